Source: an optimization exercise on an open RTL-to-GDS flow (aim: small area). Production flows keep margins and buffers that such runs may drop. Function was checked by simulation only, so behaviour that the tests miss may differ from the original. The runs stand in the order in which they began. Some may have run side by side, so a run need not build on the results above it, and the first need not be the original design. The series may have gaps, and a smaller design here may also do less where the tests do not look. No activity file was given, so power comes from the tool's default toggle rates.

File: run.sh
#!/bin/bash
# synth_recipe.tcl (not shown) runs the flow's synth.tcl, then flattens the netlist and writes it again
# the make line also repeats each setting of config.mk as NAME=value (left out here)
make -C /OpenROAD-flow-scripts/flow DESIGN_CONFIG=/design/flow/config.mk WORK_HOME=/design/flow/orfs CLKGATE_MAP_FILE= SYNTH_SCRIPT=/design/flow/synth_recipe.tcl finish
File: config.mk
export PLATFORM = sky130hd
export DESIGN_NAME = simpcpu
export DESIGN_NICKNAME = simpcpu
export VERILOG_FILES = /design/flow/design.v
export SDC_FILE = /design/flow/constraint.sdc
export NUM_CORES = 4
export LEC_CHECK = 0
export CAP_MARGIN = 20
export CORE_MARGIN = 2
export CORE_UTILIZATION = 40
export PLACE_DENSITY = 0.6
export SLEW_MARGIN = 20
File: constraint.sdc
create_clock -name core_clock -period 12.0 [get_ports {clk}]
set_input_delay 2.4000 -clock core_clock [delete_from_list [all_inputs] [get_ports {clk}]]
set_output_delay 2.4000 -clock core_clock [all_outputs]
set_load 0.01 [all_outputs]
File: design.v
`timescale 1ns / 1ps
module alu(
		input [4:0] op,
		input [W-1:0] in0,
		input [W-1:0] in1,
		output [W-1:0] out0,
		output [W-1:0] out1
    );
parameter W=16;
localparam	ZERO = 5'd0,
				ONE  = 5'd1,
				ADD  = 5'd2,
				SUB  = 5'd3,
				SHL  = 5'd4,
				SHR  = 5'd5,
				AND  = 5'd6,
				OR   = 5'd7,
				NOT  = 5'd8,
				XOR  = 5'd9,
				SWP  = 5'd10,
				DUP  = 5'd11,
				GZ   = 5'd12,
				GTH  = 5'd13,
				LTH  = 5'd14,
				ET   = 5'd15,
				DIR = 5'd16,
				INC = 5'd17,
				DEC = 5'd18;
reg [W-1:0] dout0,dout1;
assign out0=dout0;
assign out1=dout1;
always @ (*) begin
	case (op)
	ZERO:begin
		dout0 = 16'd0;
		dout1 = 16'd0;
	end
	ONE:begin
		dout0 = 16'd1;
		dout1 = 16'd1;
	end
	ADD:begin
		{dout1,dout0} = in0 + in1;
	end
	SUB:begin
		{dout1,dout0} = in0 - in1;
	end
	SHL:begin
		dout0 = in0 << in1;
		dout1 = 16'd0;
	end
	SHR:begin
		dout0 = in0 >> in1;
		dout1 = 16'd0;
	end
	AND:begin
		dout0 = in0 & in1;
		dout1 = 16'd0;
	end
	OR:begin
		dout0 = in0 | in1;
		dout1 = 16'd0;
	end
	XOR:begin
		dout0 = in0 ^ in1;
		dout1 = 16'd0;
	end
	NOT:begin
		dout0 = ~in0;
		dout1 = 16'd0;
	end
	SWP:begin
		dout0 = in1;
		dout1 = in0;
	end
	DUP:begin
		dout0 = in0;
		dout1 = in0;
	end
	GZ:begin
		dout0 = in0>0;
		dout1 = 16'd0;
	end
	GTH:begin
		dout0 = in0>in1;
		dout1 = 16'd0;
	end
	LTH:begin
		dout0 = in0==in1;
		dout1 = 16'd0;
	end
	ET:begin
		dout0 = in0==in1;
		dout1 = 16'd0;
	end
	DIR:begin
		dout0 = in0;
		dout1 = in1;
	end
	INC:begin
		dout0 = in0+1;
		dout1 = in0;
	end
	DEC:begin
		dout0 = in0-1;
		dout1 = in0;
	end
	ET:begin
		dout0 = in0-1;
		dout1 = in0;
	end
	default:begin
		dout0 = in0;
		dout1 = in1;
	end
	endcase
end
endmodule
`timescale 1ns / 1ps
module astack( 
		input clk,
		input cs,
		input rst,
		input [W-1:0] r0in,
		input [W-1:0] r1in,
		input [2:0] dsel,
		output [W-1:0] r0out,
		output [W-1:0] r1out,
		input [2:0] mode
    );
localparam NONE = 0,
	 PUSH = 1,
	POP = 2,
        REP1 = 3,
	REP2 = 4,
	POPREP = 5,
	BUB = 6;
parameter W = 16;
parameter D = 16;
reg [W-1:0] vals [D-1:0];
reg [W-1:0] vals_new [D-1:0];
assign r0out = vals[0];
assign r1out = vals[dsel];
integer cur;
integer k;
always @ (*) begin
	for(cur=0;cur<D;cur=cur+1) begin
		vals_new[cur] = vals[cur];
	end
	case(mode)
		NONE:begin
			for(cur=0;cur<D;cur=cur+1) begin
				vals_new[cur] = vals[cur];
			end
		end
		REP1:begin
			for(cur=1;cur<D;cur=cur+1) begin
				vals_new[cur] = vals[cur];
			end
			vals_new[0]=r0in;
		end
		REP2:begin
			for(cur=2;cur<D;cur=cur+1) begin
				vals_new[cur] = vals[cur];
			end
			vals_new[0]=r0in;
			vals_new[1]=r1in;
		end
		POPREP:begin
			vals_new[0] = r0in;
			for(cur=1;cur<D-1;cur=cur+1) begin
				vals_new[cur] = vals[cur+1];
			end
		end
		POP:begin
			for(cur=0;cur<D-1;cur=cur+1) begin
				vals_new[cur] = vals[cur+1];
			end
		end
		PUSH:begin
			vals_new[0] = r0in;
			for(cur=1;cur<D;cur=cur+1) begin
				vals_new[cur] = vals[cur-1];
			end
		end
		BUB:begin
			vals_new[0] = r0in;
			for(cur=1;cur<D;cur=cur+1) begin
				vals_new[cur] = vals[cur>dsel?cur:cur-1];
			end
		end
		default:begin
			for(cur=0;cur<D;cur=cur+1) begin
				vals_new[cur] = vals[cur];
			end
		end
	endcase
end
always @ (posedge clk) begin
	if (rst) begin
		for(k=0;k<D;k=k+1) begin
			vals[k] <=0;
		end
	end else if (cs) begin
		for(k=0;k<D;k=k+1) begin
			vals[k] <= vals_new[k];
		end
	end
end
endmodule
`timescale 1ns / 1ps
module simpcpu(
		input clk,
		input rst,
		input [15:0] datain,
		output [15:0] dataout,
		output [15:0] addrout,
		output datacs,
		output datawrite,
		input hold,
		output halted
    );
localparam	F_1    = 5'd0,
		F_2    = 5'd1,
		LIT_1  = 5'd2,
		LIT_2  = 5'd3,
		ALU_1  = 5'd4,
		DIN_1  = 5'd5,
		DIN_2  = 5'd6,
		DOUT_1 = 5'd7,
		DOUT_2 = 5'd8,
		CRET_1  = 5'd9,
		CALL_1 = 5'd10,
		RET_1  = 5'd11,
		HLT_1  = 5'd12,
		NOP_1  = 5'd13,
		JMPN_1 = 5'd14,
		PLS_1  = 5'd15,
		CST_1  = 5'd16;
localparam	OP_NOP = 4'd0,		 
				OP_LIT = 4'd1,		 
				OP_RD  = 4'd2,		 
				OP_WR  = 4'd3,		 
				OP_ALU = 4'd4,		 
				OP_CRT = 4'd5,		 
				OP_JMN = 4'd6,		 
				OP_CAL = 4'd7,		 
				OP_RET = 4'd8,		 
				OP_HLT = 4'd9,		 
				OP_PLS = 4'd10,		 
				OP_CST = 4'd11;		 
reg [4:0] state_d,state_q;							 
reg [15:0] ip_d,ip_q;								 
reg [15:0] op_d,op_q,op_src;							 
reg [15:0] d0in,d1in,c0in;							 
reg [2:0] csmode;										 
reg [2:0] dsmode;										 
reg [15:0] dout;										 
reg [15:0] aout;										 
reg wr;													 
reg hlt;													 
wire [15:0] d0out,d1out,c0out,a0out,a1out;	 
wire [4:0] aluop;										 
wire [3:0] mainop;									 
wire [2:0] stackop;
wire [2:0] stackd1;									 
assign dataout = dout;
assign addrout = aout;
assign datawrite = wr;
assign halted = hlt;
assign datacs = 1'b1;
assign mainop = op_src[3:0];
assign aluop  = op_src[8:4];
assign stackop = op_src[11:9];
assign stackd1 = op_src[14:12];
astack datstack (
	.r0in(d0in),
	.r1in(d1in),
	.r0out(d0out),
	.r1out(d1out),
	.clk(clk),
	.mode(dsmode),
	.cs(~hold),
	.dsel(stackd1),
	.rst(rst)
);
astack #(.D(16)) callstack (
	.r0in(c0in),
	.r1in(16'd0),
	.r0out(c0out),
	.clk(clk),
	.mode(csmode),
	.cs(~hold),
	.dsel(3'd1),
	.rst(rst)
);
alu thealu (
	.in0(d0out),
	.in1(d1out),
	.out0(a0out),
	.out1(a1out),
	.op(aluop)
);
always @ (*) begin
	state_d = state_q;
	op_d = op_q;
	op_src = op_q;
	ip_d = ip_q;
	aout = ip_q;
	dout = 16'd0;
	wr = 1'b0;
	hlt = 1'b0;
	dsmode = 3'd0;
	csmode = 3'd0;
	d0in = 16'd0;
	d1in = 16'd0;
	c0in = 16'd0;
	case (state_q)
	F_1:begin  
		state_d = F_2;
		op_d = op_q;
		aout = ip_q;
		dout = 16'd0;
		wr = 1'b0;
		hlt = 1'b0;
		dsmode = 3'd0;
		csmode = 3'd0;
		d0in = 16'd0;
		d1in = 16'd0;
		c0in = 16'd0;
		op_src = op_q;
		ip_d = ip_q;
	end
	F_2:begin  
		op_src = datain;
		case(mainop)
		OP_NOP:begin
			state_d = F_2;
			op_d = 16'd0;
			aout = ip_q+1;
			dout = 16'd0;
			wr = 1'd0;
			hlt = 1'd0;
			dsmode = 3'd0;
			csmode = 3'd0;
			d0in = 16'd0;
			d1in = 16'd0;
			c0in = 16'd0;
			ip_d = ip_q+1;
		end
		OP_LIT:begin
			state_d = LIT_2;
			op_d = datain;
			aout = ip_q + 1;
			dout = 16'd0;
			wr = 1'b0;
			hlt = 1'b0;
			dsmode = 3'd0;
			csmode = 3'd0;
			d0in = 16'd0;
			d1in = 16'd0;
			c0in = 16'd0;
			ip_d = ip_q + 1;
		end
		OP_RD:begin
			state_d = DIN_2;
			op_d = datain;
			aout = d0out;
			dout = 16'd0;
			wr = 1'b0;
			hlt = 1'b0;
			dsmode = 3'd0;
			csmode = 3'd0;
			d0in = datain;
			d1in = 16'd0;
			c0in = 16'd0;
			ip_d = ip_q + 1;
		end
		OP_WR:begin
			state_d = DOUT_2;
			op_d = datain;
			aout = d0out;
			dout = d1out;
			wr = 1'b1;
			hlt = 1'b0;
			dsmode = 3'd0;
			csmode = 3'd0;
			d0in = 16'd0;
			d1in = 16'd0;
			c0in = 16'd0;
			ip_d = ip_q;
		end
		OP_ALU:begin
			state_d = F_2;
			op_d = op_q;
			aout = ip_q + 1;
			dout = 16'd0;
			wr = 1'b0;
			hlt = 1'b0;
			dsmode = stackop;
			csmode = 3'd0;
			d0in = a0out;
			d1in = a1out;
			c0in = 16'd0;
			ip_d = ip_q + 1;
		end
		OP_CRT:begin
			state_d = F_2;
			op_d = op_q;
			aout=(a0out!=16'd0)?c0out:ip_q+1;
			dout = 16'd0;
			wr = 1'b0;
			hlt = 1'b0;
			dsmode = stackop;
			csmode = 3'd2;
			d0in = a0out;
			d1in = a1out;
			c0in = 16'd0;
			ip_d = (a0out!=16'd0)?c0out:ip_q+1;
		end
		OP_CAL:begin
			state_d = F_2;
			op_d = op_q;
			aout=d0out;
			dout = 16'd0;
			wr = 1'b0;
			hlt = 1'b0;
			dsmode = stackop;
			csmode = 3'd1;
			d0in = a0out;
			d1in = a1out;
			c0in = ip_q+1;
			ip_d = d0out;
		end
		OP_RET:begin
			state_d = F_2;
			op_d = op_q;
			aout=c0out;
			dout = 16'd0;
			wr = 1'b0;
			hlt = 1'b0;
			dsmode = stackop;
			csmode = 3'd2;
			d0in = a0out;
			d1in = a1out;
			c0in = 16'd0;
			ip_d =c0out;
		end
		OP_HLT:begin
			state_d = HLT_1;
			dout = 16'd0;
			ip_d = ip_q;
			aout = ip_q;
		end
		OP_JMN:begin
			state_d = F_2;
			op_d = op_q;
			aout=d0out;
			dout = 16'd0;
			wr = 1'b0;
			hlt = 1'b0;
			dsmode = stackop;
			csmode = 3'd0;
			d0in = a0out;
			d1in = a1out;
			c0in = 16'd0;
			ip_d = d0out;
		end
		OP_CST:begin
			state_d = F_2;
			op_d = op_q;
			aout=ip_q+1;
			dout = 16'd0;
			wr = 1'b0;
			hlt = 1'b0;
			dsmode = stackop;
			csmode = aluop[1:0];
			d0in = c0out;
			d1in = 16'd0;
			c0in = 16'd0;
			ip_d = ip_q+1;
		end
		OP_PLS:begin
			state_d = F_2;
			op_d = op_q;
			aout= ip_q+1;
			dout = 16'd0;
			wr = 1'b0;
			hlt = 1'b0;
			dsmode = stackop;
			csmode = 3'd1;
			d0in = a0out;
			d1in = a1out;
			c0in = ip_q;
			ip_d = ip_q+1;
		end		
		default:begin
			state_d = F_2;
			op_d = 16'd0;
			aout = ip_q+1;
			dout = 16'd0;
			wr = 1'd0;
			hlt = 1'd0;
			dsmode = 3'd0;
			csmode = 3'd0;
			d0in = 16'd0;
			d1in = 16'd0;
			c0in = 16'd0;
			ip_d = ip_q+1;
		end
		endcase
	end
	LIT_2:begin  
		state_d = F_2;
		op_d = op_q;
		aout=ip_q+1;
		dout = 16'd0;
		wr = 1'b0;
		hlt = 1'b0;
		dsmode = stackop;
		csmode = 3'd0;
		d0in = datain;
		d1in = 16'd0;
		c0in = 16'd0;
		op_src = op_q;
		ip_d = ip_q + 1;
	end
	DIN_2:begin  
		state_d = F_2;
		op_d = op_q;
		aout=ip_q;
		dout = 16'd0;
		wr = 1'b0;
		hlt = 1'b0;
		dsmode = stackop;
		csmode = 3'd0;
		d0in = datain;
		d1in = 16'd0;
		c0in = 16'd0;
		op_src = op_q;
		ip_d = ip_q;
	end
	DOUT_2:begin  
		state_d = F_1;
		op_d = op_q;
		aout = d0out;
		dout = d1out;
		wr = 1'b1;
		hlt = 1'b0;
		dsmode = stackop;
		csmode = 3'd0;
		d0in = 16'd0;
		d1in = 16'd0;
		c0in = 16'd0;
		op_src = op_q;
		ip_d = ip_q + 1;
	end
	HLT_1:begin	 
		state_d = HLT_1;
		op_d = op_q;
		aout=ip_q;
		dout = 16'd0;
		wr = 1'b0;
		hlt = 1'b1;
		dsmode = stackop;
		csmode = 3'd0;
		d0in = 16'd0;
		d1in = 16'd0;
		c0in = 16'd0;
		op_src = op_q;
		ip_d = ip_q;
	end
	default:begin	
		op_src = datain;
		state_d = F_2;
		op_d = 16'd0;
		aout = ip_q+1;
		dout = 16'd0;
		wr = 1'd0;
		hlt = 1'd0;
		dsmode = 3'd0;
		csmode = 3'd0;
		d0in = 16'd0;
		d1in = 16'd0;
		c0in = 16'd0;
		ip_d = ip_q+1;
	end
	endcase
end
always @ (posedge clk) begin
	if(!hold) begin
		state_q <= state_d;
		op_q <= op_d;
		ip_q <= ip_d;
	end
	if(rst) begin
		state_q <= F_1;
		op_q <= 0;
		ip_q <= 0;
	end
end
endmodule
==> results of run 1 <==
==> what timing repair did <==
item	in CTS	in global routing
pin swaps	1	1
buffers inserted	2	2
resized for setup	6	20
setup endpoints to repair	13	16
==> through the flow <==
step                power (mW)  hold WS [ns]  cells  cell area, um2
detailed placement        2.72         0.446   5167           35900
global placement          2.73         0.441   5167           35900
CTS                       4.82         0.455   5283           38300
floorplan                 2.40         0.436   4193           33700
global route              4.98         0.475   5286           38400
finish                    4.81         0.453   5289           38400
==> cells in the final DEF, fill, tap and decap left out, types with 56 or more instances in the layout <==
master,netlist,layout
inv_1,70,70
nor2_1,632,626
nand2_1,231,231
a211oi_1,480,480
buf_4,10,258
clkbuf_16,0,66
a21oi_1,194,187
o21ai_0,125,125
dfxtp_1,547,546
nand3_1,98,98
mux2i_1,277,277
a22oi_1,245,244
a221oi_1,56,56
ha_1,62,61
==> state kept, by name (all words and copies together), names as in the netlist <==
register / count
callstack.vals: 256
datstack.vals: 256
ip_q: 16
op_q: 15
state_q: 4
==> area by class of cell <==
cell class | count | area, um2
clock buffer | 88 | 1870
fill | 8196 | 45100
sequential | 547 | 11000
tap | 1080 | 1350
clock inverter | 26 | 439
antenna | 3 | 7.51
timing repair buffer | 319 | 2660
inverter | 74 | 278
multi-input combinational | 3152 | 20900
==> logic make-up after synthesis <==
family	Yosys count	synth area share (%)
AO/OA/AOI/OAI	1560	33.7
buffers and inverters	494	6.01
multiplexers	287	8.58
other	1	0.0111
AND/OR/NAND/NOR	1194	15.5
flip-flops	547	32.5
XOR/XNOR	46	1.25
adder cells (fa/ha/maj)	64	2.42
==> worst min-delay path, stage by stage, from the launching register on <==
cell and delay [ns]:
dfxtp_1 0.30, nand2_1 0.05, a21oi_1 0.05
==> power by group <==
| group | switching (mW) | total, mW | internal [mW] | leakage [nW] |
|---|---|---|---|---|
| registers | 0.0341 | 1.88 | 1.85 | 4.41 |
| clock network | 0.853 | 2.08 | 1.23 | 1.12 |
| logic | 0.554 | 0.848 | 0.294 | 6.37 |
==> final timing paths <==
path,endpoint,slack (ns)
setup / recovery,addrout[1],0.23
hold / removal,datstack.vals[15][1],0.45
setup reg to reg,ip_q[6],4.25
hold reg to reg,datstack.vals[15][1],0.45
==> metal layers <==
layer  global-route usage (%)  vias up  share of wire, %
li1                         -    15900                 -
met5                        0        -            0.0093
met2                     41.1     1579                41
met4                     16.7        2               6.3
met3                     5.07      369               8.1
met1                     40.3    15900                45
==> results.txt, run 1 <==
status no timing/DRC/antenna violations; family with the most delay on the worst path compound AO/OA/AOI/OAI gates; sequential area share after synthesis between 30% and 40%; R2R Path Start state_q[3]; Final #Nets 4,243; hold path cells 2; H-tree Lvls 3; Cell Area, Synth ~0.034 mm2; Post-synth EDFFs 0; max-slew violations 0; Die W ~300 um; largest net degree at the start of global routing 261; Finished Core Util between 40% and 50%; CTS sink cnt 547; CP Class in2out; Final min period 11.77 ns; r2r worst-path depth 27; Synth Area per Inst ~8.0 um2; most common cell in the netlist nor2_1; Die ar. 0.0865 mm2; WP buf/inv 6; total global routing overflow 0; DR iter-0 viols 3,995; DR pass1 iterations 9; library cells used by synthesis around 110; Setup Skew about 0.058 ns; Max Freq roughly 0.085 GHz; Worst-path clk slew 0.06 ns; Synth Flop Type dfxtp_1; Slew Limit Headroom between 20% and 30%; Levels on crit path 28; chip height 294 um; CTS buffer count 66; Hold Crit Start datstack.vals[15][1]; WL final 129,000 um; CP Launch Type input port; Setup TNS 0 ns; final setup violation count 0; ranking of synthesized cells by area dfxtp_1 (33%), a211oi_1 (11%), mux2i_1 (8.2%), nor2_1 (7.0%), a22oi_1 (5.5%); DP HPWL approximately 90,000 um; share of layout cells above drive strength 1 a little under an eighth; commonest cells in the netlist nor2_1 (632), dfxtp_1 (547), a211oi_1 (480); post-DR vias/cell 6.38; first-pass GRT wire length between 150,000 and 200,000 um; crit path DAT about 9.4 ns; antenna violations before repair 2; Pleak around 12 nW; Critical-path top delay cell or4b_4; final worst slack about 0.23 ns; GPL Wtd Cong roughly 1.1; Yosys reg bits roughly 550; Worst EP required around 9.6 ns; Pwr Density 125 mW/mm2; number of I/O pins between 50 and 60; via count roughly 34,000; Yosys warnings 8; Max Cap Violations 0; worst stage delay on the critical path 0.58 ns; Clock Path Buffers 3; IO Port Bufs 52; CTS Hold Bufs 0; area grow syn2layout 14.1%; Core Area around 0.084 mm2; DRC 0; Post-Synthesis Cells 4,193; Final Hold Fails 0; worst slack, placed -0.188 ns; Final ANT Viol Nets 0; period utilization 98.1%; RSZ-0062 raised after global routing false; Max IR drop VDD slightly below 100 uV; area fraction of the dominant cell type after synthesis between 30% and 40%; Clk Latency, worst-skew pair between 0.6 and 0.7 ns; DR WL/cell approximately 24 um; Worst setup startpoint datain[14]; vias in the first global route around 30,000; Crit. End Element primary output; Rows about 110; worst min-delay path class reg2reg; largest fanout on the critical path 13; Worst-Margin Slew 1.15 ns; CTS tree built; GRT Resource Usage Total between 20 and 30%; CTS root buf clkbuf_16; Initial Utilization 40.3%; post-synth top area cell dfxtp_1; Async SR Flop Fraction 0%
==> run 2: changes to the inputs <==
==> design.v (replaced) <==
module alu(
		input en,                
		input [4:0] op,
		input [W-1:0] in0,
		input [W-1:0] in1,
		output [W-1:0] out0,
		output [W-1:0] out1,
		output nz                
	);
parameter W = 16;
wire [31:0] opd = {31'd0, en} << op;
wire o_add = opd[2], o_sub = opd[3], o_shl = opd[4], o_shr = opd[5];
wire o_gth = opd[13], o_inc = opd[17], o_dec = opd[18];
wire o_gz = opd[12], o_eq = opd[14] | opd[15];
wire useb = o_add | o_sub | o_gth | o_eq;
wire inv  = o_sub | o_gth | o_eq | o_dec;
wire cin  = o_sub | o_gth | o_eq | o_inc;
wire [W-1:0] bop = (in1 & {W{useb}}) ^ {W{inv}};
wire [W-1:0] sum;
wire [4:0] cb;                           
wire [3:0] zb;                           
assign cb[0] = cin;
addc #(.N(4)) add_0 (.a(in0[3:0]), .b(bop[3:0]), .ci(cin), .s(sum[3:0]), .co(cb[1]));
assign zb[0] = ~|sum[3:0];
genvar i;
generate
	for (i = 1; i < 4; i = i + 1) begin : blk
		wire [3:0] s0, s1;
		wire c0, c1;
		addc #(.N(4)) add_a (.a(in0[4*i+3:4*i]), .b(bop[4*i+3:4*i]), .ci(1'b0), .s(s0), .co(c0));
		addc #(.N(4)) add_b (.a(in0[4*i+3:4*i]), .b(bop[4*i+3:4*i]), .ci(1'b1), .s(s1), .co(c1));
		assign sum[4*i+3:4*i] = cb[i] ? s1 : s0;
		assign cb[i+1] = cb[i] ? c1 : c0;
		assign zb[i] = cb[i] ? ~|s1 : ~|s0;
	end
endgenerate
wire cout = cb[4];
wire z = &zb;
wire big = |in1[W-1:4];
wire [W-1:0] x, t, rt;
generate
	for (i = 0; i < W; i = i + 1) begin : r
		assign x[i] = o_shr ? in0[W-1-i] : in0[i];
		assign rt[i] = t[W-1-i];
	end
endgenerate
assign t = x << in1[3:0];
wire shl_en = o_shl & ~big;
wire shr_en = o_shr & ~big;
reg [3:0] lut;
always @(*) begin
	case (op)
	5'd6:  lut = 4'b1000;           
	5'd7:  lut = 4'b1110;           
	5'd8:  lut = 4'b0011;           
	5'd9:  lut = 4'b0110;           
	5'd10: lut = 4'b1010;           
	5'd11, 5'd16, 5'd19, 5'd20, 5'd21, 5'd22, 5'd23, 5'd24, 5'd25, 5'd26,
	5'd27, 5'd28, 5'd29, 5'd30, 5'd31:
	       lut = 4'b1100;           
	default: lut = 4'b0000;
	endcase
	if (!en) lut = 4'b0000;
end
wire [W-1:0] lo;
generate
	for (i = 0; i < W; i = i + 1) begin : l
		assign lo[i] = lut[{in0[i], in1[i]}];
	end
endgenerate
wire sumop = o_add | o_sub | o_inc | o_dec;
wire flag = opd[1] | (o_gz & ~z) | (o_gth & cout & ~z) | (o_eq & z);
assign nz = (sumop & ~z) | ((shl_en | shr_en) & (|t)) | (|lo) | flag;
assign out0 = lo | (sum & {W{sumop}}) |
              (t & {W{shl_en}}) | (rt & {W{shr_en}}) | {{(W-1){1'b0}}, flag};
wire pa1 = opd[10] | opd[11] | o_inc | o_dec;
wire pb1 = opd[16] | (en & (op > 5'd18));
assign out1 = (in0 & {W{pa1}}) | (in1 & {W{pb1}}) | {W{o_sub & ~cout}} |
              {{(W-1){1'b0}}, opd[1] | (o_add & cout)};
endmodule
module addc #(
		parameter N = 8
	) (
		input [N-1:0] a,
		input [N-1:0] b,
		input ci,
		output [N-1:0] s,
		output co
	);
wire [N:0] c;
assign c[0] = ci;
genvar i;
generate
	for (i = 0; i < N; i = i + 1) begin : b_
		assign s[i] = a[i] ^ b[i] ^ c[i];
		assign c[i+1] = (a[i] & b[i]) | (c[i] & (a[i] ^ b[i]));
	end
endgenerate
assign co = c[N];
endmodule
module astack #(
		parameter W = 16,
		parameter D = 16,
		parameter SEL = 1        
	) (
		input clk,
		input p,
		input [D-1:0] k,
		input [D-1:0] u,
		input [D-1:0] d,
		input r1,
		input [W-1:0] in0,
		input [W-1:0] in1,
		input [7:0] dsel_oh,     
		output [W-1:0] r0out,
		output [W-1:0] r1out
	);
reg [W-1:0] vals [D-1:0];
wire [W-1:0] pw = {W{p}};
wire [W-1:0] in0p = in0 ^ pw;
wire [W-1:0] in1p = in1 ^ pw;
assign r0out = vals[0] ^ pw;
generate
	if (SEL) begin : rd1
		wire [W-1:0] r1s;
		ohsel #(.W(W), .N(8)) sel (
			.oh(dsel_oh),
			.v({vals[7], vals[6], vals[5], vals[4], vals[3], vals[2], vals[1], vals[0]}),
			.y(r1s)
		);
		assign r1out = r1s ^ pw;
	end else begin : nord1
		assign r1out = {W{1'b0}};
	end
endgenerate
genvar i;
generate
	for (i = 0; i < D; i = i + 1) begin : e
		wire [W-1:0] above = (i == 0) ? in0p : vals[(i == 0) ? 0 : i - 1];
		wire [W-1:0] below = (i == D - 1) ? {W{1'b0}} : vals[(i == D - 1) ? i : i + 1];
		wire [W-1:0] extra = (i == 1 && SEL) ? (in1p & {W{r1}}) : {W{1'b0}};
		always @(posedge clk)
			vals[i] <= ~((vals[i] & {W{k[i]}}) | (above & {W{u[i]}}) |
			             (below & {W{d[i]}}) | extra);
	end
endgenerate
endmodule
module ohsel #(
		parameter W = 16,
		parameter N = 8
	) (
		input [N-1:0] oh,
		input [W*N-1:0] v,
		output [W-1:0] y
	);
integer j;
reg [W-1:0] t;
always @(*) begin
	t = {W{1'b0}};
	for (j = 0; j < N; j = j + 1)
		t = t | (v[j*W +: W] & {W{oh[j]}});
end
assign y = t;
endmodule
module simpcpu(
		input clk,
		input rst,
		input [15:0] datain,
		output [15:0] dataout,
		output [15:0] addrout,
		output datacs,
		output datawrite,
		input hold,
		output halted
	);
localparam S_F1 = 3'd0, S_F2 = 3'd1, S_LIT = 3'd2, S_DIN = 3'd3,
           S_DOUT = 3'd4, S_HLT = 3'd5, S_FW = 3'd6;
reg [2:0] st;
reg [15:0] ip;
reg [5:0] opq;
reg pol;                     
wire f1   = (st == S_F1);
wire fw   = (st == S_FW);
wire f2   = (st == S_F2);
wire lit2 = (st == S_LIT);
wire din2 = (st == S_DIN);
wire dout2 = (st == S_DOUT);
wire hlt  = (st == S_HLT);
wire sec  = lit2 | din2 | dout2;
wire [3:0] mop = datain[3:0];
wire [15:0] mdec = 16'd1 << mop;
wire i_rd  = f2 & mdec[2];
wire i_wr  = f2 & mdec[3];
wire i_crt = f2 & mdec[5];
wire i_jmn = f2 & mdec[6];
wire i_cal = f2 & mdec[7];
wire i_ret = f2 & mdec[8];
wire i_hlt = f2 & mdec[9];
wire i_pls = f2 & mdec[10];
wire i_cst = f2 & mdec[11];
wire i_lit = f2 & mdec[1];
wire i_alu = f2 & (mdec[4] | mdec[5] | mdec[6] | mdec[7] | mdec[8] | mdec[10]);
wire [2:0] dsel  = f2 ? datain[14:12] : opq[5:3];
wire [2:0] dmode = (i_alu | i_cst) ? datain[11:9] : sec ? opq[2:0] : 3'd0;
wire [15:0] d0out, d1out, c0out, a0out, a1out;
wire a0nz;
wire [15:0] ipinc = ip + 16'd1;
alu thealu (
	.en(i_alu),
	.op(datain[8:4]),
	.in0(d0out),
	.in1(d1out),
	.out0(a0out),
	.out1(a1out),
	.nz(a0nz)
);
wire taken = i_crt & a0nz;
wire memop = i_rd | i_wr | dout2;
wire s_d  = memop | i_jmn | i_cal;
wire s_c  = i_ret | taken;
wire s_ip = f1 | hlt | i_hlt;
wire s_inc = ~(s_d | s_c | s_ip);
assign addrout = (ip & {16{s_ip}}) | (ipinc & {16{s_inc}}) |
                 (d0out & {16{s_d}}) | (c0out & {16{s_c}});
wire go = ~hold & ~rst;
wire ipk = ~rst & (hold | memop);
wire ipa = go & ~memop;
assign dataout = d1out;
assign datawrite = i_wr | dout2;
assign halted = hlt;
assign datacs = 1'b1;
wire m_push = dmode == 3'd1;
wire m_pop  = dmode == 3'd2;
wire m_rep1 = dmode == 3'd3;
wire m_rep2 = dmode == 3'd4;
wire m_poprep = dmode == 3'd5;
wire m_bub  = dmode == 3'd6;
wire m_w0 = m_push | m_rep1 | m_rep2 | m_poprep | m_bub;
wire [15:0] dk, du, dd;
genvar i;
generate
	for (i = 0; i < 16; i = i + 1) begin : ds
		wire up, dn;
		if (i == 0) begin
			assign up = m_w0;
			assign dn = m_pop;
		end else if (i == 1) begin
			assign up = m_push | (m_bub & (dsel != 3'd0));
			assign dn = m_pop | m_poprep;
		end else if (i < 8) begin
			assign up = m_push | (m_bub & (dsel >= i));
			assign dn = m_pop | m_poprep;
		end else if (i < 15) begin
			assign up = m_push;
			assign dn = m_pop | m_poprep;
		end else begin
			assign up = m_push;
			assign dn = 1'b0;
		end
		assign du[i] = go & up;
		assign dd[i] = go & dn;
		assign dk[i] = ~rst & ~(go & (up | dn | (i == 1 && m_rep2)));
	end
endgenerate
wire [15:0] d0in = a0out | (c0out & {16{i_cst}}) |
                   (datain & {16{lit2 | din2}});
wire [15:0] d1in = a1out;
astack #(.W(16), .D(16)) datstack (
	.clk(clk),
	.p(pol),
	.k(dk), .u(du), .d(dd), .r1(go & m_rep2),
	.in0(d0in), .in1(d1in),
	.dsel_oh(8'd1 << dsel),
	.r0out(d0out), .r1out(d1out)
);
wire [1:0] cmode = i_cst ? datain[5:4] : (i_cal | i_pls) ? 2'd1 :
                   (i_crt | i_ret) ? 2'd2 : 2'd0;
wire c_push = cmode == 2'd1;
wire c_pop  = cmode == 2'd2;
wire c_rep  = cmode == 2'd3;
wire [15:0] ck, cu, cd;
generate
	for (i = 0; i < 16; i = i + 1) begin : cs
		wire dn = (i == 15) ? 1'b0 : c_pop;
		assign cu[i] = go & (c_push | (i == 0 && c_rep));
		assign cd[i] = go & dn;
		assign ck[i] = ~rst & ~(cu[i] | cd[i]);
	end
endgenerate
wire [15:0] c0in = (ipinc & {16{i_cal}}) | (ip & {16{i_pls}});
astack #(.W(16), .D(16), .SEL(0)) callstack (
	.clk(clk),
	.p(pol),
	.k(ck), .u(cu), .d(cd), .r1(1'b0),
	.in0(c0in), .in1(16'd0),
	.dsel_oh(8'd0),
	.r0out(c0out), .r1out()
);
always @(posedge clk) begin
	if (rst) begin
		st <= S_F1;
	end else if (!hold) begin
		case (st)
		S_F2: st <= mdec[1] ? S_LIT : mdec[2] ? S_DIN : mdec[3] ? S_DOUT :
		            mdec[9] ? S_HLT : S_F2;
		S_DOUT: st <= S_FW;
		S_HLT: st <= S_HLT;
		default: st <= S_F2;
		endcase
	end
	pol <= rst | ~pol;
	ip <= (ip & {16{ipk}}) | (addrout & {16{ipa}});
	if (!hold && f2)
		opq <= {datain[14:12], datain[11:9]};
end
endmodule
==> flow/run.sh (new file) <==
#!/bin/bash
# Own layout flow: the standard flow (standard.sh, unchanged synthesis) with
# two settings changed through the environment the ORFS scripts read:
#  - every input and output port is still buffered, with sky130_fd_sc_hd__buf_2
#    (the default picks clkdlybuf4s50_1, a slow delay buffer)
#  - clock tree synthesis clusters up to 30 sinks within 100 um per leaf buffer
#    and adds no dummy loads
# The make output goes to standard.log; each ORFS step logs under orfs/logs.
set -euo pipefail
export BUFFER_PORTS_ARGS="-buffer_cell sky130_fd_sc_hd__buf_2"
export CTS_ARGS="-sink_clustering_enable -repair_clock_nets -sink_clustering_size 30 -sink_clustering_max_diameter 100 -dont_use_dummy_load"
bash standard.sh > standard.log 2>&1
==> standard.sh (new file) <==
#!/bin/bash
# synth_recipe.tcl (not shown) runs the flow's synth.tcl, then flattens the netlist and writes it again
# the make line also repeats each setting of config.mk as NAME=value (left out here)
make -C /OpenROAD-flow-scripts/flow DESIGN_CONFIG=/design/flow/config.mk WORK_HOME=/design/flow/orfs CLKGATE_MAP_FILE= SYNTH_SCRIPT=/design/flow/synth_recipe.tcl "${@:-finish}"
--- a/config.mk
+++ b/config.mk
@@ -9,4 +9,6 @@
 export CORE_MARGIN = 2
 export CORE_UTILIZATION = 40
 export PLACE_DENSITY = 0.6
+export SETUP_SLACK_MARGIN = 0.15
 export SLEW_MARGIN = 20
+export SYNTH_HIERARCHICAL = 1
removed: run.sh
==> results.txt, run 2 <==
status no timing/DRC/antenna violations; Final #Nets around 2,200; CTS root buf clkbuf_16; Pwr Density 156 mW/mm2; DP HPWL 48,500 um; Clock Path Buffers 3; period utilization approximately 97%; Worst EP required 9.60 ns; WL final 71,000 um; CTS Hold Bufs 0; Final Hold Fails 0; CTS tree built; worst min-delay path class reg2reg; Crit. End Element primary output; # fillers roughly 5,600; Critical-path top delay cell or4b_2; most frequent cells in the layout dfxtp_1 (531), a222oi_1 (490), a22oi_1 (111); GPL Wtd Cong 0.991; antenna violations before repair 3; Max IR drop VDD 81.7 uV; first-pass GRT wire length about 110,000 um; final setup violation count 0; Post-Synthesis Cells 2,211; post-DR vias/cell between 6 and 7; Die W around 250 um; Clk Latency, worst-skew pair 0.58 ns; CTS buffer count 24; Overall Power about 4 mW; number of I/O pins 54; Final min period ~12 ns; Slew Limit Headroom 24.4%; area of the multi-input gates ~0.012 mm2; H-tree Lvls 1; Pleak ~9.3 nW; DR pass1 iterations 17; largest net degree at the start of global routing about 110; Synth Area per Inst between 10 and 15 um2; final worst slack ~0.39 ns; largest registers callstack.vals: 256 flops, datstack.vals: 256 flops, ip: 16 flops; total global routing overflow 0; Max Cap Violations 0; RSZ-0062 raised after global routing false; chip height ~250 um; Core Area 0.0592 mm2; area grow syn2layout 7.01%; CP Launch Type input port; Die ar. 0.0622 mm2; worst slack, placed roughly 0.022 ns; worst stage delay on the critical path around 0.63 ns; GRT Resource Usage Total ~21%; Cell Area, Synth 0.0241 mm2; share of layout cells above drive strength 1 about 11%; max-slew violations 0; vias in the first global route ~18,000; Register Area around 0.011 mm2; DR iter-0 viols approximately 4,400; Final ANT Viol Nets 0; crit path DAT 9.21 ns; Max Freq ~0.086 GHz; Setup TNS 0 ns; Initial Utilization roughly two fifths; DRC 0; CTS sink cnt 538; DR WL/cell about 24 um; Worst-Margin Slew 1.13 ns; Worst-path clk slew ~0.08 ns; Rows slightly below 90; CP Class in2out; Yosys warnings 13; largest fanout on the critical path 20; Setup Skew 0.0734 ns; IO Port Bufs 52; commonest non-fill, non-tap cell in the layout dfxtp_1; via count just over 20,000
## run 2: layout make-up
type | count | area share, %
antenna | 1 | 0.00971
clock buffer | 24 | 2.33
inverter | 88 | 1.29
multi-input combinational | 1397 | 46.9
sequential | 538 | 42.0
tap | 773 | 3.75
timing repair buffer | 136 | 3.66
## run 2: worst max-delay path, delay by kind of cell
kind,cells,cell delay [ns]
multiplexers,3,0.93
AO/OA/AOI/OAI,6,1.59
buffers and inverters,8,1.09
AND/OR/NAND/NOR,9,1.87
adder cells (fa/ha/maj),4,1.09
XOR/XNOR,1,0.22
## run 2: worst paths after layout
path | startpoint | end | slack, ns | cells past startpoint
max | datain[13] | addrout[8] | 0.39 | 31
max reg2reg | st[1] | ip[7] | 3.88 | 29
min reg2reg | callstack.vals[15][3] | callstack.vals[14][3] | 0.42 | 1
min | callstack.vals[15][3] | callstack.vals[14][3] | 0.42 | 1
## run 2: metrics by stage
step | std cells | hold WS [ns] | utilization (%) | instance area [um2]
after global routing | 2957 | 0.424 | 43.5 | 25800
after floorplan | 2215 | 0.408 | - | 24100
after CTS | 2949 | 0.416 | 43.2 | 25600
after detailed placement | 2925 | 0.432 | 42.2 | 25000
after global placement | 2925 | 0.423 | 42.2 | 25000
final | 2957 | 0.415 | 43.5 | 25800
## run 2: routing by layer
metal | share of wire [%] | wire length (um) | vias up | global-route usage, %
li1 | - | - | 9321 | -
met4 | 2.6 | 1820 | 4 | 6.14
met1 | 46 | 32600 | 10400 | 31.7
met5 | 0.025 | 18 | - | 0
met3 | 6.8 | 4850 | 95 | 2.76
met2 | 45 | 31700 | 841 | 32.7
## run 2: repair_timing
| action | CTS | global route |
|---|---|---|
| setup endpoints to repair | 11 | 16 |
| pin swaps | 0 | 3 |
| setup buffers | 0 | 5 |
| gates resized for setup | 1 | 14 |
## run 2: power breakdown
group          internal, mW  switching (mW)
Sequential             1.99           0.193
Clock                 0.359           0.530
Combinational         0.400           0.546
Total                  2.75            1.27
==> run 3: changes to the inputs <==
--- a/design.v
+++ b/design.v
@@ -1,11 +1,11 @@
 module alu(
-		input en,                
+		input en,
 		input [4:0] op,
 		input [W-1:0] in0,
 		input [W-1:0] in1,
 		output [W-1:0] out0,
 		output [W-1:0] out1,
-		output nz                
+		output nz
 	);
 parameter W = 16;
 wire [31:0] opd = {31'd0, en} << op;
@@ -15,38 +15,17 @@
 wire useb = o_add | o_sub | o_gth | o_eq;
 wire inv  = o_sub | o_gth | o_eq | o_dec;
 wire cin  = o_sub | o_gth | o_eq | o_inc;
-wire [W-1:0] bop = (in1 & {W{useb}}) ^ {W{inv}};
 wire [W-1:0] sum;
-wire [4:0] cb;                           
-wire [3:0] zb;                           
-assign cb[0] = cin;
-addc #(.N(4)) add_0 (.a(in0[3:0]), .b(bop[3:0]), .ci(cin), .s(sum[3:0]), .co(cb[1]));
-assign zb[0] = ~|sum[3:0];
-genvar i;
-generate
-	for (i = 1; i < 4; i = i + 1) begin : blk
-		wire [3:0] s0, s1;
-		wire c0, c1;
-		addc #(.N(4)) add_a (.a(in0[4*i+3:4*i]), .b(bop[4*i+3:4*i]), .ci(1'b0), .s(s0), .co(c0));
-		addc #(.N(4)) add_b (.a(in0[4*i+3:4*i]), .b(bop[4*i+3:4*i]), .ci(1'b1), .s(s1), .co(c1));
-		assign sum[4*i+3:4*i] = cb[i] ? s1 : s0;
-		assign cb[i+1] = cb[i] ? c1 : c0;
-		assign zb[i] = cb[i] ? ~|s1 : ~|s0;
-	end
-endgenerate
-wire cout = cb[4];
-wire z = &zb;
-wire big = |in1[W-1:4];
-wire [W-1:0] x, t, rt;
-generate
-	for (i = 0; i < W; i = i + 1) begin : r
-		assign x[i] = o_shr ? in0[W-1-i] : in0[i];
-		assign rt[i] = t[W-1-i];
-	end
-endgenerate
-assign t = x << in1[3:0];
-wire shl_en = o_shl & ~big;
-wire shr_en = o_shr & ~big;
+wire cout, z;
+addsub #(.W(W)) add (
+	.a(in0), .b(in1), .useb(useb), .inv(inv), .cin(cin),
+	.s(sum), .co(cout), .z(z)
+);
+wire [W-1:0] sh;
+wire shnz;
+shifter #(.W(W)) shf (
+	.a(in0), .b(in1), .l(o_shl), .r(o_shr), .y(sh), .nz(shnz)
+);
 reg [3:0] lut;
 always @(*) begin
 	case (op)
@@ -63,21 +42,39 @@
 	if (!en) lut = 4'b0000;
 end
 wire [W-1:0] lo;
-generate
-	for (i = 0; i < W; i = i + 1) begin : l
-		assign lo[i] = lut[{in0[i], in1[i]}];
-	end
-endgenerate
+bitop #(.W(W)) bop (.a(in0), .b(in1), .lut(lut), .y(lo));
 wire sumop = o_add | o_sub | o_inc | o_dec;
 wire flag = opd[1] | (o_gz & ~z) | (o_gth & cout & ~z) | (o_eq & z);
-assign nz = (sumop & ~z) | ((shl_en | shr_en) & (|t)) | (|lo) | flag;
-assign out0 = lo | (sum & {W{sumop}}) |
-              (t & {W{shl_en}}) | (rt & {W{shr_en}}) | {{(W-1){1'b0}}, flag};
+assign nz = (sumop & ~z) | shnz | (|lo) | flag;
+assign out0 = lo | (sum & {W{sumop}}) | sh | {{(W-1){1'b0}}, flag};
 wire pa1 = opd[10] | opd[11] | o_inc | o_dec;
 wire pb1 = opd[16] | (en & (op > 5'd18));
 assign out1 = (in0 & {W{pa1}}) | (in1 & {W{pb1}}) | {W{o_sub & ~cout}} |
               {{(W-1){1'b0}}, opd[1] | (o_add & cout)};
 endmodule
+module addsub #(
+		parameter W = 16
+	) (
+		input [W-1:0] a,
+		input [W-1:0] b,
+		input useb,
+		input inv,
+		input cin,
+		output [W-1:0] s,
+		output co,
+		output z
+	);
+localparam H = W / 2;
+wire [W-1:0] bb = (b & {W{useb}}) ^ {W{inv}};
+wire cl, c0, c1;
+wire [W-1:H] s0, s1;
+addc #(.N(H)) add_l (.a(a[H-1:0]), .b(bb[H-1:0]), .ci(cin), .s(s[H-1:0]), .co(cl));
+addc #(.N(W-H)) add_0 (.a(a[W-1:H]), .b(bb[W-1:H]), .ci(1'b0), .s(s0), .co(c0));
+addc #(.N(W-H)) add_1 (.a(a[W-1:H]), .b(bb[W-1:H]), .ci(1'b1), .s(s1), .co(c1));
+assign s[W-1:H] = cl ? s1 : s0;
+assign co = cl ? c1 : c0;
+assign z = ~|s[H-1:0] & (cl ? ~|s1 : ~|s0);
+endmodule
 module addc #(
 		parameter N = 8
 	) (
@@ -98,6 +95,61 @@
 endgenerate
 assign co = c[N];
 endmodule
+module shifter #(
+		parameter W = 16
+	) (
+		input [W-1:0] a,
+		input [W-1:0] b,
+		input l,
+		input r,
+		output [W-1:0] y,
+		output nz
+	);
+wire big = |b[W-1:4];
+wire [W-1:0] s1, s2, s3, t;
+shstage #(.W(W), .K(1), .INV(0)) st0 (.x(a),  .sl(b[0] & ~r), .sr(b[0] & r), .sn(~b[0]), .y(s1));
+shstage #(.W(W), .K(2), .INV(1)) st1 (.x(s1), .sl(b[1] & ~r), .sr(b[1] & r), .sn(~b[1]), .y(s2));
+shstage #(.W(W), .K(4), .INV(0)) st2 (.x(s2), .sl(b[2] & ~r), .sr(b[2] & r), .sn(~b[2]), .y(s3));
+shstage #(.W(W), .K(8), .INV(1)) st3 (.x(s3), .sl(b[3] & ~r), .sr(b[3] & r), .sn(~b[3]), .y(t));
+wire en = (l | r) & ~big;
+assign y = t & {W{en}};
+assign nz = en & (|t);
+endmodule
+module shstage #(
+		parameter W = 16,
+		parameter K = 1,
+		parameter INV = 0
+	) (
+		input [W-1:0] x,
+		input sl,
+		input sr,
+		input sn,
+		output [W-1:0] y
+	);
+genvar i;
+generate
+	for (i = 0; i < W; i = i + 1) begin : b_
+		wire xl = (i >= K) ? x[(i >= K) ? i - K : 0] : INV[0];
+		wire xr = (i + K < W) ? x[(i + K < W) ? i + K : 0] : INV[0];
+		assign y[i] = ~((sl & xl) | (sr & xr) | (sn & x[i]));
+	end
+endgenerate
+endmodule
+module bitop #(
+		parameter W = 16
+	) (
+		input [W-1:0] a,
+		input [W-1:0] b,
+		input [3:0] lut,
+		output [W-1:0] y
+	);
+genvar i;
+generate
+	for (i = 0; i < W; i = i + 1) begin : l
+		assign y[i] = lut[{a[i], b[i]}];
+	end
+endgenerate
+endmodule
 module astack #(
 		parameter W = 16,
 		parameter D = 16,
@@ -176,7 +228,7 @@
 localparam S_F1 = 3'd0, S_F2 = 3'd1, S_LIT = 3'd2, S_DIN = 3'd3,
            S_DOUT = 3'd4, S_HLT = 3'd5, S_FW = 3'd6;
 reg [2:0] st;
-reg [15:0] ip;
+wire [15:0] ip, ipinc;
 reg [5:0] opq;
 reg pol;                     
 wire f1   = (st == S_F1);
@@ -204,7 +256,6 @@
 wire [2:0] dmode = (i_alu | i_cst) ? datain[11:9] : sec ? opq[2:0] : 3'd0;
 wire [15:0] d0out, d1out, c0out, a0out, a1out;
 wire a0nz;
-wire [15:0] ipinc = ip + 16'd1;
 alu thealu (
 	.en(i_alu),
 	.op(datain[8:4]),
@@ -220,11 +271,17 @@
 wire s_c  = i_ret | taken;
 wire s_ip = f1 | hlt | i_hlt;
 wire s_inc = ~(s_d | s_c | s_ip);
-assign addrout = (ip & {16{s_ip}}) | (ipinc & {16{s_inc}}) |
-                 (d0out & {16{s_d}}) | (c0out & {16{s_c}});
 wire go = ~hold & ~rst;
 wire ipk = ~rst & (hold | memop);
 wire ipa = go & ~memop;
+ipdp dp (
+	.clk(clk),
+	.s_ip(s_ip), .s_inc(s_inc), .s_d(s_d), .s_c(s_c),
+	.ipk(ipk), .ipa(ipa),
+	.cal(i_cal), .pls(i_pls), .cst(i_cst), .ld(lit2 | din2),
+	.d0out(d0out), .c0out(c0out), .a0out(a0out), .datain(datain),
+	.ip(ip), .ipinc(ipinc), .addrout(addrout), .c0in(c0in), .d0in(d0in)
+);
 assign dataout = d1out;
 assign datawrite = i_wr | dout2;
 assign halted = hlt;
@@ -262,8 +319,7 @@
 		assign dk[i] = ~rst & ~(go & (up | dn | (i == 1 && m_rep2)));
 	end
 endgenerate
-wire [15:0] d0in = a0out | (c0out & {16{i_cst}}) |
-                   (datain & {16{lit2 | din2}});
+wire [15:0] d0in, c0in;
 wire [15:0] d1in = a1out;
 astack #(.W(16), .D(16)) datstack (
 	.clk(clk),
@@ -287,7 +343,6 @@
 		assign ck[i] = ~rst & ~(cu[i] | cd[i]);
 	end
 endgenerate
-wire [15:0] c0in = (ipinc & {16{i_cal}}) | (ip & {16{i_pls}});
 astack #(.W(16), .D(16), .SEL(0)) callstack (
 	.clk(clk),
 	.p(pol),
@@ -309,8 +364,36 @@
 		endcase
 	end
 	pol <= rst | ~pol;
-	ip <= (ip & {16{ipk}}) | (addrout & {16{ipa}});
 	if (!hold && f2)
 		opq <= {datain[14:12], datain[11:9]};
 end
 endmodule
+module ipdp(
+		input clk,
+		input s_ip, s_inc, s_d, s_c,    
+		input ipk, ipa,                 
+		input cal, pls,                 
+		input cst, ld,                  
+		input [15:0] d0out, c0out, a0out, datain,
+		output reg [15:0] ip,
+		output [15:0] ipinc,
+		output [15:0] addrout,
+		output [15:0] c0in,
+		output [15:0] d0in
+	);
+wire [16:0] ipc;
+assign ipc[0] = 1'b1;
+genvar j;
+generate
+	for (j = 0; j < 16; j = j + 1) begin : inc
+		assign ipinc[j] = ip[j] ^ ipc[j];
+		assign ipc[j+1] = ip[j] & ipc[j];
+	end
+endgenerate
+assign addrout = (ip & {16{s_ip}}) | (ipinc & {16{s_inc}}) |
+                 (d0out & {16{s_d}}) | (c0out & {16{s_c}});
+assign c0in = (ipinc & {16{cal}}) | (ip & {16{pls}});
+assign d0in = a0out | (c0out & {16{cst}}) | (datain & {16{ld}});
+always @(posedge clk)
+	ip <= (ip & {16{ipk}}) | (addrout & {16{ipa}});
+endmodule
==> flow/run.sh (replaced) <==
#!/bin/bash
# Own layout flow: the standard flow (standard.sh, unchanged synthesis) with
# a few settings changed through the environment the ORFS scripts read:
#  - every input and output port is still buffered, with sky130_fd_sc_hd__buf_2
#    (the default picks clkdlybuf4s50_1, a slow delay buffer)
#  - clock tree synthesis clusters up to 30 sinks within 100 um per leaf buffer
#    and adds no dummy loads
#  - placement, resizing, CTS and global routing see a max fanout of 50
#    (flow/fanout.tcl), so buffer trees split the stacks' wide select nets
# The make output goes to standard.log; each ORFS step logs under orfs/logs.
set -euo pipefail
here=$(pwd)
export BUFFER_PORTS_ARGS="-buffer_cell sky130_fd_sc_hd__buf_2"
export CTS_ARGS="-sink_clustering_enable -repair_clock_nets -sink_clustering_size 30 -sink_clustering_max_diameter 100 -dont_use_dummy_load"
for step in GLOBAL_PLACE RESIZE CTS GLOBAL_ROUTE; do
	export PRE_${step}_TCL="$here/flow/fanout.tcl"
done
bash standard.sh > standard.log 2>&1
==> flow/fanout.tcl (new file) <==
set_max_fanout 50 [current_design]
==> results.txt, run 3 <==
commonest non-fill, non-tap cell in the layout dfxtp_1; sw power between 1 and 1.5 mW; Comb pwr share ~22%; Max Cap Violations 0; Worst-path clk slew roughly 0.10 ns; worst slack, placed 0.139 ns; top sig layer met4; area grow syn2layout 6.55%; Slew Limit Headroom between 20% and 30%; Antenna Cells 0; DRC 0; chip height 246 um; Max Freq ~0.086 GHz; Seq pwr share between 50% and 60%; met2 WL 29,400 um; Worst EP required around 9.6 ns; RSZ-0062 raised after global routing false; Setup TNS 0 ns; Yosys warnings 14; Pleak 9.05 nW; Sw Ratio 30.8%; Max IR drop VDD 101 uV; first-pass GRT wire length 99,800 um; Post-Synthesis Cells between 2,000 and 2,500; Initial Utilization 40.5%; Clk Latency, worst-skew pair around 0.58 ns; WP buf/inv 8; CTS tree built; most frequent cells in the layout dfxtp_1 (532), a222oi_1 (514), a22oi_1 (134); Critical-path top delay cell fa_1; period utilization 96.6%; number of I/O pins 54; final setup violation count 0; DP HPWL between 40,000 and 50,000 um; CP Class in2out; Pwr Density ~160 mW/mm2; DR WL/cell 23.2 um; Top cell by count, worst path fa_1; vias in the first global route 17,100; DR pass1 iterations 14; antenna violations before repair 0; via count between 15,000 and 20,000; Final Hold Fails 0; share of layout cells above drive strength 1 between 10% and 20%; Final ANT Viol Nets 0; Die W about 250 um; GPL Wtd Cong just under 1; Finished Core Util 43.2%; Core Area between 0.05 and 0.06 mm2; worst stage delay on the critical path ~0.41 ns; clock share of power around 22%; status no timing/DRC/antenna violations; Rows 88; Die ar. ~0.06 mm2; DRT met1 WL slightly below 30,000 um; Final min period between 10 and 15 ns; Clock Path Buffers 3; Crit. End Element primary output; DR iter-0 viols between 4,000 and 5,000; max-slew violations 0; WL final between 60,000 and 70,000 um; crit path DAT between 9 and 10 ns; CP Launch Type input port; final worst slack about 0.4 ns; total global routing overflow 0; Setup Fix Bufs, Post-CTS 0; # fillers approximately 5,500; post-DR vias/cell between 6 and 7; worst min-delay path class reg2reg; largest fanout on the critical path 8; H-tree Lvls 1; CTS root buf clkbuf_16; GRT Resource Usage Total between 20% and 30%; Cell Area, Synth approximately 0.023 mm2; hold_ws between 0.4 and 0.5 ns; Setup Skew 0.0663 ns; CTS sink cnt around 540; Worst-Margin Slew 1.15 ns; CTS buffer count 22; Synth Area per Inst roughly 12 um2; largest net degree at the start of global routing between 50 and 60; Pint approximately 2.7 mW; metal3 WL 4040 um; IO Port Bufs 52; largest registers callstack.vals: 256 flops, datstack.vals: 256 flops, dp.ip: 16 flops; family with the most delay on the worst path adder cells; Final #Nets just over 2,000
[run 3: cell count changes in the layout (fill, tap and decap cells not counted), moves of 16 or more]
cell | previous run | this run
a22o_1 | 12 | 32
a222oi_1 | 490 | 514
nor2_1 | 68 | 37
buf_4 | 81 | 101
o22ai_1 | 17 | 1
nand2_1 | 72 | 54
inv_1 | 85 | 39
o21ai_0 | 55 | 11
a22oi_1 | 111 | 134
[run 3: repair_timing]
item | 4_1_cts | 5_1_grt
resized for setup | 1 | 30
hold buffers | 0 | 0
pin swaps | 0 | 9
setup endpoints to repair | 3 | 16
cloned | 0 | 1
[run 3: routing by layer]
| layer | GRT usage (%) | vias to the layer above |
|---|---|---|
| met3 | 1.96 | 65 |
| met1 | 29.3 | 9689 |
| li1 | - | 8769 |
| met2 | 32.1 | 803 |
| met4 | 3.81 | 0 |
| met5 | 0 | - |
[run 3: final timing paths]
path / start / end / slack [ns] / depth (start not counted)
setup / recovery: datain[13] / addrout[0] / 0.41 / 35
hold / removal: datstack.vals[15][6] / datstack.vals[14][6] / 0.45 / 1
setup reg to reg: st[1] / dp.ip[15] / 3.77 / 34
hold reg to reg: datstack.vals[15][6] / datstack.vals[14][6] / 0.45 / 1
[run 3: through the flow]
stage | instances | total power, mW | instance area [um2]
2_1_floorplan | 2018 | 2.77 | 23400
3_3_place_gp | 2744 | 3.03 | 24200
3_5_place_dp | 2744 | 3.05 | 24200
4_1_cts | 2766 | 3.90 | 24800
5_1_grt | 2767 | 4.07 | 24900
6_report | 2767 | 3.89 | 24900
[run 3: layout make-up]
class	instances	area [um2]	share of cell area, %
Inverter	41	154	0.618
Timing Repair Buffer	154	1020	4.11
Multi-Input combinational cell	1247	11400	45.7
Tap cell	765	957	3.84
Clock buffer	22	551	2.21
Sequential cell	538	10800	43.5
[run 3: power groups by stage]
stage | clock (mW) | combinational [mW] | sequential, mW
2_1_floorplan | 0 | 0.619 | 2.15
3_3_place_gp | 0 | 0.838 | 2.19
3_5_place_dp | 0 | 0.845 | 2.20
4_1_cts | 0.888 | 0.849 | 2.16
5_1_grt | 0.946 | 0.932 | 2.19
6_report | 0.851 | 0.868 | 2.17
==> run 4: changes to the inputs <==
--- a/design.v
+++ b/design.v
@@ -3,6 +3,10 @@
 		input [4:0] op,
 		input [W-1:0] in0,
 		input [W-1:0] in1,
+		input [W-1:0] x0,        
+		input xs0,
+		input [W-1:0] x1,        
+		input xs1,
 		output [W-1:0] out0,
 		output [W-1:0] out1,
 		output nz
@@ -22,9 +26,9 @@
 	.s(sum), .co(cout), .z(z)
 );
 wire [W-1:0] sh;
-wire shnz;
+wire shen, shnz;
 shifter #(.W(W)) shf (
-	.a(in0), .b(in1), .l(o_shl), .r(o_shr), .y(sh), .nz(shnz)
+	.a(in0), .b(in1), .l(o_shl), .r(o_shr), .y(sh), .en(shen), .nz(shnz)
 );
 reg [3:0] lut;
 always @(*) begin
@@ -46,7 +50,8 @@
 wire sumop = o_add | o_sub | o_inc | o_dec;
 wire flag = opd[1] | (o_gz & ~z) | (o_gth & cout & ~z) | (o_eq & z);
 assign nz = (sumop & ~z) | shnz | (|lo) | flag;
-assign out0 = lo | (sum & {W{sumop}}) | sh | {{(W-1){1'b0}}, flag};
+assign out0 = lo | (sum & {W{sumop}}) | (sh & {W{shen}}) | {{(W-1){1'b0}}, flag} |
+              (x0 & {W{xs0}}) | (x1 & {W{xs1}});
 wire pa1 = opd[10] | opd[11] | o_inc | o_dec;
 wire pb1 = opd[16] | (en & (op > 5'd18));
 assign out1 = (in0 & {W{pa1}}) | (in1 & {W{pb1}}) | {W{o_sub & ~cout}} |
@@ -103,6 +108,7 @@
 		input l,
 		input r,
 		output [W-1:0] y,
+		output en,
 		output nz
 	);
 wire big = |b[W-1:4];
@@ -111,8 +117,8 @@
 shstage #(.W(W), .K(2), .INV(1)) st1 (.x(s1), .sl(b[1] & ~r), .sr(b[1] & r), .sn(~b[1]), .y(s2));
 shstage #(.W(W), .K(4), .INV(0)) st2 (.x(s2), .sl(b[2] & ~r), .sr(b[2] & r), .sn(~b[2]), .y(s3));
 shstage #(.W(W), .K(8), .INV(1)) st3 (.x(s3), .sl(b[3] & ~r), .sr(b[3] & r), .sn(~b[3]), .y(t));
-wire en = (l | r) & ~big;
-assign y = t & {W{en}};
+assign en = (l | r) & ~big;
+assign y = t;
 assign nz = en & (|t);
 endmodule
 module shstage #(
@@ -261,6 +267,8 @@
 	.op(datain[8:4]),
 	.in0(d0out),
 	.in1(d1out),
+	.x0(c0out), .xs0(i_cst),
+	.x1(datain), .xs1(lit2 | din2),
 	.out0(a0out),
 	.out1(a1out),
 	.nz(a0nz)
@@ -278,9 +286,9 @@
 	.clk(clk),
 	.s_ip(s_ip), .s_inc(s_inc), .s_d(s_d), .s_c(s_c),
 	.ipk(ipk), .ipa(ipa),
-	.cal(i_cal), .pls(i_pls), .cst(i_cst), .ld(lit2 | din2),
-	.d0out(d0out), .c0out(c0out), .a0out(a0out), .datain(datain),
-	.ip(ip), .ipinc(ipinc), .addrout(addrout), .c0in(c0in), .d0in(d0in)
+	.cal(i_cal), .pls(i_pls),
+	.d0out(d0out), .c0out(c0out),
+	.ip(ip), .ipinc(ipinc), .addrout(addrout), .c0in(c0in)
 );
 assign dataout = d1out;
 assign datawrite = i_wr | dout2;
@@ -319,7 +327,8 @@
 		assign dk[i] = ~rst & ~(go & (up | dn | (i == 1 && m_rep2)));
 	end
 endgenerate
-wire [15:0] d0in, c0in;
+wire [15:0] c0in;
+wire [15:0] d0in = a0out;      
 wire [15:0] d1in = a1out;
 astack #(.W(16), .D(16)) datstack (
 	.clk(clk),
@@ -373,13 +382,11 @@
 		input s_ip, s_inc, s_d, s_c,    
 		input ipk, ipa,                 
 		input cal, pls,                 
-		input cst, ld,                  
-		input [15:0] d0out, c0out, a0out, datain,
+		input [15:0] d0out, c0out,
 		output reg [15:0] ip,
 		output [15:0] ipinc,
 		output [15:0] addrout,
-		output [15:0] c0in,
-		output [15:0] d0in
+		output [15:0] c0in
 	);
 wire [16:0] ipc;
 assign ipc[0] = 1'b1;
@@ -393,7 +400,6 @@
 assign addrout = (ip & {16{s_ip}}) | (ipinc & {16{s_inc}}) |
                  (d0out & {16{s_d}}) | (c0out & {16{s_c}});
 assign c0in = (ipinc & {16{cal}}) | (ip & {16{pls}});
-assign d0in = a0out | (c0out & {16{cst}}) | (datain & {16{ld}});
 always @(posedge clk)
 	ip <= (ip & {16{ipk}}) | (addrout & {16{ipa}});
 endmodule
==> results.txt, run 4 <==
Slew Limit Headroom between 20% and 30%; RSZ-0062 raised after global routing false; Max Freq about 0.086 GHz; GRT Resource Usage Total 19.7%; worst min-delay path class reg2reg; total global routing overflow 0; DRC 0; IO Port Bufs between 50 and 60; DR pass1 iterations 17; Top cell by count, worst path fa_2; DP HPWL approximately 44,000 um; Crit. End Element primary output; antenna violations before repair 2; Setup Skew 0.0770 ns; WL final approximately 63,000 um; Finished Core Util 43.2%; DRT met1 WL between 20,000 and 30,000 um; Clk Latency, worst-skew pair between 0.5 and 0.6 ns; Rows slightly below 90; period utilization a little over nine tenths; area of the multi-input gates ~0.011 mm2; Final #Nets approximately 2,100; worst stage delay on the critical path between 0.4 and 0.5 ns; Pleak 8.85 nW; final worst slack a little over 0.4 ns; CTS buffer count 23; crit path DAT 9.19 ns; H-tree Lvls 1; Synth Area per Inst 11.5 um2; # fillers 5,474; largest fanout on the critical path 8; Setup TNS 0 ns; top sig layer met5; DR WL/cell approximately 23 um; share of layout cells above drive strength 1 between 10% and 20%; final setup violation count 0; Worst EP required approximately 9.6 ns; largest registers callstack.vals: 256 flops, datstack.vals: 256 flops, dp.ip: 16 flops; post-DR vias/cell around 7; via count around 19,000; Pwr Density 157 mW/mm2; CP Launch Type input port; Die W between 200 and 250 um; DR iter-0 viols 4,235; CTS sink cnt 538; met2 WL 27,800 um; CTS root buf clkbuf_16; Final ANT Viol Nets 0; Max IR drop VDD between 80 and 90 uV; family with the most delay on the worst path adder cells; placed insts ~2,700; most frequent cells in the layout dfxtp_1 (532), a222oi_1 (515), a22oi_1 (149); worst slack, placed roughly 0.078 ns; Final Hold Fails 0; commonest non-fill, non-tap cell in the layout dfxtp_1; WP buf/inv 7; metal3 WL about 3800 um; largest net degree at the start of global routing 51; first-pass GRT wire length 99,000 um; Die ar. roughly 0.06 mm2; Final min period 11.59 ns; Yosys warnings 14; Worst-Margin Slew between 1 and 1.5 ns; Initial Utilization 40.4%; Max Cap Violations 0; vias in the first global route around 17,000; Critical-path top delay cell fa_1; Register Area about 0.011 mm2; CP Class in2out; max-slew violations 0; Post-Synthesis Cells ~2,000; Worst-path clk slew 0.11 ns; CTS tree built; post-route insts no fill 2,776; Core Area 0.0577 mm2; area grow syn2layout 6.85%; Cell Area, Synth 0.0233 mm2; status no timing/DRC/antenna violations; number of I/O pins 54; Clock Path Buffers 3; chip height 245 um; GPL Wtd Cong 0.951
[run 4: worst paths after layout]
check                        from              endpoint  slack (ns)  cells after the start
max                    datain[13]            addrout[3]        0.41                     35
min          datstack.vals[15][8]  datstack.vals[14][8]        0.41                      1
max reg2reg                 st[0]             dp.ip[15]        3.82                     34
min reg2reg  datstack.vals[15][8]  datstack.vals[14][8]        0.41                      1
[run 4: per-layer routing]
metal  vias to the layer above  track usage, %
met5                         -               0
met4                         2            5.78
met3                        94            2.29
met2                       748            30.6
met1                      9668            28.8
li1                       8787               -
[run 4: repair_timing]
action                                  4_1_cts  5_1_grt
pin swaps                                     1       16
cloned                                        0        1
setup buffers                                 0        7
endpoints found under the setup margin       13       16
resized for setup                             3       47
hold buffers                                  0        0
[run 4: worst reg2reg max path, delay by kind of cell (launching register included)]
kind | cells | cell delay (ns)
compound gates | 9 | 1.63
xor+xnor | 2 | 0.41
fa+ha+maj | 8 | 2.66
buf+inv | 5 | 0.47
flops | 1 | 0.47
mux | 1 | 0.42
simple gates | 9 | 2.04
[run 4: power breakdown]
part	internal, mW	leakage [nW]	switching, mW
registers	1.99	4.52	0.181
logic	0.370	4.05	0.488
clock network	0.345	0.283	0.530
[run 4: cell type report]
class | count | share of cell area, %
multi-input combinational | 1246 | 45.5
sequential | 538 | 43.5
timing repair buffer | 147 | 4.00
tap | 765 | 3.84
clock buffer | 23 | 2.31
inverter | 56 | 0.859
antenna | 1 | 0.0100
[run 4: through the flow]
step | area, um2 | total power [mW] | hold WS (ns)
after global placement | 24100 | 3.01 | 0.423
final | 24900 | 3.90 | 0.407
after floorplan | 23300 | 2.77 | 0.407
after CTS | 24700 | 3.90 | 0.406
after global routing | 24900 | 4.09 | 0.436
after detailed placement | 24100 | 3.03 | 0.430
==> run 5: changes to the inputs <==
--- a/design.v
+++ b/design.v
@@ -45,13 +45,17 @@
 	endcase
 	if (!en) lut = 4'b0000;
 end
-wire [W-1:0] lo;
-bitop #(.W(W)) bop (.a(in0), .b(in1), .lut(lut), .y(lo));
+wire [W-1:0] lon;                        
+bitop #(.W(W)) bop (.a(in0), .b(in1), .lut(~lut), .y(lon));
 wire sumop = o_add | o_sub | o_inc | o_dec;
 wire flag = opd[1] | (o_gz & ~z) | (o_gth & cout & ~z) | (o_eq & z);
-assign nz = (sumop & ~z) | shnz | (|lo) | flag;
-assign out0 = lo | (sum & {W{sumop}}) | (sh & {W{shen}}) | {{(W-1){1'b0}}, flag} |
-              (x0 & {W{xs0}}) | (x1 & {W{xs1}});
+assign nz = (sumop & ~z) | shnz | ~(&lon) | flag;
+wire [W-1:0] o0;
+aomux #(.W(W)) om (
+	.lon(lon), .a(sum), .sa(sumop), .b(sh), .sb(shen),
+	.c(x0), .sc(xs0), .d(x1), .sd(xs1), .y(o0)
+);
+assign out0 = o0 | {{(W-1){1'b0}}, flag};
 wire pa1 = opd[10] | opd[11] | o_inc | o_dec;
 wire pb1 = opd[16] | (en & (op > 5'd18));
 assign out1 = (in0 & {W{pa1}}) | (in1 & {W{pb1}}) | {W{o_sub & ~cout}} |
@@ -141,6 +145,22 @@
 	end
 endgenerate
 endmodule
+module aomux #(
+		parameter W = 16
+	) (
+		input [W-1:0] lon,
+		input [W-1:0] a,
+		input sa,
+		input [W-1:0] b,
+		input sb,
+		input [W-1:0] c,
+		input sc,
+		input [W-1:0] d,
+		input sd,
+		output [W-1:0] y
+	);
+assign y = ~(lon & ~((a & {W{sa}}) | (b & {W{sb}})) & ~((c & {W{sc}}) | (d & {W{sd}})));
+endmodule
 module bitop #(
 		parameter W = 16
 	) (
@@ -211,14 +231,21 @@
 		input [W*N-1:0] v,
 		output [W-1:0] y
 	);
-integer j;
-reg [W-1:0] t;
-always @(*) begin
-	t = {W{1'b0}};
-	for (j = 0; j < N; j = j + 1)
-		t = t | (v[j*W +: W] & {W{oh[j]}});
-end
-assign y = t;
+wire [W-1:0] g0, g1, g2;
+aoi3 #(.W(W)) a0 (.s(oh[2:0]), .v(v[3*W-1:0]), .y(g0));
+aoi3 #(.W(W)) a1 (.s(oh[5:3]), .v(v[6*W-1:3*W]), .y(g1));
+aoi3 #(.W(W)) a2 (.s({1'b0, oh[7:6]}), .v({{W{1'b0}}, v[8*W-1:6*W]}), .y(g2));
+assign y = ~(g0 & g1 & g2);
+endmodule
+module aoi3 #(
+		parameter W = 16
+	) (
+		input [2:0] s,
+		input [3*W-1:0] v,
+		output [W-1:0] y
+	);
+assign y = ~((v[W-1:0] & {W{s[0]}}) | (v[2*W-1:W] & {W{s[1]}}) |
+             (v[3*W-1:2*W] & {W{s[2]}}));
 endmodule
 module simpcpu(
 		input clk,
--- a/config.mk
+++ b/config.mk
@@ -9,6 +9,6 @@
 export CORE_MARGIN = 2
 export CORE_UTILIZATION = 40
 export PLACE_DENSITY = 0.6
-export SETUP_SLACK_MARGIN = 0.15
+export SETUP_SLACK_MARGIN = 0.05
 export SLEW_MARGIN = 20
 export SYNTH_HIERARCHICAL = 1
==> results.txt, run 5 <==
H-tree Lvls 1; Final #Nets 2,090; CP Launch Type input port; final setup violation count 0; DR WL/cell ~24 um; R2R Path Start st[0]; number of I/O pins 54; worst stage delay on the critical path roughly 0.4 ns; Hold Path Sink callstack.vals[13][14]; post-DR vias/cell around 6.9; Clk Latency, worst-skew pair roughly 0.58 ns; Critical-path top delay cell a222oi_1; CTS sink cnt 538; area of the multi-input gates ~0.011 mm2; CP Class in2out; placed insts roughly 2,800; Top cell by count, worst path fa_2; GR Util met2 roughly 30%; post-route insts no fill ~2,800; Max IR drop VDD 94.7 uV; Max Cap Violations 0; Hold Crit Start callstack.vals[14][14]; post-route design area approximately 0.025 mm2; period utilization a little over nine tenths; Final ANT Viol Nets 0; GRT Resource Usage Total 20.8%; Die ar. 0.0599 mm2; Cell Area, Synth around 0.023 mm2; # fillers 5,422; Yosys warnings 13; largest fanout on the critical path 8; r2r worst-path depth 35; hold path cells 1; CTS buffer count 23; met3 Track Usage GR roughly 1.7%; Worst EP required approximately 9.6 ns; IO Port Bufs between 50 and 60; Finished Core Util roughly 44%; Final Hold Fails 0; Initial Utilization about two fifths; reg2reg setup slack 3.72 ns; Post-Synthesis Cells 1,996; via count ~19,000; CTS Hold Bufs 0; DRC 0; largest registers callstack.vals: 256 flops, datstack.vals: 256 flops, dp.ip: 16 flops; share of layout cells above drive strength 1 14.6%; Worst-Margin Slew between 1 and 1.5 ns; Worst-path clk slew 0.10 ns; Max Freq between 0.08 and 0.09 GHz; chip height 245 um; largest net degree at the start of global routing 51; Setup Skew about 0.05 ns; CTS root buf clkbuf_16; Clock Path Buffers 3; max-slew violations 0; total global routing overflow 0; most frequent cells in the layout a222oi_1 (578), dfxtp_1 (532), buf_4 (117); status no timing/DRC/antenna violations; Final min period 11.63 ns; met1 Use GR a little under a third; WL final about 66,000 um; first-pass GRT wire length 102,000 um; Slew Limit Headroom about 14%; DR pass1 iterations 19; Core Area between 0.05 and 0.06 mm2; DR iter-0 viols approximately 4,800; dpl cell area between 0.02 and 0.025 mm2; DP HPWL 46,600 um; Crit. End Element primary output; CTS tree built; worst reg2reg path endpoint dp.ip[15]; commonest non-fill, non-tap cell in the layout a222oi_1; area grow syn2layout 8.14%; Worst setup startpoint datain[13]; crit path DAT 9.23 ns; vias in the first global route approximately 17,000; Pwr Density around 160 mW/mm2; Register Area between 0.01 and 0.015 mm2; Die W roughly 240 um; antenna violations before repair 0; Pleak between 9 and 10 nW; GPL Wtd Cong 0.969; Synth Area per Inst 11.6 um2; RSZ-0062 raised after global routing false; gr busiest metal met1; Rows approximately 90; worst min-delay path class reg2reg
-- run 5: worst max-delay path: cells and delay by family --
family          cells  cell delay [ns]
fa+ha+maj           8             2.49
compound gates      8             1.83
buf+inv             9             0.94
simple gates        7             0.83
xor+xnor            2             0.43
mux                 1             0.29
-- run 5: worst max-delay path by stage --
stage                             end  slack [ns]  cells past startpoint
after floorplan            addrout[2]        0.63                     32
after global placement     addrout[4]       -0.11                     36
after detailed placement   addrout[2]       -0.34                     36
after CTS                  addrout[2]        0.08                     36
after global routing      addrout[15]       0.002                     35
final                     addrout[15]        0.37                     35
-- run 5: where the power goes --
part	total (mW)	internal, mW	switching (mW)
combinational	0.870	0.371	0.499
clock	0.872	0.345	0.527
sequential	2.17	1.99	0.184
total	3.91	2.70	1.21
-- run 5: through the flow --
| stage | total power [mW] | setup slack (ns) | setup TNS, ns | hold WS, ns |
|---|---|---|---|---|
| finish | 3.91 | 0.369 | 0 | 0.423 |
| global route | 4.10 | 0.00168 | 0 | 0.433 |
| CTS | 3.92 | 0.0815 | 0 | 0.425 |
| detailed placement | 3.05 | -0.337 | -4.76 | 0.431 |
| global placement | 3.04 | -0.108 | -1.01 | 0.424 |
| floorplan | 2.74 | 0.631 | 0 | 0.407 |
-- run 5: area by class of cell --
class | count | area share (%)
Clock buffer | 23 | 2.30
Tap cell | 765 | 3.82
Inverter | 40 | 0.599
Multi-Input combinational cell | 1257 | 45.5
Timing Repair Buffer | 169 | 4.54
Sequential cell | 538 | 43.2
Antenna cell | 1 | 0.00999
-- run 5: metal layers --
layer  routed length (um)  vias up  share of wire (%)
met4                 3720        0                5.6
met5                    0        -                  0
met2                28100      892                 42
met3                 4490      122                6.8
li1                     -     8822                  -
met1                29800     9494                 45
-- run 5: timing repair --
item / CTS / global route
gates resized for setup: 5 / 29
setup buffers: 0 / 1
pin swaps: 0 / 13
setup endpoints to repair: 16 / 16
==> run 6: changes to the inputs <==
--- a/design.v
+++ b/design.v
@@ -3,6 +3,8 @@
 		input [4:0] op,
 		input [W-1:0] in0,
 		input [W-1:0] in1,
+		input [W-1:0] in1r,      
+		input p,
 		input [W-1:0] x0,        
 		input xs0,
 		input [W-1:0] x1,        
@@ -22,7 +24,7 @@
 wire [W-1:0] sum;
 wire cout, z;
 addsub #(.W(W)) add (
-	.a(in0), .b(in1), .useb(useb), .inv(inv), .cin(cin),
+	.a(in0), .b(in1r), .useb(useb), .inv(inv ^ (p & useb)), .cin(cin),
 	.s(sum), .co(cout), .z(z)
 );
 wire [W-1:0] sh;
@@ -191,7 +193,8 @@
 		input [W-1:0] in1,
 		input [7:0] dsel_oh,     
 		output [W-1:0] r0out,
-		output [W-1:0] r1out
+		output [W-1:0] r1out,
+		output [W-1:0] r1raw      
 	);
 reg [W-1:0] vals [D-1:0];
 wire [W-1:0] pw = {W{p}};
@@ -207,8 +210,10 @@
 			.y(r1s)
 		);
 		assign r1out = r1s ^ pw;
+		assign r1raw = r1s;
 	end else begin : nord1
 		assign r1out = {W{1'b0}};
+		assign r1raw = {W{1'b0}};
 	end
 endgenerate
 genvar i;
@@ -287,13 +292,15 @@
 wire i_alu = f2 & (mdec[4] | mdec[5] | mdec[6] | mdec[7] | mdec[8] | mdec[10]);
 wire [2:0] dsel  = f2 ? datain[14:12] : opq[5:3];
 wire [2:0] dmode = (i_alu | i_cst) ? datain[11:9] : sec ? opq[2:0] : 3'd0;
-wire [15:0] d0out, d1out, c0out, a0out, a1out;
+wire [15:0] d0out, d1out, d1raw, c0out, a0out, a1out;
 wire a0nz;
 alu thealu (
 	.en(i_alu),
 	.op(datain[8:4]),
 	.in0(d0out),
 	.in1(d1out),
+	.in1r(d1raw),
+	.p(pol),
 	.x0(c0out), .xs0(i_cst),
 	.x1(datain), .xs1(lit2 | din2),
 	.out0(a0out),
@@ -363,7 +370,7 @@
 	.k(dk), .u(du), .d(dd), .r1(go & m_rep2),
 	.in0(d0in), .in1(d1in),
 	.dsel_oh(8'd1 << dsel),
-	.r0out(d0out), .r1out(d1out)
+	.r0out(d0out), .r1out(d1out), .r1raw(d1raw)
 );
 wire [1:0] cmode = i_cst ? datain[5:4] : (i_cal | i_pls) ? 2'd1 :
                    (i_crt | i_ret) ? 2'd2 : 2'd0;
@@ -385,7 +392,7 @@
 	.k(ck), .u(cu), .d(cd), .r1(1'b0),
 	.in0(c0in), .in1(16'd0),
 	.dsel_oh(8'd0),
-	.r0out(c0out), .r1out()
+	.r0out(c0out), .r1out(), .r1raw()
 );
 always @(posedge clk) begin
 	if (rst) begin
==> flow/run.sh (replaced) <==
#!/bin/bash
# Own layout flow: the standard flow (standard.sh, unchanged synthesis) with
# a few settings changed through the environment the ORFS scripts read:
#  - every input and output port is still buffered, with sky130_fd_sc_hd__buf_2
#    (the default picks clkdlybuf4s50_1, a slow delay buffer)
#  - clock tree synthesis clusters up to 27 sinks within 90 um per leaf buffer
#    and adds no dummy loads
#  - placement, resizing, CTS and global routing see a max fanout of 50
#    (flow/fanout.tcl), so buffer trees split the stacks' wide select nets
# The make output goes to standard.log; each ORFS step logs under orfs/logs.
set -euo pipefail
here=$(pwd)
export BUFFER_PORTS_ARGS="-buffer_cell sky130_fd_sc_hd__buf_2"
export CTS_ARGS="-sink_clustering_enable -repair_clock_nets -sink_clustering_size 27 -sink_clustering_max_diameter 90 -dont_use_dummy_load"
for step in GLOBAL_PLACE RESIZE CTS GLOBAL_ROUTE; do
	export PRE_${step}_TCL="$here/flow/fanout.tcl"
done
bash standard.sh > standard.log 2>&1
==> results.txt, run 6 <==
DR WL/cell 23.5 um; H-tree Lvls 1; crit path DAT between 9 and 10 ns; Worst EP required 9.60 ns; Yosys warnings 13; sw power roughly 1.2 mW; largest fanout on the critical path 8; largest net degree at the start of global routing 51; Die ar. 0.0599 mm2; Clk Latency, worst-skew pair a little under 0.6 ns; vias in the first global route approximately 17,000; DR iter-0 viols 4,743; Max Freq around 0.086 GHz; Initial Utilization 40.3%; number of I/O pins 54; Cell Area, Synth about 0.023 mm2; final worst slack around 0.43 ns; CTS Hold Bufs 0; Slew Limit Headroom between 15 and 20%; Pleak 8.98 nW; CTS tree built; DP HPWL roughly 46,000 um; Post-Synthesis Cells around 2,000; first-pass GRT wire length between 100,000 and 150,000 um; Clock Path Buffers 3; largest registers callstack.vals: 256 flops, datstack.vals: 256 flops, dp.ip: 16 flops; CP Launch Type input port; GRT Resource Usage Total about 20%; via count 19,400; Comb pwr share between 20% and 30%; Pwr Density 158 mW/mm2; worst min-delay path class reg2reg; Die W roughly 240 um; Setup TNS 0 ns; Final min period roughly 12 ns; most frequent cells in the layout a222oi_1 (578), dfxtp_1 (532), xor2_1 (99); Sw Ratio between 30% and 40%; total global routing overflow 0; share of layout cells above drive strength 1 between 10 and 15%; Max Cap Violations 0; Core Area approximately 0.057 mm2; Final #Nets 2,071; RSZ-0062 raised after global routing false; DRC 0; Synth Area per Inst around 12 um2; clock share of power between 20% and 30%; Antenna Cells 0; max-slew violations 0; Pint between 2 and 3 mW; Max IR drop VDD about 100 uV; GPL Wtd Cong about 0.96; status no timing/DRC/antenna violations; post-DR vias/cell between 6 and 7; # fillers around 5,500; final setup violation count 0; CTS root buf clkbuf_16; area grow syn2layout 7.26%; Final ANT Viol Nets 0; worst stage delay on the critical path ~0.43 ns; DR pass1 iterations 15; chip height around 240 um; Setup Skew ~0.051 ns; commonest non-fill, non-tap cell in the layout a222oi_1; CP Class in2out; Crit. End Element primary output; Rows between 80 and 90; Top cell by count, worst path fa_1; worst slack, placed about 0.16 ns; IO Port Bufs 52; Seq pwr share between 50% and 60%; Final Hold Fails 0; reg2reg setup slack slightly below 4 ns; Critical-path top delay cell fa_1; Worst-Margin Slew between 1 and 1.5 ns; Worst-path clk slew roughly 0.090 ns; period utilization a little over nine tenths; CTS sink cnt about 540; CTS buffer count 26; WL final roughly 65,000 um; antenna violations before repair 0
[run 6: changes by cell type in the layout (fill, tap and decap cells not counted), sizes merged, moves of 2 or more]
cell and change:
buf -23, clkbuf +3, nand2 +2, o21a -2
o22ai +2
[run 6: metrics by stage]
stage / std cells / instance area (um2) / hold slack [ns] / util, % / power (mW)
finish: 2773 / 24900 / 0.416 / 43.2 / 3.93
global placement: 2739 / 24100 / 0.423 / 41.9 / 3.01
detailed placement: 2739 / 24100 / 0.433 / 41.9 / 3.02
floorplan: 2019 / 23300 / 0.414 / - / 2.74
global route: 2773 / 24900 / 0.428 / 43.2 / 4.11
CTS: 2765 / 24700 / 0.402 / 43.0 / 3.94
[run 6: final cells by class]
cell class	instances	area (um2)	area share, %
tap	765	957	3.85
inverter	40	154	0.619
timing repair buffer	146	970	3.90
sequential	538	10800	43.6
multi-input combinational	1258	11300	45.4
clock buffer	26	651	2.62
[run 6: worst paths after layout]
kind | startpoint | end | depth (start not counted)
worst max-delay path | datain[13] | addrout[15] | 33
worst min-delay path | callstack.vals[14][4] | callstack.vals[15][4] | 1
worst min register to register | callstack.vals[14][4] | callstack.vals[15][4] | 1
worst max register to register | st[2] | dp.ip[13] | 34
[run 6: routing by layer]
layer  GRT usage [%]  routed length (um)  vias to the layer above
li1                -                   -                     8805
met1            30.6               30500                     9599
met2            29.9               27600                      851
met3            1.69                4250                       96
met4            8.73                2840                        0
met5               0                   0                        -
[run 6: repair_timing]
item | in CTS | in global routing
endpoints found under the setup margin | 0 | 16
gates resized for setup | 0 | 17
setup buffers | 0 | 5
[run 6: critical path: cells and delay by family]
family | cells | cell delay, ns
AO/OA/AOI/OAI | 7 | 1.58
XOR/XNOR | 1 | 0.10
adder cells (fa/ha/maj) | 8 | 2.92
buffers and inverters | 8 | 0.95
multiplexers | 1 | 0.33
AND/OR/NAND/NOR | 8 | 0.87
[run 6: power groups by stage]
stage	Sequential, mW	Clock, mW	Combinational, mW
floorplan	2.15	0	0.592
global placement	2.20	0	0.812
detailed placement	2.21	0	0.816
CTS	2.16	0.953	0.820
global route	2.20	1.02	0.898
finish	2.17	0.920	0.841
==> run 7: changes to the inputs <==
--- a/config.mk
+++ b/config.mk
@@ -8,6 +8,7 @@
 export CAP_MARGIN = 20
 export CORE_MARGIN = 2
 export CORE_UTILIZATION = 40
+export GPL_ROUTABILITY_DRIVEN = 0
 export PLACE_DENSITY = 0.6
 export SETUP_SLACK_MARGIN = 0.05
 export SLEW_MARGIN = 20
==> results.txt, run 7 <==
status no timing/DRC/antenna violations; crit path to addrout[15]; WL final 63,800 um; DP HPWL around 44,000 um; Setup Skew 0.0376 ns; # fillers 5,447; worst reg2reg path endpoint dp.ip[15]; Die ar. around 0.060 mm2; Worst EP required 9.60 ns; Antenna Cells 0; Crit. End Element primary output; total global routing overflow 0; Clk Latency, worst-skew pair ~0.56 ns; r2r worst-path depth 33; Worst-path clk slew ~0.1 ns; DR iter-0 viols approximately 5,000; Max Freq 0.0860 GHz; area grow syn2layout 6.73%; chip height between 200 and 250 um; Rows 88; commonest non-fill, non-tap cell in the layout a222oi_1; Yosys warnings 13; largest fanout on the critical path 8; CP Class in2out; worst stage delay on the critical path between 0.4 and 0.5 ns; DRC 0; IO Port Bufs between 50 and 60; Setup TNS 0 ns; Final Hold Fails 0; final setup violation count 0; CTS Hold Bufs 0; period utilization 96.9%; worst min-delay path class reg2reg; Worst setup startpoint datain[12]; Post-Synthesis Cells between 1,500 and 2,000; CP Launch Type input port; via count around 20,000; Worst-Margin Slew approximately 1.3 ns; Max Cap Violations 0; CTS root buf clkbuf_16; largest registers callstack.vals: 256 flops, datstack.vals: 256 flops, dp.ip: 16 flops; crit path DAT 9.23 ns; largest net degree at the start of global routing between 50 and 60; antenna violations before repair 1; R2R Path Start st[1]; Initial Utilization 40.3%; max-slew violations 0; reg2reg setup slack just over 4 ns; dpl cell area 0.0240 mm2; Top cell by count, worst path fa_1; post-DR vias/cell a little over 7; share of layout cells above drive strength 1 between 10% and 20%; post-route design area 0.0247 mm2; RSZ-0062 raised after global routing false; Final min period ~12 ns; vias in the first global route approximately 17,000; Slew Limit Headroom roughly 15%; CTS tree built; Die W 245 um; CTS sink cnt 538; Final #Nets between 2,000 and 2,500; Max IR drop VDD 101 uV; Overall Power about 3.9 mW; CTS buffer count 24; DR WL/cell about 23 um; Critical-path top delay cell fa_1; H-tree Lvls 1; Pwr Density 157 mW/mm2; Synth Area per Inst between 10 and 15 um2; Final ANT Viol Nets 0; number of I/O pins 54; DR pass1 iterations 17; Pleak 8.89 nW; most frequent cells in the layout a222oi_1 (578), dfxtp_1 (532), xor2_1 (99); first-pass GRT wire length 98,500 um; Clock Path Buffers 3; Core Area between 0.05 and 0.06 mm2; Cell Area, Synth approximately 0.023 mm2; GRT Resource Usage Total between 10% and 20%; hold path cells 1
[run 7: worst max-delay path, delay by kind of cell]
family / cells / cell delay, ns
multiplexers: 1 / 0.32
buffers and inverters: 7 / 0.79
XOR/XNOR: 1 / 0.12
AND/OR/NAND/NOR: 8 / 1.09
adder cells (fa/ha/maj): 8 / 2.81
AO/OA/AOI/OAI: 7 / 1.67
[run 7: stage by stage]
step                      utilization (%)  setup WS (ns)  hold WS, ns  instances
after floorplan                         -          0.775        0.414       2019
after global placement               41.7          0.349        0.424       2728
after detailed placement             41.7          0.178        0.430       2729
after CTS                            42.8          0.182        0.419       2753
after global routing                 43.0         0.0683        0.457       2759
final                                43.0          0.375        0.423       2759
[run 7: repair_timing]
| item | 4_1_cts | 5_1_grt |
|---|---|---|
| resized for setup | 0 | 20 |
| endpoints found under the setup margin | 0 | 16 |
| hold endpoints to repair | 0 | 0 |
| setup buffers | 0 | 5 |
[run 7: worst min-delay path by stage]
stage	startpoint	to	slack (ns)
floorplan	callstack.vals[15][15]	callstack.vals[15][15]	0.41
global placement	callstack.vals[15][15]	callstack.vals[15][15]	0.42
detailed placement	datstack.vals[15][14]	datstack.vals[15][14]	0.43
CTS	callstack.vals[13][4]	callstack.vals[12][4]	0.42
global route	datstack.vals[15][13]	datstack.vals[14][13]	0.46
finish	callstack.vals[13][4]	callstack.vals[12][4]	0.42
[run 7: layer usage]
metal | GRT usage, % | part of all wire [%] | vias to the layer above
li1 | - | - | 8737
met1 | 28.4 | 45 | 9660
met2 | 30.1 | 43 | 1047
met3 | 2.11 | 7.8 | 134
met4 | 8.61 | 4.7 | 2
met5 | 0 | 0.020 | -
[run 7: final cells by class]
cell class	instances	area, um2	area share (%)
clock buffer	24	601	2.43
inverter	40	154	0.622
multi-input combinational	1258	11300	45.7
sequential	538	10800	43.8
tap	765	957	3.87
timing repair buffer	134	880	3.56
[run 7: power by group]
part	switching, mW	internal (mW)
combinational	0.473	0.343
sequential	0.185	1.99
clock	0.526	0.359
total	1.18	2.69

## afterwards: timing with drivers on the ports
Ports are ideal in the flow. The routed layouts listed here were re-timed in OpenROAD. Step 1, drivers: a clkbuf_16 drives clk and a buf_2 each remaining input, both assumed. Step 2 also shifts input and output timing later by t, the mid clock arrival at the registers, as if the neighbouring blocks saw the same clock. Slacks: ideal ports / drivers / drivers and shift; pairs: ideal ports / drivers.
run | t, ns | slack for setup (ns) | worst setup path at the end | slew at the worst register clock pin (ns) | worst data-port slew with drivers (ns)
run 1 | 0.691 | 0.231 / 0.122 / 0.122 | input to output | 0.06 / 0.06 | 0.13
run 2 | 0.613 | 0.387 / 0.307 / 0.307 | input to output | 0.11 / 0.11 | 0.11
run 3 | 0.610 | 0.405 / 0.343 / 0.343 | input to output | 0.12 / 0.12 | 0.07
run 4 | 0.607 | 0.412 / 0.373 / 0.373 | input to output | 0.12 / 0.12 | 0.10
run 5 | 0.603 | 0.369 / 0.308 / 0.308 | input to output | 0.11 / 0.11 | 0.08
run 6 | 0.605 | 0.433 / 0.402 / 0.402 | input to output | 0.10 / 0.10 | 0.04
run 7 | 0.601 | 0.375 / 0.336 / 0.336 | input to output | 0.10 / 0.10 | 0.05
After both steps setup and hold are still met in every run listed. For run 1, which loses most, drivers alone change the setup slack by -0.109 ns; drivers and shift together by -0.109 ns.
